Context: an optimization exercise on an open-source flow, tuned for small area and a short achievable clock period. The choices shown serve that exercise and are no tape-out recipe.
Only simulation tests tie the RTL to the original design; equivalence was not proved.
Runs are listed by start time; runs that overlapped did not see each other's results, and the first one shown may already differ from the original design.
Not every run is shown, and edits may drop behaviour that the tests do not exercise.
Power is estimated from default activity; no workload was simulated.

**design/flow/design.v**
```verilog
`timescale 1ns / 1ps
module instruction_memory(
    input [31:0] pc,
    input clk,
    input [31:0] imem_rdata0,
    input [31:0] imem_rdata1,
    output reg [31:0] instr,
    output reg compressed_or_not,
    input reset
    );
    always @(*) begin
        if (reset == 1) begin
            instr = 0;
            compressed_or_not = 0;
        end
        else begin
            if (pc[1] == 0) begin
                if (imem_rdata0[1:0] == 3) begin  
                    instr = imem_rdata0;
                    compressed_or_not = 0;
                end
                else begin  
                    instr = {{16{1'b0}}, imem_rdata0[15:0]};
                    compressed_or_not = 1;
                end
            end
            else begin
                if (imem_rdata0[17:16] == 3) begin  
                    instr = {imem_rdata1[15:0], imem_rdata0[31:16]};
                    compressed_or_not = 0;
                end
                else begin  
                    instr = {{16{1'b0}}, imem_rdata0[31:16]};
                    compressed_or_not = 1;
                end
            end
        end
    end
endmodule
`timescale 1ns / 1ps
module instruction_decoder(
    input [31:0] instr,
    input compressed_or_not,
    output reg [31:0] instr_o
    );
    parameter reg00 = 5'b00000; parameter reg01 = 5'b00001; parameter reg02 = 5'b00010; parameter reg03 = 5'b00011;
    parameter reg04 = 5'b00100; parameter reg05 = 5'b00101; parameter reg06 = 5'b00110; parameter reg07 = 5'b00111;
    parameter reg08 = 5'b01000; parameter reg09 = 5'b01001; parameter reg10 = 5'b01010; parameter reg11 = 5'b01011;
    parameter reg12 = 5'b01100; parameter reg13 = 5'b01101; parameter reg14 = 5'b01110; parameter reg15 = 5'b01111;
    parameter reg16 = 5'b10000; parameter reg17 = 5'b10001; parameter reg18 = 5'b10010; parameter reg19 = 5'b10011;
    parameter reg20 = 5'b10100; parameter reg21 = 5'b10101; parameter reg22 = 5'b10110; parameter reg23 = 5'b10111;
    parameter reg24 = 5'b11000; parameter reg25 = 5'b11001; parameter reg26 = 5'b11010; parameter reg27 = 5'b11011;
    parameter reg28 = 5'b11100; parameter reg29 = 5'b11101; parameter reg30 = 5'b11110; parameter reg31 = 5'b11111;
    parameter opb = 7'b1100011;  
    parameter ops = 7'b0100011;  
    parameter opl = 7'b0000011;  
    parameter opz = 7'b0110011;  
    parameter opi = 7'b0010011;  
    parameter jlr = 7'b1100111;  
    parameter jal = 7'b1101111;  
    parameter lui = 7'b0110111;  
    parameter aui = 7'b0010111;  
    always@(*)begin
        if (compressed_or_not == 0) begin  
            instr_o = instr;
        end
        else begin  
            instr_o = 1;
            case(instr[1:0])
                2'b00:begin  
                    case(instr[15:13])
                        3'b000: begin  
                            instr_o = {{{2'b00},{instr[12:5]},{2'b00}},{reg02},{3'b000},{{2'b01},{instr[4:2]}},{opi}};
                        end
                        3'b001: begin  
                        end
                        3'b010: begin  
                            instr_o = {{{5'b00000},{instr[12:10],instr[6:5]},{2'b00}},{{2'b01},{instr[9:7]}},{3'b010},{{2'b01},{instr[4:2]}},{opl}};
                        end
                        3'b011: begin  
                        end
                        3'b101: begin  
                        end
                        3'b110: begin  
                            instr_o = {{{instr[12:10],instr[6:5]},{2'b00}},{{2'b01},{instr[4:2]}},{{2'b01},{instr[9:7]}},{3'b010},{5'b00000},{ops}};
                        end
                        3'b111: begin  
                        end
                    endcase
                end
                2'b01: begin  
                    case(instr[15:13])
                        3'b000:begin
                            case(instr[12:10])
                                3'b000: begin  
                                    instr_o = {{12'b000000000000},{reg00},{3'b000},{reg00},{7'b0000000}};
                                end
                                default: begin  
                                    instr_o = {{{6{instr[12]}},{instr[12]},{instr[6:2]}},{instr[11:7]},{3'b000},{instr[11:7]},{opi}};
                                end    
                            endcase 
                        end
                        3'b001:begin  
                            instr_o = {{{instr[12]},{instr[12:2]}},{8{instr[12]}},{reg01},{jal}};
                        end
                        3'b010:begin  
                            instr_o = {{{7{instr[12]}},{instr[6:2]}},{reg00},{3'b000},{instr[11:7]},{opi}};  
                        end
                        3'b011:begin  
                                    instr_o = {{{2'b00},{instr[12]},{instr[6:2]},{4'b0000}},{reg02},{3'b000},{reg02},{opi}};
                        end
                        3'b100:begin  
                            case(instr[11:10])
                                2'b00: begin  
                                    instr_o = {{6'b000000},{{instr[12]},{instr[6:2]}},{{2'b01},{instr[9:7]}},{3'b101},{{2'b01},{instr[9:7]}},{opi}};
                                end
                                2'b01: begin  
                                    instr_o = {{6'b010000},{{instr[12]},{instr[6:2]}},{{2'b01},{instr[9:7]}},{3'b101},{{2'b01},{instr[9:7]}},{opi}};
                                end
                                2'b01: begin  
                                    instr_o = {{6'b000000},{{instr[12]},{instr[6:2]}},{{2'b01},{instr[9:7]}},{3'b111},{{2'b01},{instr[9:7]}},{opi}};
                                end
                                2'b11: begin  
                                    case(instr[6:5])
                                        2'b00: begin  
                                            instr_o = {{7'b0100000},{{2'b01},{instr[4:2]}},{{2'b01},{instr[9:7]}},{3'b000},{{2'b01},{instr[9:7]}},{opz}};
                                        end                                         
                                        2'b01: begin  
                                            instr_o = {{7'b0000000},{{2'b01},{instr[4:2]}},{{2'b01},{instr[9:7]}},{3'b100},{{2'b01},{instr[9:7]}},{opz}};
                                        end                                         
                                        2'b10: begin  
                                            instr_o = {{7'b0000000},{{2'b01},{instr[4:2]}},{{2'b01},{instr[9:7]}},{3'b110},{{2'b01},{instr[9:7]}},{opz}};
                                        end                                         
                                        2'b11: begin  
                                            instr_o = {{7'b0000000},{{2'b01},{instr[4:2]}},{{2'b01},{instr[9:7]}},{3'b111},{{2'b01},{instr[9:7]}},{opz}}; 
                                        end
                                    endcase 
                                end
                           endcase
                        end
                        3'b101:begin  
                            instr_o = {{{instr[12]},{instr[12:2]}},{8{instr[12]}},{reg00},{jal}};
                        end
                        3'b110:begin  
                            instr_o = {{1'b0},{instr[6:2],{1'b0}},{{2'b01},{instr[9:7]}},{reg00},{3'b000},{{2'b01},{instr[12:10]}},{opb}};
                        end
                        3'b111:begin  
                            instr_o = {{1'b0},{instr[6:2],{1'b0}},{{2'b01},{instr[9:7]}},{reg00},{3'b001},{{2'b01},{instr[12:10]}},{opb}};
                        end
                    endcase
                end
                2'b10: begin
                    case(instr[15:13])
                        3'b000: begin  
                            instr_o = {{6'b000000},{{instr[12]},{instr[6:2]}},{instr[11:7]},{3'b001},{instr[11:7]},{opi}};
                        end
                        3'b001: begin  
                        end
                        3'b010: begin  
                            instr_o = {{4'b0000},{{instr[12]},{instr[6:2],{2'b00}}},{reg02},{3'b010},{instr[11:7]},{7'b0000011}};
                        end
                        3'b011: begin  
                        end
                        3'b100: begin  
                            case(instr[12])
                                0: begin
                                    if (instr[11:7] != 0 & instr[6:2] == 0) begin  
                                        instr_o = {{12'b000000000000},{instr[11:7]},{3'b000},{reg00},{jlr}};
                                    end
                                    else if(instr[11:7] != 0 & instr[6:2] != 0)begin  
                                        instr_o = {{7'b0000000},{instr[6:2]},{reg00},{3'b000},{{2'b01},{instr[9:7]}},{opz}};
                                    end
                                end
                                1: begin
                                    if (instr[11:7] == 0 & instr[6:2] == 0) begin  
                                    end
                                    else if(instr[11:7] != 0 & instr[6:2] == 0)begin  
                                        instr_o = {{12'b000000000000},{instr[11:7]},{3'b000},{reg01},{jlr}};
                                    end
                                    else if(instr[11:7] != 0 & instr[6:2] != 0)begin  
                                        instr_o = {{7'b0000000},{instr[6:2]},{instr[11:7]},{3'b000},{{instr[11:7]}},{opz}};
                                    end
                                end
                            endcase
                        end
                        3'b101: begin  
                        end
                        3'b110: begin  
                            instr_o = {{{4'b0000},{instr[12:7]},{2'b00}},{reg02},{3'b010},{instr[6:2]},{ops}};
                        end
                        3'b111: begin  
                        end
                    endcase
                end
            endcase
        end
    end
endmodule
`timescale 1ns / 1ps
module pc_adder(
    input [31:0] in_up,
    input [31:0] in_down,
    output reg [31:0] out,
    input reset,
    input compressed_or_not,
    input instruction_pointer
    );
    parameter [31:0] start_point = 32'h8000006c;
    always @ (*) begin  
        if (reset == 1) begin
            out = start_point;
        end
        else begin
            if (compressed_or_not == 0) begin
                out = in_up + in_down;
            end
            else begin
                out = in_up + 2;
            end
        end
    end
endmodule
`timescale 1ns / 1ps
module pc_adder_2(
    input [31:0] in_up,
    input [31:0] in_down,
    output reg [31:0] out,
    input reset
    );
    reg signed [31:0] srcA;
    reg signed [31:0] srcB;
    always @ (*) begin
        srcA = in_up;
        srcB = in_down;
        if (reset == 1) begin
            out = 0;
        end
        else begin
            out = srcA + srcB;
        end
    end
endmodule
`timescale 1ns / 1ps
module clk_pc_src_merge(
input clk,
input reset,
input [31:0] pc_1,
input [31:0] pc_2,
input [31:0] pc_3,
input [31:0] pc_4,
input [31:0] pc_5,
input StallF,
input jump,
input branch_o,branch_o_delay,
input zero,zero_delay,
input target_choose,
input branch_load_back,
output reg [31:0] pc_out
    );
    parameter [31:0] start_point = 32'h8000006c;
    always@(posedge clk) begin
        if (reset == 1) begin
            pc_out <= start_point;
        end
        else begin
            if (StallF == 1) begin
            end
            else begin
                if ((jump == 1 | (branch_o_delay == 1 & branch_load_back == 0)) & target_choose == 0)begin  
                    pc_out <= pc_2;  
                end
                else if (target_choose == 1 & jump ==1) begin
                    pc_out <= pc_2;
                end
                else if(target_choose == 1) begin
                    pc_out <= pc_3;
                end    
                else if(branch_load_back == 1 & zero == 0) begin
                    pc_out <= pc_4;
                end
                else if(branch_load_back == 1 & zero == 1) begin
                    pc_out <= pc_5;
                end
                else begin
                    pc_out <= pc_1;  
                end
            end
        end
    end
endmodule
`timescale 1ns / 1ps
module jump_branch(
    input zero,
    input branch,
    input jump,
    input branch_o_delayed,
    output pc_src,
    output pc_src_branch
    );
    assign pc_src = ((zero&branch_o_delayed)|jump);
    assign pc_src_branch = (branch | jump);
endmodule
`timescale 1ns / 1ps
module fetch_to_decode(
    input clk,
    input reset,
    input StallD,
    input FlushD,
    input [31:0] instr,
    input [31:0] pc_plus,
    input [31:0] pcf,
    output reg [31:0]instr_o,
    output reg [31:0]pc_plus_o,
    output reg [31:0]pcf_o
    );
    always@(posedge clk) begin
        if (reset == 1 | FlushD == 1) begin
            instr_o <= 0;
            pc_plus_o <= 0;
            pcf_o <= 0;
        end
        else begin
            if (StallD == 0) begin
                instr_o <= instr;
                pc_plus_o <= pc_plus;
                pcf_o <= pcf;
            end
            else begin
            end
        end
    end
endmodule
`timescale 1ns / 1ps
module register_file(
    input [4:0] a1,
    input [4:0] a2,
    input [4:0] a3,
    input [31:0] wd3,
    input reg_write,
    output reg [31:0] rd1,
    output reg [31:0] rd2,
    input reset,
    input clk
    );
    reg [31:0] mem [31:0];
    integer i;
    always @(*) begin
        if (reg_write == 1 && a3 != 0 && a3 == a1) rd1 = wd3;
        else rd1 = mem[a1];
        if (reg_write == 1 && a3 != 0 && a3 == a2) rd2 = wd3;
        else rd2 = mem[a2];
    end
    always @(posedge clk) begin
        if (reset == 1) begin
            for (i = 0; i < 32; i = i + 1) mem[i] <= 0;
        end
        else if (reg_write == 1 && a3 != 0) begin
            mem[a3] <= wd3;
        end
    end
endmodule
`timescale 1ns / 1ps
module extend(
    input [31:0] ex_in,
    input [2:0] imm_src,
    output reg [31:0] imm_ext
    );
    reg [31:0] holder0, holder1, holder2, holder3, holder4, holder5;
    always@(*) begin
        holder0 =  {{20{ex_in[31]}},ex_in[31:20]};
        holder1 =  {{18{ex_in[31]}},ex_in[31:25],ex_in[11:7],2'b00};
        holder2 =  {{20{ex_in[31]}},ex_in[7],ex_in[30:25],ex_in[11:8],1'b0}; 
        holder3 =  {{12{ex_in[31]}},ex_in[19:12],ex_in[20],ex_in[30:21],1'b0};; 
        holder4 =  {ex_in[31:12],{12{1'b0}}}; 
        holder5 =  {ex_in[20],ex_in[19:12],ex_in[11],ex_in[19:12],{11{1'b0}}}; 
        imm_ext = 0;
        case(imm_src)
            0: begin
                imm_ext = {{20{ex_in[31]}},ex_in[31:20]};  
            end
            1: begin
                imm_ext = {{18{ex_in[31]}},ex_in[31:25],ex_in[11:7],2'b00};
            end
            2: begin
                imm_ext = {{20{ex_in[31]}},ex_in[7],ex_in[30:25],ex_in[11:8],1'b0};  
            end
            3: begin
                imm_ext = {{12{ex_in[31]}},ex_in[19:12],ex_in[20],ex_in[30:21],1'b0};  
            end
            4: begin
                imm_ext = {ex_in[31:12],{12{1'b0}}};  
            end
            5: begin
                imm_ext = {ex_in[20],ex_in[19:12],ex_in[11],ex_in[19:12],{11{1'b0}}};  
            end
            6: begin
                imm_ext = {{12{ex_in[31]}},{ex_in[31:20]},{ex_in[11:7]},{ex_in[14:12]}};  
            end
        endcase
    end
endmodule
`timescale 1ns / 1ps
module control_unit(
    input [6:0] op,
    input [2:0] funct3,
    input funct7,
    input zero,
    output reg pc_src,  
    output reg [1:0] result_src,
    output reg [3:0] mem_write,
    output reg [6:0] alu_control,
    output reg alu_src,
    output reg [2:0] imm_src,
    output reg reg_write,
    output reg jump,
    output reg branch,
    output reg call_from_memory,
    input reset
    );
    always@(*)begin
        if (reset == 1) begin
            pc_src = 0;          
            result_src = 0; 
            mem_write = 0;  
            alu_control = 0;
            alu_src = 0;          
            imm_src = 0;    
            reg_write = 0;       
            jump = 0;             
            branch = 0;
            call_from_memory = 0;
        end
        else begin
        pc_src = 0;
        result_src = 0;
        mem_write = 0;
        alu_control = 0;
        alu_src = 0;
        imm_src = 0;
        reg_write = 0;
        jump = 0;
        branch = 0;
        call_from_memory = 0;
        case(op)
            7'b0000000: begin
                result_src = 0;
                alu_src = 0;
                alu_control = 0;
                reg_write = 0;
                imm_src = 0;
                pc_src = 0;
                mem_write = 0;
                jump = 0;
                branch = 0;
                call_from_memory = 0;
            end
            7'b0110111: begin  
                result_src = 0;
                alu_src = 1;
                alu_control = 16;
                reg_write = 1;
                imm_src = 4;
                pc_src = 0;
                mem_write = 0;
                jump = 0;
                branch = 0;
                call_from_memory = 0;
            end
            7'b0010111: begin  
                imm_src = 4;
                pc_src = 0;
                reg_write = 1;
                mem_write = 0;
                result_src = 3;
                alu_control = 0;  
                alu_src = 0;  
                jump = 0;
                branch = 0;
                call_from_memory = 0;
            end
            7'b1101111: begin  
                result_src = 2;
                imm_src = 3;
                pc_src = 1;  
                reg_write = 1;
                mem_write = 0;
                alu_control = 0;  
                alu_src = 0;  
                jump = 1;
                branch = 0;
                call_from_memory = 0;
            end
            7'b1100111: begin  
                case(funct3)
                    3'b000: begin
                        imm_src = 0; 
                        alu_src = 1;
                        alu_control = 0; 
                        result_src = 2;
                        pc_src = 1;
                        reg_write = 1;
                        jump = 1;
                        branch = 0;
                        call_from_memory = 0;
                    end
                endcase     
            end
            7'b1100011: begin  
                imm_src = 2;  
                reg_write = 1;
                alu_src = 0;
                mem_write = 0;
                result_src = 0;  
                jump = 0;
                branch = 1;
                call_from_memory = 0;
                case(funct3)
                    3'b000: begin  
                        alu_control = 10;
                    end
                    3'b001: begin  
                        alu_control = 11; 
                    end
                    3'b100: begin  
                        alu_control = 12;
                    end
                    3'b101: begin  
                        alu_control = 13; 
                    end
                    3'b110: begin  
                        alu_control = 14;
                    end
                    3'b111: begin  
                        alu_control = 15;
                    end
                endcase 
            end
            7'b0000011: begin  
                imm_src = 0;  
                reg_write = 1;
                alu_src = 1;
                result_src = 1;
                pc_src = 0;
                jump = 0;
                branch = 0;
                call_from_memory = 1;
                case(funct3)
                    3'b000: begin  
                        alu_control = 0;
                        mem_write = 6;
                    end
                    3'b001: begin  
                        alu_control = 0;
                        mem_write = 5;
                    end
                    3'b010: begin  
                        alu_control = 0;
                        mem_write = 4;
                    end
                    3'b100: begin  
                        alu_control = 0;
                        mem_write = 7;
                    end
                    3'b101: begin  
                        alu_control = 0;
                        mem_write = 8;
                    end
                endcase 
            end
            7'b0100011: begin  
                imm_src = 1;  
                reg_write = 0;
                alu_src = 1;
                result_src = 1;  
                pc_src = 0;
                alu_control = 0;
                jump = 0;
                branch = 0;
                call_from_memory = 0;
                case(funct3)
                    3'b000: begin  
                        mem_write = 3; 
                    end
                    3'b001: begin  
                        mem_write = 2;
                    end
                    3'b010: begin  
                        mem_write = 1;
                    end
                endcase 
            end
            7'b0010011: begin  
                reg_write = 1;
                imm_src = 0; 
                alu_src = 1;
                mem_write = 0;
                result_src = 0;
                pc_src = 0;
                jump = 0;
                branch = 0;
                call_from_memory = 0;
                case(funct3)
                    3'b000: begin  
                        alu_control = 0;
                    end
                    3'b010: begin  
                        alu_control = 5;
                    end
                    3'b011: begin  
                        alu_control = 7;
                    end
                    3'b100: begin  
                        alu_control = 4;
                    end
                    3'b110: begin  
                        alu_control = 3;
                    end
                    3'b111: begin  
                        alu_control = 2;
                    end
                    3'b001: begin  
                        alu_control = 6;
                    end
                    3'b101: begin  
                        case(funct7)
                        0: begin  
                            alu_control = 8;
                        end
                        1: begin  
                            alu_control = 9;
                        end
                        endcase
                    end
                endcase 
            end
            7'b0110011: begin   
                reg_write = 1;
                imm_src = 0;  
                alu_src = 0;
                mem_write = 0; 
                result_src = 0;
                pc_src = 0;
                jump = 0;
                branch = 0;
                call_from_memory = 0;
                case(funct3)
                    3'b000: begin  
                        case({op[5],funct7})
                            2'b00,2'b01,2'b10: begin  
                                alu_control = 0;
                            end
                            2'b11: begin  
                                alu_control = 1;
                            end
                        endcase
                    end
                    3'b001: begin  
                        alu_control = 6;
                    end
                    3'b010: begin  
                        alu_control = 5;
                    end
                    3'b011: begin  
                        alu_control = 7;
                    end
                    3'b100: begin  
                        alu_control = 4;
                    end
                    3'b101: begin  
                        case (funct7)
                        0: begin  
                            alu_control = 8;
                        end
                        1: begin  
                            alu_control = 9;    
                        end
                        endcase
                    end
                    3'b110: begin  
                        alu_control = 3;
                    end
                    3'b111: begin  
                        alu_control = 2;
                    end
                endcase 
            end
            7'b0000000: begin
                pc_src = 0;          
                result_src = 0; 
                mem_write = 0;  
                alu_control = 0;
                alu_src = 0;          
                imm_src = 0;    
                reg_write = 0;       
                jump = 0;             
                branch = 0;
                call_from_memory = 0;
            end
        endcase
    end  
    end
endmodule
`timescale 1ns / 1ps
module decode_to_execute(
    input clk,
    input reset,
    input FlushE,
    input reg_write,
    input [1:0] result_src,
    input [3:0] mem_write,
    input jump,
    input branch,
    input [6:0] alu_control,
    input alu_src,
    input [31:0] rd1,
    input [31:0] rd2,
    input [31:0] pc,
    input [4:0] rs1,
    input [4:0] rs2,
    input [4:0] rdD,
    input [31:0] imm_ext,
    input [31:0] pc_plus,
    input [31:0] pc_target_wire_pre,
    input target_choose,
    input call_from_memory,
    input StallE,
    output reg reg_write_o,
    output reg [1:0] result_src_o,
    output reg [3:0] mem_write_o,
    output reg jump_o,
    output reg branch_o,
    output reg [6:0] alu_control_o,
    output reg alu_src_o,
    output reg [31:0] rd1_o,
    output reg [31:0] rd2_o,
    output reg [31:0] pc_o,
    output reg [4:0] rs1_o,
    output reg [4:0] rs2_o,
    output reg [4:0] rdD_o,
    output reg [31:0] imm_ext_o,
    output reg [31:0] pc_plus_o,
    output reg [31:0] pc_target_wire,
    output reg target_choose_o,
    output reg call_from_memory_o
    );
    always@(posedge clk) begin
        if (reset == 1 | FlushE == 1) begin
            reg_write_o <= 0;
            result_src_o <= 0;
            mem_write_o <= 0;
            jump_o <= 0;
            branch_o <= 0;
            alu_control_o <= 0;
            alu_src_o <= 0;
            rd1_o <= 0;
            rd2_o <= 0;
            pc_o <= 0;
            rs1_o <= 0;
            rs2_o <= 0;
            rdD_o <= 0;
            imm_ext_o <= 0;
            pc_plus_o <= 0;
            pc_target_wire <= 0;
            target_choose_o <= 0;
            call_from_memory_o <= 0;
        end
        else begin
            if (StallE == 0) begin
                reg_write_o <= reg_write;
                result_src_o <= result_src;
                mem_write_o <= mem_write;
                jump_o <= jump;
                branch_o <= branch;
                alu_control_o <= alu_control;
                alu_src_o <= alu_src;
                rd1_o <= rd1;
                rd2_o <= rd2;
                pc_o <= pc;
                rs1_o <= rs1;
                rs2_o <= rs2;
                rdD_o <= rdD;
                imm_ext_o <= imm_ext;
                pc_plus_o <= pc_plus;
                pc_target_wire <= pc_target_wire_pre;
                target_choose_o <= target_choose;
                call_from_memory_o <= call_from_memory;
            end
        end
    end
endmodule
`timescale 1ns / 1ps
module two_bit_multiplexer(
    input [31:0]in_1,
    input [31:0]in_2,
    input [31:0]in_3,
    input [31:0]in_4,
    input [1:0] control,
    output reg [31:0]out,
    input reset
    );
    always@(*) begin
        if (reset == 1) begin
            out = 0;
        end
        else begin
            case(control)
                0: begin
                    out = in_1;
                end
                1: begin
                    out = in_2;
                end
                2: begin
                    out = in_3;
                end
                3: begin
                    out = in_4;
                end
            endcase
        end
    end
endmodule
`timescale 1ns / 1ps
module one_bit_multiplexer(
    input [31:0]in_up,
    input [31:0]in_down,
    input control,
    output reg [31:0]out
    );
    always@(*)begin
        case (control)
            0: begin
                out = in_up;
            end
            1: begin
                out = in_down;
            end
        endcase
    end
endmodule
`timescale 1ns / 1ps
module alu#(parameter N=32)(
    input [31:0] srcA_us,  
    input [31:0] srcB_us,  
    input [6:0] alu_control,
    input [6:0] alu_control_1,
    output reg [31:0] alu_result,
    output reg zero,
    input clk,
    input reset
    );
    wire [31:0] sum, sub;
    reg signed [31:0] srcA;
    reg signed [31:0] srcB;
    reg signed [31:0] takip;
    always@(*) begin
    srcA = srcA_us;
    srcB = srcB_us;
    zero = 0;
    alu_result = 0;
    if (reset == 1) begin
        zero = 0;
        alu_result = 0;
    end
    else begin
        srcA = srcA_us;
        srcB = srcB_us;
        case(alu_control)
            0:begin  
                alu_result = (srcA+srcB);
                zero = 0;
            end
            1:begin  
                    alu_result = (srcA-srcB);
                zero = 0;
            end
            2:begin  
                alu_result = srcA & srcB;
                zero = 0;
            end
            3:begin  
                alu_result = srcA | srcB;
                zero = 0;
            end
            4:begin  
                alu_result = srcA ^ srcB;
                zero = 0;
            end
            5:begin  
                zero = 0;
                if (srcA < srcB)begin
                    alu_result = 1;
                end
                else begin
                    alu_result = 0;
                end
            end
            6:begin  
                zero = 0;
                alu_result = srcA << srcB[4:0];
            end
            7:begin  
                zero = 0;
                if (srcA_us < srcB_us)begin
                    alu_result = 1;
                end
                else begin
                    alu_result = 0;
                end
            end
            8:begin  
                zero = 0;
                alu_result = srcA >> srcB[4:0];
            end
            9:begin  
                zero = 0;
                alu_result = srcA >>> srcB[4:0];
            end
            10:begin  
                if (srcA == srcB) begin
                    zero = 1;
                    alu_result = 1; 
                end
                else begin
                    zero = 0;
                    alu_result = 0;
                end
            end
            11:begin  
                if (srcA != srcB) begin
                    zero = 1;
                    alu_result = 1; 
                end
                else begin
                    zero = 0;
                    alu_result = 0;
                end
            end
            12:begin  
                if (srcA < srcB) begin
                    zero = 1; 
                    alu_result = 1;
                end
                else begin
                    zero = 0;
                    alu_result = 0;
                end
            end
            13:begin  
                if (srcA >= srcB) begin
                    zero = 1; 
                    alu_result = 1;
                end
                else begin
                    zero = 0;
                    alu_result = 0;
                end
            end
            14:begin  
                if (srcA_us < srcB_us) begin
                    zero = 1; 
                    alu_result = 1;
                end
                else begin
                    zero = 0;
                    alu_result = 0;
                end
            end
            15:begin  
                if (srcA_us >= srcB_us) begin
                    zero = 1; 
                    alu_result = 1;
                end
                else begin
                    zero = 0;
                    alu_result = 0;
                end
            end
            16:begin
                zero = 0;
                alu_result = srcB;
            end
            17:begin
            end
        endcase
    end  
    end
endmodule
`timescale 1ns / 1ps
module execute_to_memory(
    input clk,
    input reset,
    input reg_write,
    input [1:0] result_src,
    input [3:0] mem_write,
    input [31:0] alu_result,
    input [31:0] write_data,
    input [4:0] rdE,
    input [31:0] pc_plus,
    input [31:0] pc_target_wire,
    input target_choose,
    input StallM,
    input call_from_memory,
    output reg reg_write_o,
    output reg [1:0]  result_src_o,
    output reg [3:0]  mem_write_o,
    output reg [31:0] alu_result_o,
    output reg [31:0] write_data_o,
    output reg [4:0] rdE_o,
    output reg [31:0] pc_plus_o,
    output reg [31:0] pc_target_wire_o,
    output reg target_choose_o,
    output call_from_memory_o
    );
    always@(posedge clk) begin
        if (reset == 1) begin
            reg_write_o <= 0;
            result_src_o <= 0;
            mem_write_o <= 0;
            alu_result_o <= 0;
            write_data_o <= 0;
            rdE_o <= 0;
            pc_plus_o <= 0;
            pc_target_wire_o <= 0;
            target_choose_o <= 0;        
        end
        else begin
            if(StallM == 0)begin
                reg_write_o <= reg_write;
                result_src_o <= result_src;
                mem_write_o <= mem_write;
                alu_result_o <= alu_result;
                write_data_o <= write_data;
                rdE_o <= rdE;
                pc_plus_o <= pc_plus;
                pc_target_wire_o <= pc_target_wire;
                target_choose_o <= target_choose;
            end
        end
    end
endmodule
`timescale 1ns / 1ps
module load_unit(
    input [3:0] mem_write,
    input [31:0] addr,
    input [31:0] dmem_rdata,
    output reg [31:0] read_data
    );
    wire [15:0] half = addr[1] ? dmem_rdata[31:16] : dmem_rdata[15:0];
    reg [7:0] byte_sel;
    always @(*) begin
        case (addr[1:0])
            2'b00: byte_sel = dmem_rdata[7:0];
            2'b01: byte_sel = dmem_rdata[15:8];
            2'b10: byte_sel = dmem_rdata[23:16];
            default: byte_sel = dmem_rdata[31:24];
        endcase
        case (mem_write)
            4: read_data = dmem_rdata;
            5: read_data = {{16{half[15]}}, half};
            6: read_data = {{24{byte_sel[7]}}, byte_sel};
            7: read_data = {24'b0, byte_sel};
            8: read_data = {16'b0, half};
            default: read_data = addr;
        endcase
    end
endmodule
`timescale 1ns / 1ps
module memory_to_writeback(
    input clk,
    input reset,
    input reg_write,
    input [1:0] result_src,
    input [31:0] alu_result,
    input [31:0] read_data,
    input [4:0] rdM,
    input [31:0] pc_plus,
    input [31:0] pc_target_wire,
    output reg reg_write_o,
    output reg [1:0] result_src_o,
    output reg [31:0] alu_result_o,
    output reg [31:0] read_data_o,
    output reg [4:0] rdM_o,
    output reg [31:0] pc_plus_o,
    output reg [31:0] pc_target_wire_o
    );
    always@(posedge clk) begin
        if (reset == 1) begin
            reg_write_o <= 0;
            result_src_o <= 0;
            alu_result_o <= 0;
            read_data_o <= 0;
            rdM_o <= 0;
            pc_plus_o <= 0;
            pc_target_wire_o <= 0; 
        end
        else begin
            reg_write_o <= reg_write;
            result_src_o <= result_src;
            alu_result_o <= alu_result;
            read_data_o <= read_data;
            rdM_o <= rdM;
            pc_plus_o <=  pc_plus;
            pc_target_wire_o <= pc_target_wire;
        end
    end
endmodule
`timescale 1ns / 1ps
module hazard_unit(
    input clk,
    input reset,
    input [4:0] Rs1D,
    input [4:0] Rs2D,
    input [4:0] Rs2E,
    input [4:0] Rs1E,
    input PCSrcE,
    input [1:0] Result_SrcE,
    input [4:0] RdE,
    input [4:0] RdM,
    input [4:0] RdW,
    input RegWriteM,
    input RegWriteW,
    input [6:0] op,
    input branch_load_back,
    input branch_o,
    input miss,
    input call_from_memory,
    input call_from_memoryE,
    input call_from_memoryM,
    output reg [1:0] ForwardAE,
    output reg [1:0] ForwardBE,
    output reg StallF,
    output reg StallD,
    output reg StallE,
    output reg StallM,
    output reg FlushD,
    output reg FlushE
    );
    reg lwStall;
    reg [6:0] opD,opE,opM,opW;
    always@(posedge clk) begin
        opD <= op;
        opE <= op;
        opM <= opE;
        opW <= opM;
    end
    always@(*) begin
        if (reset == 1) begin
            ForwardAE   = 0;
            ForwardBE   = 0;
            lwStall     = 0;
            StallF      = 0;
            StallD      = 0;
            StallE      = 0;
            StallM      = 0;
            FlushD      = 0;
            FlushE      = 0;
        end
        else begin
            if (((Rs1E==RdM)&RegWriteM)&(Rs1E != 0)) begin
                ForwardAE = 2;
            end
            else if (((Rs1E==RdW)&RegWriteW)&(Rs1E != 0)) begin
                ForwardAE = 1;
            end
            else begin
                ForwardAE = 0;
            end
            if (((Rs2E==RdM)&RegWriteM)&(Rs2E != 0)) begin
                ForwardBE = 2;
            end
            else if (((Rs2E==RdW)&RegWriteW)&(Rs2E != 0)) begin
                ForwardBE = 1;
            end
            else begin
                ForwardBE <= 0;
            end
            lwStall = Result_SrcE&((Rs1D == RdE)|(Rs2D == RdE));
            StallF = lwStall | miss;
            StallD = lwStall | miss;
            StallE = miss ; 
            StallM = miss ; 
            FlushD = PCSrcE | branch_load_back ; 
            FlushE = lwStall | PCSrcE | branch_load_back;  
        end
    end
endmodule
`timescale 1ns / 1ps
module registerr(
    input reset,
    input clk,
    input in_1,
    input in_2,
    input in_3,
    input in_4,
    output reg out1,
    output reg out2,
    output reg out3,
    output reg out4
    );
    always @(posedge clk) begin
        if (reset == 1)begin
            out1 <= 0;
            out2 <= 0;
            out3 <= 0;
            out4 <= 0;
        end
        else begin
            out1 <= in_1;
            out2 <= in_2;
            out3 <= in_3;
            out4 <= in_4;
        end
    end
endmodule
`timescale 1ns / 1ps
module pc_register(
    input clk,
    input reset,
    input [31:0] PCPlus4,
    input [31:0] PCTarget,
    input branch_load_back,
    input compressed_or_not,
    output reg [31:0] PCE,
    output reg [31:0] PCTarE
    );
    reg [31:0] PCD,PCD1,PCD2,PCD3,PCTar,PCTar1,PCTar2,PCTar3;
    reg branch_holder;
    always @(posedge clk) begin
    if (reset) begin
        branch_holder <= 0;
        PCD <= 0;
        PCE <= 0;
        PCTar <= 0;
        PCTarE <= 0;
        end
    else begin
        branch_holder <= branch_load_back;
        if (branch_load_back == 0) begin
            if (branch_holder == 0) begin
               PCD <= PCPlus4;
               PCD1 <= PCD;
               PCD2 <= PCD1;
               PCD3 <= PCD2;
               PCE <= PCPlus4; 
               PCTar <= PCTarget;
               PCTar1 <= PCTar;
               PCTar2 <= PCTar1;
               PCTar3 <= PCTar2;
               PCTarE <= PCTarget;
            end
        end
    end
    end
endmodule
`timescale 1ns / 1ps
module branch_predictor_pc_based(
    input clk,
    input reset,
    input branch,
    input branch_delayed,
    input alu_branch,
    input [31:0] pc,
    input [31:0] pc_2,
    input branch_o_delayed,
    output reg branch_predict,
    output branch_load_back
    );
    parameter N = 256;
    reg [1:0] branch_mem [N:0];
    reg [1:0] branch_mem_2 [N:0];
    integer i;
    reg [7:0] global_history;
    reg [6:0]predict;
    reg bpredict;
    reg [6:0] any_holder;
    reg [6:0] any_holder2;
    reg [6:0] any_holder3;
    reg [6:0] any_holder4;
    reg predict_holder_gshare, predict_holder_bimodal;
    assign branch_load_back = (branch_o_delayed != alu_branch);
     always@(*) begin
        predict = 0;
        any_holder = pc[6:0];
        any_holder3 = pc[6:0] ^ global_history;
        if (reset == 1) begin
            branch_predict = 0;
            bpredict = 0;
        end
        else if (branch == 0)begin
            branch_predict = 0;
            bpredict = 0;
        end
        else begin
            predict = branch_mem_2[ pc[6:0] | global_history[6:0] ];
            any_holder = pc[6:0];
            any_holder3 = pc[6:0] ^ global_history;
            if (predict == 0 | predict == 1) begin
                bpredict = 0;
            end    
            else begin
                bpredict = 1;
            end
            if (branch_mem[pc[6:0]] == 0 | branch_mem[pc[6:0]] == 1) begin
                branch_predict = 0;
            end    
            else begin
                branch_predict = 1;
            end
        end
    end  
    reg [6:0] branch_holder;
    integer gshare=0,bimodal=0,m=0;
    always@(posedge clk) begin
        any_holder2 <= any_holder3;
        branch_holder <= pc[6:0];
        predict_holder_gshare <= bpredict;
        predict_holder_bimodal <= branch_predict;
        if (branch_delayed == 1)begin
            if (alu_branch == predict_holder_gshare)begin
                gshare = gshare +1;
            end
            if (alu_branch == predict_holder_bimodal) begin
                bimodal = bimodal + 1;
            end
            m = m + 1;
        end
        if (reset == 1) begin
            global_history <= 0;
            for (i=0;i<N+1;i=i+1) begin
                branch_mem[i] <= 1;
                branch_mem_2[i] <= 1;
            end
        end
        else begin
            if (branch_delayed == 1) begin
                global_history <= {global_history[6:0],predict_holder_gshare};
                if (alu_branch == 1) begin
                    case(branch_mem[branch_holder])
                        2'b00: begin
                             branch_mem[branch_holder] <= 2'b01;
                             end
                        2'b01: begin 
                             branch_mem[branch_holder] <= 2'b10;
                             end
                        2'b10: begin
                             branch_mem[branch_holder] <= 2'b11;
                             end
                        2'b11: begin
                             branch_mem[branch_holder] <= 2'b11;
                             end
                    endcase
                    case(branch_mem_2[any_holder2])
                        2'b00: begin
                             branch_mem_2[any_holder2] <= 2'b01;
                             end
                        2'b01: begin 
                             branch_mem_2[any_holder2] <= 2'b10;
                             end
                        2'b10: begin
                             branch_mem_2[any_holder2] <= 2'b11;
                             end
                        2'b11: begin
                             branch_mem_2[any_holder2] <= 2'b11;
                             end
                    endcase
                end
                else begin
                      case(branch_mem[branch_holder])
                        2'b00: begin 
                            branch_mem[branch_holder] <= 2'b00;
                            end
                        2'b01: begin 
                            branch_mem[branch_holder] <= 2'b00;
                            end
                        2'b10: begin 
                            branch_mem[branch_holder] <= 2'b01;
                            end
                        2'b11: begin 
                            branch_mem[branch_holder] <= 2'b10; 
                            end
                    endcase
                    case(branch_mem_2[any_holder2])
                        2'b00: begin 
                            branch_mem_2[any_holder2] <= 2'b00;
                            end
                        2'b01: begin 
                            branch_mem_2[any_holder2] <= 2'b00;
                            end
                        2'b10: begin 
                            branch_mem_2[any_holder2] <= 2'b01;
                            end
                        2'b11: begin 
                            branch_mem_2[any_holder2] <= 2'b10; 
                            end
                    endcase
                end  
            end
            else begin
            end
        end
    end
endmodule
`timescale 1ns / 1ps
module riscv_core(
    input clk,
    input reset,
    output [31:0] imem_addr,
    input [31:0] imem_rdata0,
    input [31:0] imem_rdata1,
    output [31:0] dmem_addr,
    output [31:0] dmem_wdata,
    output [3:0] dmem_op,
    input [31:0] dmem_rdata,
    output wb_en,
    output [4:0] wb_rd,
    output [31:0] wb_data
    );
    wire [31:0] SrcA,SrcB;
    wire [31:0] pc_wire;
    wire [31:0] pc_next_wire,pc_next_wire2;
    wire [31:0] instr_wire;
    wire [31:0] rd1_wire;
    wire [31:0] Alu_Carry;
    wire [31:0] srcb_wire;
    wire [31:0] rd2_wire;
    wire [31:0] imm_ext_wire;
    wire [31:0] alu_result_wire;
    wire [31:0] read_data_wire;
    wire [31:0] result_wire;
    wire [31:0] pc_plus_wire;
    wire [31:0] pc_target_wire, pc_target_wire_pre;
    wire zero;
    wire reg_write_wire;
    wire [2:0] imm_src_wire;
    wire alu_src_wire;
    wire [6:0] alu_control_wire;
    wire [3:0] mem_write_wire;
    wire [1:0] result_src_wire;
    wire  pc_src_wire;
    wire [31:0] pc_plus_adder = 4;
    wire [31:0] PCF, PCD, PCE;
    wire [31:0] InstrF;  
    wire [4:0] Rs1E,Rs2E;  
    wire [4:0] RdE,RdM,RdW;  
    wire [31:0] ImmExtE;  
    wire [31:0] PcPlus4F, PcPlus4D, PcPlusE, PcPlusM, PcPlusW;  
    wire [31:0] RD1E,RD2E;  
    wire [31:0] WriteDataE,WriteDataM;
    wire [31:0] AluResultM, AluResultW;  
    wire [31:0] ReadDataW;  
    wire RegWriteE, RegWriteM, RegWriteW;  
    wire JumpD, JumpE, BranchD, BranchE;
    wire [3:0] MemWriteE, MemWriteM;  
    wire [1:0] Result_SrcE, Result_SrcM, Result_SrcW;  
    wire Alu_SrcE;
    wire [31:0] pc_targetM, pc_targetW;
    wire [1:0] ForwardBE, ForwardAE;
    wire StallF,StallD,StallE,StallM,FlushD,FlushE;
    wire target_choose,target_chooseE,target_chooseM;
    wire branch_o;
    wire [31:0] pc_wire_pre;
    wire branch_o_delay, branch_delayed;
    wire branch_load_back, branch_load_back_delayed;
    wire [31:0] pc_holder_for_branch_load_back, PCTar_reg_delay, PCPlus_reg_delay;
    wire pc_src_branch, zero_delay;
    wire compressed_or_not;
    wire [31:0] instruction_carry,instruction_carry_2;
    wire call_from_memory_wire, call_from_memory_wireE, call_from_memory_wireM;
    wire miss_wire;
    wire [31:0] cache_data_wire;
    wire [31:0] mainmem_result_wire;
    wire save_to_cache_wire;
    jump_branch jbra (.jump(JumpE),.branch(branch_o),.zero(zero),.pc_src(pc_src_wire),.branch_o_delayed(branch_o_delay),.pc_src_branch(pc_src_branch));
    clk_pc_src_merge pc_src_all (.reset(reset),.clk(clk),.StallF(StallF),.pc_1(PcPlus4F),.pc_2(pc_target_wire),.pc_3(alu_result_wire),.pc_4(PCPlus_reg_delay),
                                 .pc_5(PCTar_reg_delay),.jump(JumpE),.branch_o(branch_o),.branch_o_delay(branch_o_delay),.target_choose(target_chooseE),.zero(zero),
                                 .zero_delay(zero_delay),.branch_load_back(branch_load_back),.pc_out(pc_wire));
    instruction_memory in_mem (.clk(clk),.reset(reset),.pc(pc_wire),.imem_rdata0(imem_rdata0),.imem_rdata1(imem_rdata1),.instr(instruction_carry),.compressed_or_not(compressed_or_not));
    instruction_decoder in_dec (.instr(instruction_carry),.compressed_or_not(compressed_or_not),.instr_o(InstrF));
    pc_adder pc_add_1 (.reset(reset),.in_up(pc_wire),.in_down(pc_plus_adder),.out(PcPlus4F),.compressed_or_not(compressed_or_not));
    fetch_to_decode f2d (.StallD(StallD),.FlushD(FlushD),.clk(clk),.reset(reset),.instr(InstrF),.instr_o(instr_wire),
                         .pc_plus(PcPlus4F),.pc_plus_o(PcPlus4D),.pcf(pc_wire),.pcf_o(PCD));
    register_file reg_file (.clk(clk),.reset(reset),.a1(instr_wire[19:15]),.a2(instr_wire[24:20]),.a3(RdW),
                            .wd3(result_wire),.reg_write(RegWriteW),.rd1(rd1_wire),.rd2(rd2_wire));
    extend ext (.ex_in(instr_wire),.imm_src(imm_src_wire),.imm_ext(imm_ext_wire));
    control_unit c_unit (.reset(reset),.jump(JumpD),.branch(BranchD),.op(instr_wire[6:0]),.funct3(instr_wire[14:12]),.funct7(instr_wire[30]),
                        .zero(zero),.pc_src(target_choose),.result_src(result_src_wire),
                        .mem_write(mem_write_wire),.alu_control(alu_control_wire),.alu_src(alu_src_wire),
                        .imm_src(imm_src_wire),.reg_write(reg_write_wire),.call_from_memory(call_from_memory_wire));
    pc_adder_2 pc_add_2 (.reset(reset),.in_up(PCD),.in_down(imm_ext_wire),.out(pc_target_wire_pre));
    decode_to_execute d2e (.StallE(StallE),.FlushE(FlushE),.clk(clk),.reset(reset),.reg_write(reg_write_wire),.result_src(result_src_wire),.mem_write(mem_write_wire),.jump(JumpD),.branch(BranchD),
                            .alu_control(alu_control_wire),.alu_src(alu_src_wire),.rd1(rd1_wire),.rd2(rd2_wire),.pc(PCD),.rs1(instr_wire[19:15]),
                            .rs2(instr_wire[24:20]),.rdD(instr_wire[11:7]),.imm_ext(imm_ext_wire),.pc_plus(PcPlus4D),.pc_target_wire_pre(pc_target_wire_pre),.target_choose(target_choose),
                            .call_from_memory(call_from_memory_wire),
                            .reg_write_o(RegWriteE),.result_src_o(Result_SrcE),.mem_write_o(MemWriteE),.jump_o(JumpE),.branch_o(BranchE),
                            .alu_control_o(Alu_Carry[6:0]),.alu_src_o(Alu_SrcE),.rd1_o(RD1E),.rd2_o(RD2E),.pc_o(PCE),.rs1_o(Rs1E),
                            .rs2_o(Rs2E),.rdD_o(RdE),.imm_ext_o(ImmExtE),.pc_plus_o(PcPlusE),.pc_target_wire(pc_target_wire),.target_choose_o(target_chooseE),
                            .call_from_memory_o(call_from_memory_wireE));
    two_bit_multiplexer srca (.reset(reset),.in_1(RD1E),.in_2(result_wire),.in_3(AluResultM),.in_4(32'd0),.control(ForwardAE),.out(SrcA));
    two_bit_multiplexer w_data_e (.reset(reset),.in_1(RD2E),.in_2(result_wire),.in_3(AluResultM),.in_4(32'd0),.control(ForwardBE),.out(WriteDataE));
    one_bit_multiplexer alu_src_mult (.in_up(WriteDataE),.in_down(ImmExtE),.control(Alu_SrcE),.out(srcb_wire));
    alu alu1 (.reset(reset),.clk(clk),.srcA_us(SrcA),.srcB_us(srcb_wire),.alu_control(Alu_Carry[6:0]),
              .alu_control_1(alu_control_wire),.zero(zero),.alu_result(alu_result_wire));
    execute_to_memory e2m (.StallM(StallM),.clk(clk),.reset(reset),.reg_write(RegWriteE),.result_src(Result_SrcE),.mem_write(MemWriteE),.call_from_memory(call_from_memory_wireE),
                            .alu_result(alu_result_wire),.write_data(WriteDataE),.rdE(RdE),.pc_plus(PcPlusE),.pc_target_wire(pc_target_wire),.target_choose(target_chooseE),
                            .reg_write_o(RegWriteM),.result_src_o(Result_SrcM),.mem_write_o(MemWriteM),.call_from_memory_o(call_from_memory_wireM),
                            .alu_result_o(AluResultM),.write_data_o(WriteDataM),.rdE_o(RdM),.pc_plus_o(PcPlusM),.pc_target_wire_o(pc_targetM),.target_choose_o(target_chooseM));
    assign miss_wire = 1'b0;
    load_unit ld_unit (.mem_write(MemWriteM),.addr(AluResultM),.dmem_rdata(dmem_rdata),.read_data(read_data_wire));
    memory_to_writeback m2w (.clk(clk),.reset(reset),.reg_write(RegWriteM),.result_src(Result_SrcM),.alu_result(AluResultM),
                             .read_data(read_data_wire),.rdM(RdM),.pc_plus(PcPlusM),.pc_target_wire(pc_targetM),
                             .reg_write_o(RegWriteW),.result_src_o(Result_SrcW),.alu_result_o(AluResultW),
                             .read_data_o(ReadDataW),.rdM_o(RdW),.pc_plus_o(PcPlusW),.pc_target_wire_o(pc_targetW));
    two_bit_multiplexer result_src_mult (.reset(reset),.in_1(AluResultW),.in_2(ReadDataW),.in_3(PcPlusW),.in_4(pc_targetW),.control(Result_SrcW),.out(result_wire));
    hazard_unit hunit (.clk(clk),.reset(reset),.op(instr_wire[6:0]),.branch_load_back(branch_load_back),.miss(miss_wire),
                       .StallF(StallF),.StallD(StallD),.StallE(StallE),.StallM(StallM),.FlushD(FlushD),.Rs1D(instr_wire[19:15]),.Rs2D(instr_wire[24:20]),.FlushE(FlushE),.RdE(RdE),.Rs2E(Rs2E),
                       .Rs1E(Rs1E),.PCSrcE(pc_src_wire),.ForwardAE(ForwardAE),.ForwardBE(ForwardBE),.call_from_memory(call_from_memory_wire),.call_from_memoryE(call_from_memory_wireE),.call_from_memoryM(call_from_memory_wireM),
                       .Result_SrcE(Result_SrcE),.RdM(RdM),.RegWriteM(RegWriteM),.RdW(RdW),.RegWriteW(RegWriteW),.branch_o(branch_o));
    registerr regreg (.reset(reset),.clk(clk),.in_1(branch_o),.in_2(BranchD),.in_3(branch_load_back),.in_4(zero),.out1(branch_o_delay),.out2(branch_delayed),.out3(branch_load_back_delayed),.out4(zero_delay));
    pc_register pc_reg (.clk(clk),.reset(reset),.PCPlus4(PcPlus4D),.PCTarget(pc_target_wire_pre),.PCE(PCPlus_reg_delay),.PCTarE(PCTar_reg_delay),.branch_load_back(branch_load_back),.compressed_or_not(compressed_or_not));
    branch_predictor_pc_based bra_pre_pc_base (.clk(clk),.reset(reset),.branch(BranchD),.alu_branch(zero),.pc(PCD),.pc_2(pc_wire)
                                              ,.branch_delayed(branch_delayed),.branch_o_delayed(branch_o_delay),.branch_load_back(branch_load_back),.branch_predict(branch_o));
    assign imem_addr = pc_wire;
    assign dmem_addr = AluResultM;
    assign dmem_wdata = WriteDataM;
    assign dmem_op = MemWriteM;
    assign wb_en = RegWriteW;
    assign wb_rd = RdW;
    assign wb_data = result_wire;
endmodule
```
**design/flow/run.sh**
```bash
#!/bin/bash
# synth_recipe.tcl (not shown) runs the flow's synth.tcl, then flattens the netlist and writes it again
# the make line also repeats each setting of config.mk as NAME=value (left out here)
make -C /OpenROAD-flow-scripts/flow DESIGN_CONFIG=/design/flow/config.mk WORK_HOME=/design/flow/orfs CLKGATE_MAP_FILE= SYNTH_SCRIPT=/design/flow/synth_recipe.tcl finish
```
**design/flow/config.mk**
```make
export PLATFORM = sky130hd
export DESIGN_NAME = riscv_core
export DESIGN_NICKNAME = riscv_core
export VERILOG_FILES = /design/flow/design.v
export SDC_FILE = /design/flow/constraint.sdc
export NUM_CORES = 4
export LEC_CHECK = 0
export CAP_MARGIN = 20
export CORE_MARGIN = 2
export CORE_UTILIZATION = 40
export PLACE_DENSITY = 0.6
export SLEW_MARGIN = 20
```
**design/flow/constraint.sdc**
```tcl
create_clock -name core_clock -period 15.0 [get_ports {clk}]
set_input_delay 3.0000 -clock core_clock [delete_from_list [all_inputs] [get_ports {clk}]]
set_output_delay 3.0000 -clock core_clock [all_outputs]
set_load 0.01 [all_outputs]
```
==> impl_metrics.csv, run 1 <==
group,metric,value,unit
flow_run,drv_cap,0,
critical_path,critPathKind,"in2reg",
critical_path,cp-start-kind,"input pin",
pwr,finalPower,12970,uW
global_routing,grt_pass1_wl,575.4,mm
cells_and_area,nets,9183,
sta,fin_crit_sh,71.56,%
clock_tree,post_cts_buffers,0,
detailed_routing,via_count,79876,
sta,slew_headroom,18.88,%
detailed_routing,drt_first_iter_violations,10992,
cells_and_area,final_area,115600,sq um
placed_design,place_congestion,0.9963,
synth,ys_warn_count,20,
floorplanning,coreArea,256700,sq um
pwr,p_comb_share,13.9,%
global_routing,gr-total-overflow,0,
synth,netlist_top_cells_area,"edfxtp_1, mux4_2, dfxtp_1",
floorplanning,initial_core_util,40.22,%
floorplanning,die_h,512.0,um
detailed_routing,drc,0,
synth,synth_edf_count,1280,
cells_and_area,drive_gt1_share,17.67,%
min_path,min_path_type,"reg2reg",
clock_tree,numCtsBuffers,206,
pwr,ir_worst_vdd,128.3,uV
synth,syn-cell-area,103200,sq um
sta,tns,0,ps
synth,ys_types,100,
pwr,p_switching,3543,uW
clock_tree,cts_tree,"yes",
global_routing,grt_max_degree,160,
pwr,p_sw_share,27.32,%
clock_tree,cts.hold.buffers_added,0,
synth,post-synth-top-count-cell,"nor2_1",
sta,post-route-min-period,10730,ps
detailed_routing,drtAntennaViolNets,0,
pwr,p_per_area,112.1,nW/um^2
clock_tree,htreeDepth,4,
placed_design,io_buffers,219,
synth,yosysSeqAreaShare,50.30,%
floorplanning,die_w,512.0,um
outcome,status,"complete, no violations",
sta,worstMarginPinSlew,1217,ps
floorplanning,num_rows,186,
sta,final-hold-violation-count,0,
floorplanning,io-pin-count,236,
critical_path,end_kind,"flip-flop",
clock_tree,clk_path_buf_depth,3,
synth,synth.avg_cell_area,11.40,sq um
pwr,internal-power,9424,uW
sta,slew_viol_final,0,
sta,whs,431.5,ps
pwr,p_leak,0.03831,uW
clock_tree,clock-root-buffer,"clkbuf_16",
clock_tree,cts.repair.resized,0,
clock_tree,clk_latency,890,ps
sta,grt_setup_unrepaired,"no",
floorplanning,dieArea,262200,sq um
synth,yosys.area.top_type,"edfxtp_1",
cells_and_area,multi_input_area,47760,sq um
pwr,p_clk_share,39.1,%
synth,synth-async-reset-ratio,0,%
clock_tree,clock_sinks,1954,
cells_and_area,fin_util,45.05,%
critical_path,crit_required,15790,ps
detailed_routing,wl,408.8,mm
cells_and_area,seq_area,51980,sq um
placed_design,dpl_cell_area,109000,sq um
sta,timing.fmax,0.09316,GHz
synth,ys_ff_latch,1954,
global_routing,grt_pass1_vias,77721,
cells_and_area,syn2layout_area_growth,12.01,%
synth,synthTopCellsByCount,"nor2_1, edfxtp_1, nand2_1",
global_routing,grt_usage,30.45,%
detailed_routing,post_drt_wl_per_cell,32.68,um
synth,syn_inst,9057,
cells_and_area,fillCellCount,23366,
synth,synthFlopType,"edfxtp_1",
detailed_routing,viasPerCell,6.386,
global_routing,antenna_found_initial,17,
detailed_routing,drt-pass1-iter-count,6,
placed_design,dp_hpwl,269.5,mm
synth,synth_top_area_share,37.23,%
pwr,p_seq_share,47.0,%
critical_path,cp_max_fo,40,
critical_path,worstPathArrival,11520,ps
clock_tree,clk_pin_slew_worst_paths,70,ps
sta,skew,57.51,ps
sta,setup_viol,0,
## worst max-delay path, cell delays in order
cell and delay (ps):
buf_8 390, nor2b_1 90, buf_4 210, o211a_1 250
nand2_2 290, buf_4 420, nor2_1 90, a21oi_1 240
a211oi_1 140, mux2i_1 560, inv_1 100, ha_1 470
or2_2 370, or4_1 610, nor3_1 400, nand2_1 110
nor4_1 840, o41ai_1 250, a211oi_2 270, buf_4 280
nand2_1 120, ha_2 460, nor2b_4 660, buf_4 450
nor2_1 70, a211oi_1 250
## power groups by stage
stage,sequential [uW],combinational [uW],clock (uW)
detailed placement,6200,1750,0
finish,6090,1800,5080
global placement,6190,1750,0
CTS,6090,1750,5110
floorplan,6090,1100,0
global route,6100,1880,5320
## layout by cell type (no fill, tap or decap), types with 209 or more instances in the layout
master | Yosys | layout
a211oi_1 | 211 | 209
a21oi_1 | 405 | 403
buf_4 | 15 | 274
clkbuf_16 | 0 | 209
clkdlybuf4s50_1 | 0 | 218
dfxtp_1 | 674 | 659
edfxtp_1 | 1280 | 1280
mux4_2 | 810 | 810
nand2_1 | 861 | 792
nor2_1 | 1609 | 1603
nor2b_1 | 279 | 278
o21ai_0 | 314 | 312
## sequential cells by signal, indices dropped and copies added (netlist names), 7 cells and up, named ones only
signal,cells
m2w.pc_target_wire_o,32
pc_reg.PCTarE,32
e2m.pc_target_wire_o,32
f2d.pc_plus_o,32
f2d.pcf_o,32
pc_reg.PCE,32
m2w.pc_plus_o,32
e2m.write_data_o,32
d2e.pc_plus_o,32
bra_pre_pc_base.branch_holder,7
pc_src_all.pc_out,32
m2w.read_data_o,32
d2e.imm_ext_o,32
bra_pre_pc_base.branch_mem,256
e2m.pc_plus_o,32
d2e.rd2_o,32
m2w.alu_result_o,32
d2e.pc_target_wire,32
d2e.rd1_o,32
f2d.instr_o,32
e2m.alu_result_o,32
reg_file.mem,1024
## stage by stage
step | setup WS (ps) | std cells
2_1_floorplan | 6087 | 9088
6_report | 4265 | 12508
3_5_place_dp | 3295 | 12121
4_1_cts | 4220 | 12499
3_3_place_gp | 3355 | 12120
5_1_grt | 4063 | 12500
## cells by family (layout without fill, tap and decap cells)
group,Yosys count,after routing,synth area share [%]
simple gates,3317,3317,13.94
flops,1954,1954,50.30
compound gates,1538,1538,9.873
buf+inv,1024,1051,3.962
mux,963,963,19.18
fa+ha+maj,142,142,1.743
xor+xnor,118,118,1.001
other cells,1,41,0.003632
## cell type report
cell class | count | share of cell area, %
Antenna cell | 9 | 0.01948
Clock buffer | 283 | 4.901
Clock inverter | 95 | 0.8212
Inverter | 174 | 0.5724
Multi-Input combinational cell | 6110 | 41.31
Sequential cell | 1954 | 44.95
Tap cell | 3384 | 3.661
Timing Repair Buffer | 499 | 3.770
## final timing paths
check | to | depth (start not counted) | slack (ps) | start
max | pc_reg.PCTarE[2]$_SDFFE_PP0P_ | 26 | 4270 | reset
max reg2reg | pc_reg.PCTarE[2]$_SDFFE_PP0P_ | 23 | 5870 | m2w.result_src_o[0]$_SDFF_PP0_
min | m2w.pc_target_wire_o[23]$_SDFF_PP0_ | 1 | 430 | e2m.pc_target_wire_o[23]$_SDFF_PP0_
min reg2reg | m2w.pc_target_wire_o[23]$_SDFF_PP0_ | 1 | 430 | e2m.pc_target_wire_o[23]$_SDFF_PP0_
## per-layer routing
layer	global-route usage (%)	vias up	share of wire (%)
li1	-	33322	-
met4	14.94	10	5.6
met2	48.52	5214	46
met5	0	-	0.018
met3	7.085	1011	11
met1	39.01	40319	37
==> run 2, diff against run 1 <==
==> design/flow/design.v (replaced) <==
`timescale 1ns / 1ps
module rvc_expand(
    input  [15:0] h,
    output reg [31:0] o
    );
    localparam [6:0] opb = 7'b1100011, ops = 7'b0100011, opl = 7'b0000011,
                     opz = 7'b0110011, opi = 7'b0010011, jlr = 7'b1100111,
                     jal = 7'b1101111;
    always @(*) begin
        o = 32'd1;
        case (h[1:0])
            2'b00: case (h[15:13])
                3'b000: o = {2'b00, h[12:5], 2'b00, 5'd2, 3'b000, 2'b01, h[4:2], opi};
                3'b010: o = {5'b00000, h[12:10], h[6:5], 2'b00, 2'b01, h[9:7], 3'b010, 2'b01, h[4:2], opl};
                3'b110: o = {h[12:10], h[6:5], 2'b00, 2'b01, h[4:2], 2'b01, h[9:7], 3'b010, 5'b00000, ops};
                default: ;
            endcase
            2'b01: case (h[15:13])
                3'b000: if (h[12:10] == 3'b000) o = 32'd0;
                        else o = {{7{h[12]}}, h[6:2], h[11:7], 3'b000, h[11:7], opi};
                3'b001: o = {h[12], h[12:2], {8{h[12]}}, 5'd1, jal};
                3'b010: o = {{7{h[12]}}, h[6:2], 5'd0, 3'b000, h[11:7], opi};
                3'b011: o = {2'b00, h[12], h[6:2], 4'b0000, 5'd2, 3'b000, 5'd2, opi};
                3'b100: case (h[11:10])
                    2'b00: o = {6'b000000, h[12], h[6:2], 2'b01, h[9:7], 3'b101, 2'b01, h[9:7], opi};
                    2'b01: o = {6'b010000, h[12], h[6:2], 2'b01, h[9:7], 3'b101, 2'b01, h[9:7], opi};
                    2'b11: case (h[6:5])
                        2'b00: o = {7'b0100000, 2'b01, h[4:2], 2'b01, h[9:7], 3'b000, 2'b01, h[9:7], opz};
                        2'b01: o = {7'b0000000, 2'b01, h[4:2], 2'b01, h[9:7], 3'b100, 2'b01, h[9:7], opz};
                        2'b10: o = {7'b0000000, 2'b01, h[4:2], 2'b01, h[9:7], 3'b110, 2'b01, h[9:7], opz};
                        default: o = {7'b0000000, 2'b01, h[4:2], 2'b01, h[9:7], 3'b111, 2'b01, h[9:7], opz};
                    endcase
                    default: ;
                endcase
                3'b101: o = {h[12], h[12:2], {8{h[12]}}, 5'd0, jal};
                3'b110: o = {1'b0, h[6:2], 1'b0, 2'b01, h[9:7], 5'd0, 3'b000, 2'b01, h[12:10], opb};
                default: o = {1'b0, h[6:2], 1'b0, 2'b01, h[9:7], 5'd0, 3'b001, 2'b01, h[12:10], opb};
            endcase
            2'b10: case (h[15:13])
                3'b000: o = {6'b000000, h[12], h[6:2], h[11:7], 3'b001, h[11:7], opi};
                3'b010: o = {4'b0000, h[12], h[6:2], 2'b00, 5'd2, 3'b010, h[11:7], opl};
                3'b100: begin
                    if (h[11:7] != 5'd0) begin
                        if (h[6:2] == 5'd0) o = {12'd0, h[11:7], 3'b000, 4'd0, h[12], jlr};
                        else if (h[12]) o = {7'b0000000, h[6:2], h[11:7], 3'b000, h[11:7], opz};
                        else o = {7'b0000000, h[6:2], 5'd0, 3'b000, 2'b01, h[9:7], opz};
                    end
                end
                3'b110: o = {4'b0000, h[12:7], 2'b00, 5'd2, 3'b010, h[6:2], ops};
                default: ;
            endcase
            default: ;
        endcase
    end
endmodule
`timescale 1ns / 1ps
module riscv_core(
    input clk,
    input reset,
    output [31:0] imem_addr,
    input [31:0] imem_rdata0,
    input [31:0] imem_rdata1,
    output [31:0] dmem_addr,
    output [31:0] dmem_wdata,
    output [3:0] dmem_op,
    input [31:0] dmem_rdata,
    output wb_en,
    output [4:0] wb_rd,
    output [31:0] wb_data
    );
    localparam [31:0] START = 32'h8000006c;
    reg  [31:0] pc;
    reg  [31:0] rawD;
    reg  [31:0] pcD;
    reg  [1:0]  incD;           
    reg         regwE, jumpE, brE, ldsE;
    reg  [1:0]  rsrcE;
    reg  [3:0]  memopE;
    reg  [2:0]  f3E;
    reg         altE, passbE, alusrcE;
    reg  [4:0]  rs1E, rs2E, rdE;
    reg  [31:0] rd1E, rd2E, immE;
    reg         holdR;
    reg  [31:0] pcPlusR, pcTarR;
    reg         regwM;
    reg  [1:0]  rsrcM;
    reg  [3:0]  memopM;
    reg  [4:0]  rdM;
    reg  [31:0] aluM, dataM;
    reg         regwW;
    reg  [4:0]  rdW;
    reg  [31:0] resW;
    reg         bod, bdel;
    reg  [6:0]  bpIdx;
    reg  [1:0]  bpVal;
    reg  [1:0]  bpt [0:127];
    wire [15:0] lo16 = pc[1] ? imem_rdata0[31:16] : imem_rdata0[15:0];
    wire [15:0] hi16 = pc[1] ? imem_rdata1[15:0]  : imem_rdata0[31:16];
    wire        cF   = (lo16[1:0] != 2'b11);
    wire [31:0] pcPlus2F = pc + 32'd2;
    wire [31:0] pcPlus4F = pc + 32'd4;
    wire [31:0] pcPlusF  = cF ? pcPlus2F : pcPlus4F;
    wire        cD = incD[0];
    wire [31:0] expD;
    rvc_expand u_exp (.h(rawD[15:0]), .o(expD));
    wire [31:0] iD = cD ? expD : rawD;
    wire [6:0]  op  = iD[6:0];
    wire [2:0]  f3  = iD[14:12];
    wire        f7  = iD[30];
    wire [4:0]  rs1D = iD[19:15];
    wire [4:0]  rs2D = iD[24:20];
    wire [4:0]  rdD  = iD[11:7];
    wire isLUI  = (op == 7'b0110111);
    wire isAUI  = (op == 7'b0010111);
    wire isJAL  = (op == 7'b1101111);
    wire isJALR = (op == 7'b1100111) && (f3 == 3'b000);
    wire isBR   = (op == 7'b1100011);
    wire isLD   = (op == 7'b0000011);
    wire isST   = (op == 7'b0100011);
    wire isOPI  = (op == 7'b0010011);
    wire isOP   = (op == 7'b0110011);
    wire brValid = isBR && (f3[2] || !f3[1]);
    wire regwD  = isLUI | isAUI | isJAL | isJALR | isBR | isLD | isOPI | isOP;
    wire jumpD  = isJAL | isJALR;
    wire [1:0] rsrcD = isAUI ? 2'd3 : jumpD ? 2'd2 : (isLD | isST) ? 2'd1 : 2'd0;
    reg  [3:0] memopD;
    always @(*) begin
        memopD = 4'd0;
        if (isLD) case (f3)
            3'b000: memopD = 4'd6;
            3'b001: memopD = 4'd5;
            3'b010: memopD = 4'd4;
            3'b100: memopD = 4'd7;
            3'b101: memopD = 4'd8;
            default: ;
        endcase
        if (isST) case (f3)
            3'b000: memopD = 4'd3;
            3'b001: memopD = 4'd2;
            3'b010: memopD = 4'd1;
            default: ;
        endcase
    end
    wire alusrcD = isLUI | isJALR | isLD | isST | isOPI;
    wire [2:0] f3aD  = (isOP | isOPI | brValid) ? f3 : 3'b000;
    wire       altD  = (isOP & f7 & (f3 == 3'b000)) | ((isOP | isOPI) & f7 & (f3 == 3'b101));
    wire       passbD = isLUI;
    reg [31:0] immD;
    always @(*) begin
        if (isLUI | isAUI)      immD = {iD[31:12], 12'd0};
        else if (isJAL)         immD = {{12{iD[31]}}, iD[19:12], iD[20], iD[30:21], 1'b0};
        else if (isBR)          immD = {{20{iD[31]}}, iD[7], iD[30:25], iD[11:8], 1'b0};
        else if (isST)          immD = {{18{iD[31]}}, iD[31:25], iD[11:7], 2'b00};
        else                    immD = {{20{iD[31]}}, iD[31:20]};
    end
    wire [31:0] pcTarD  = pcD + immD;
    wire [31:0] pcPlusD = pcD + {29'd0, incD, 1'b0};
    reg  [31:0] rf [1:31];
    wire        wrW = regwW && (rdW != 5'd0);
    reg  [31:0] rf1, rf2;
    integer k;
    always @(*) begin
        rf1 = 32'd0;
        rf2 = 32'd0;
        for (k = 1; k < 32; k = k + 1) begin
            if (rs1D == k) rf1 = rf1 | rf[k];
            if (rs2D == k) rf2 = rf2 | rf[k];
        end
    end
    wire [31:0] rd1D = (wrW && rdW == rs1D) ? resW : rf1;
    wire [31:0] rd2D = (wrW && rdW == rs2D) ? resW : rf2;
    wire [31:0] rfWd = reset ? 32'd0 : resW;
    genvar g;
    generate
        for (g = 1; g < 32; g = g + 1) begin : g_rf
            always @(posedge clk)
                if (reset || (wrW && rdW == g)) rf[g] <= rfWd;
        end
    endgenerate
    wire fa2 = regwM && (rdM == rs1E) && (rs1E != 5'd0);
    wire fa1 = regwW && (rdW == rs1E) && (rs1E != 5'd0);
    wire fb2 = regwM && (rdM == rs2E) && (rs2E != 5'd0);
    wire fb1 = regwW && (rdW == rs2E) && (rs2E != 5'd0);
    wire [31:0] srcA = fa2 ? aluM : fa1 ? resW : rd1E;
    wire [31:0] wdE  = fb2 ? aluM : fb1 ? resW : rd2E;
    wire [31:0] srcB = alusrcE ? immE : wdE;
    wire eqAB  = (srcA == wdE);
    wire ltAB  = ({~srcA[31], srcA[30:0]} < {~wdE[31], wdE[30:0]});
    wire ltuAB = (srcA < wdE);
    wire brCond = f3E[2] ? ((f3E[1] ? ltuAB : ltAB) ^ f3E[0]) : (eqAB ^ f3E[0]);
    wire zero = brE & brCond;
    wire [31:0] sum = altE ? (srcA - srcB) : (srcA + srcB);
    wire sltr  = ({~srcA[31], srcA[30:0]} < {~srcB[31], srcB[30:0]});
    wire sltur = (srcA < srcB);
    wire signed [31:0] srcAs = srcA;
    wire [31:0] sraR = srcAs >>> srcB[4:0];
    wire [31:0] srlR = srcA >> srcB[4:0];
    wire [31:0] shr = altE ? sraR : srlR;
    reg  [31:0] aluE;
    always @(*) begin
        if (passbE)   aluE = srcB;
        else if (brE) aluE = {31'd0, brCond};
        else case (f3E)
            3'b000: aluE = sum;
            3'b001: aluE = srcA << srcB[4:0];
            3'b010: aluE = {31'd0, sltr};
            3'b011: aluE = {31'd0, sltur};
            3'b100: aluE = srcA ^ srcB;
            3'b101: aluE = shr;
            3'b110: aluE = srcA | srcB;
            default: aluE = srcA & srcB;
        endcase
    end
    wire lwStall = ldsE && ((rs1D == rdE) || (rs2D == rdE));
    wire blb     = bod ^ zero;
    wire flushD  = jumpE | bod | zero;
    wire flushE  = lwStall | flushD;
    always @(posedge clk) begin
        if (reset)
            pc <= START;
        else if (!lwStall)
            pc <= (jumpE | zero) ? pcTarR : bod ? pcPlusR : pcPlusF;
    end
    always @(posedge clk) begin
        if (reset || flushD) begin
            rawD <= 32'd0;
            pcD  <= 32'd0;
            incD <= 2'b00;
        end else if (!lwStall) begin
            rawD <= {hi16, lo16};
            pcD  <= pc;
            incD <= cF ? 2'b01 : 2'b10;
        end
    end
    always @(posedge clk) begin
        if (reset || flushE) begin
            regwE  <= 1'b0;
            jumpE  <= 1'b0;
            brE    <= 1'b0;
            ldsE   <= 1'b0;
            memopE <= 4'd0;
        end else begin
            regwE  <= regwD;
            jumpE  <= jumpD;
            brE    <= brValid;
            ldsE   <= rsrcD[0];
            memopE <= memopD;
        end
        rsrcE   <= rsrcD;
        f3E     <= f3aD;
        altE    <= altD;
        passbE  <= passbD;
        alusrcE <= alusrcD;
        rs1E    <= rs1D;
        rs2E    <= rs2D;
        rdE     <= rdD;
        rd1E    <= rd1D;
        rd2E    <= rd2D;
        immE    <= immD;
    end
    always @(posedge clk) begin
        holdR <= !reset && blb;
        if (!blb && !holdR) begin
            pcPlusR <= pcPlusD;
            pcTarR  <= pcTarD;
        end
    end
    always @(posedge clk) begin
        if (reset) begin
            regwM  <= 1'b0;
            memopM <= 4'd0;
        end else begin
            regwM  <= regwE;
            memopM <= memopE;
        end
        rsrcM <= rsrcE;
        rdM   <= rdE;
        aluM  <= aluE;
        dataM <= rsrcE[1] ? (rsrcE[0] ? pcTarR : pcPlusR) : wdE;
    end
    wire [15:0] half = aluM[1] ? dmem_rdata[31:16] : dmem_rdata[15:0];
    wire [7:0]  byt  = aluM[0] ? half[15:8] : half[7:0];
    reg  [31:0] ldM;
    always @(*) begin
        case (memopM)
            4'd4: ldM = dmem_rdata;
            4'd5: ldM = {{16{half[15]}}, half};
            4'd6: ldM = {{24{byt[7]}}, byt};
            4'd7: ldM = {24'd0, byt};
            4'd8: ldM = {16'd0, half};
            default: ldM = aluM;
        endcase
    end
    wire [31:0] resM = rsrcM[1] ? dataM : rsrcM[0] ? ldM : aluM;
    always @(posedge clk) begin
        regwW <= !reset && regwM;
        rdW   <= rdM;
        resW  <= resM;
    end
    wire [1:0] bpRd = bpt[pcD[6:0]];
    wire [1:0] bpNew = zero ? ((bpVal == 2'b11) ? 2'b11 : bpVal + 2'd1)
                            : ((bpVal == 2'b00) ? 2'b00 : bpVal - 2'd1);
    wire bpUpd = bdel;
    always @(posedge clk) begin
        bod   <= !reset && isBR && bpRd[1];
        bdel  <= !reset && isBR;
        bpIdx <= pcD[6:0];
        bpVal <= (bpUpd && bpIdx == pcD[6:0]) ? bpNew : bpRd;
    end
    wire [1:0] bpWd = reset ? 2'b01 : bpNew;
    generate
        for (g = 0; g < 128; g = g + 1) begin : g_bp
            always @(posedge clk)
                if (reset || (bpUpd && bpIdx == g)) bpt[g] <= bpWd;
        end
    endgenerate
    assign imem_addr  = pc;
    assign dmem_addr  = aluM;
    assign dmem_wdata = dataM;
    assign dmem_op    = memopM;
    assign wb_en      = regwW;
    assign wb_rd      = rdW;
    assign wb_data    = resW;
endmodule
==> impl_metrics.csv, run 2 <==
group,metric,value,unit
critical_path,crit_path_max_incr_delay,920,ps
sta,setup_viol,0,
cells_and_area,top_regs,"rf x992, bpt x256",
sta,skew,98.02,ps
placed_design,place_inst,10499,
critical_path,crit_chain,"nand2_1, a21o_1, a21oi_1, o32ai_1, a22oi_1, nand3_1, nand2_1, o21ai_0, a211oi_1, ha_1, o21ai_0, a2111o_1, a21oi_1, o21ai_0, a21boi_0, o311ai_0, o211ai_1, nand4_1, a311oi_1, nor4_1, a311o_1",
pwr,p_leak,0.03481,uW
synth,post-synth-top-count-cell,"edfxtp_1",
cells_and_area,largest_register,"rf",
cells_and_area,largest_register_ff_count,992,
floorplanning,io-pin-count,236,
critical_path,end_kind,"flip-flop",
floorplanning,num_rows,169,
critical_path,cp-start-kind,"flip-flop",
detailed_routing,viasPerCell,7.352,
clock_tree,cts_tree,"yes",
critical_path,crit_required,15600,ps
global_routing,gr-total-overflow,0,
synth,ys_types,110,
placed_design,dp_hpwl,281.3,mm
outcome,status,"complete, no violations",
detailed_routing,drt-pass1-iter-count,12,
synth,syn_inst,7706,
floorplanning,die_h,464.4,um
min_path,min_path_type,"reg2reg",
synth,netlist_top_cells_area,"edfxtp_1, dfxtp_1, a22oi_1",
synth,ys_ff_latch,1663,
cells_and_area,multi_input_area,36160,sq um
clock_tree,clock-root-buffer,"clkbuf_16",
floorplanning,coreArea,211500,sq um
critical_path,startpoint,"rawD[11]$_SDFFE_PP0N_",
clock_tree,clk_latency,900,ps
global_routing,grt_usage,39.92,%
global_routing,grt_pass1_vias,73379,
detailed_routing,drt_first_iter_violations,17275,
pwr,p_per_area,184.1,nW/um^2
placed_design,io_buffers,219,
cells_and_area,drive_gt1_share,11.22,%
critical_path,worstPathArrival,8660,ps
clock_tree,numCtsBuffers,177,
synth,synth_top_area_share,46.46,%
synth,ys_warn_count,4,
min_path,min_from,"rdE[3]$_DFF_P_",
synth,synth.avg_cell_area,11.00,sq um
critical_path,cp_max_fo,23,
sta,post-route-min-period,8066,ps
sta,tns,0,ps
clock_tree,clk_path_buf_depth,3,
floorplanning,initial_core_util,40.10,%
synth,yosys.area.top_type,"edfxtp_1",
detailed_routing,drc,0,
pwr,ir_worst_vdd,141.5,uV
sta,slew_viol_final,0,
synth,yosysSeqAreaShare,54.75,%
synth,syn-cell-area,84800,sq um
sta,fin_crit_sh,53.77,%
clock_tree,htreeDepth,4,
critical_path,slowest_stage,"dfxtp_1",
clock_tree,cts.hold.buffers_added,0,
cells_and_area,fillCellCount,19339,
flow_run,drv_cap,0,
detailed_routing,post_drt_wl_per_cell,41.30,um
cells_and_area,final_common_cell,"edfxtp_1",
placed_design,place_congestion,1.056,
critical_path,timing.rr.start,"rawD[11]$_SDFFE_PP0N_",
critical_path,critPathKind,"reg2reg",
synth,synthTopCellsByCount,"edfxtp_1, a22oi_1, nand2_1",
cells_and_area,seq_area,46430,sq um
sta,final-hold-violation-count,0,
cells_and_area,fin_cells,10856,
critical_path,critPathBufInv,0,
critical_path,crit_family,"compound AO/OA/AOI/OAI gates",
detailed_routing,wl,448.3,mm
floorplanning,dieArea,215700,sq um
synth,synthFlopType,"edfxtp_1",
clock_tree,clock_sinks,1663,
sta,worstMarginPinSlew,1258,ps
synth,synth-async-reset-ratio,0,%
cells_and_area,layout_common_cells,"edfxtp_1, a22oi_1, nand2_1",
global_routing,grt_max_degree,162,
synth,synth_edf_count,1312,
global_routing,antenna_found_initial,43,
sta,timing.fmax,0.1240,GHz
detailed_routing,drtAntennaViolNets,0,
sta,grt_setup_unrepaired,"no",
cells_and_area,nets,8140,
clock_tree,post_cts_buffers,0,
critical_path,cp_common_cell,"o21ai_0",
cells_and_area,syn2layout_area_growth,15.25,%
detailed_routing,via_count,79812,
floorplanning,die_w,464.4,um
global_routing,grt_pass1_wl,603.7,mm
clock_tree,clk_pin_slew_worst_paths,60,ps
clock_tree,cts.repair.resized,0,
sta,slew_headroom,15.42,%
-- run 2: cell types whose count changed after synthesis, sizes merged, moves of 99 or more --
cell / delta
a22o: +206
nand4: +138
nor2b: -197
nand3: +108
clkbuf: -283
a211oi: -99
nor2: -1108
a221oi: +187
dfxtp: -323
a22oi: +507
nand2: -334
mux4: -808
a21o: +128
-- run 2: cells by family (layout without fill, tap and decap cells) --
logic type / Yosys count / count (layout) / synth area share [%]
AOI/OAI and AO/OA: 2741 / 2741 / 23.27
xor gates and xnor gates: 145 / 145 / 1.498
adders and majority gates: 183 / 183 / 2.736
buffers and inverters: 746 / 1051 / 3.619
DFF: 1663 / 1663 / 54.75
muxes: 214 / 214 / 2.637
other: 0 / 24 / 0
and+or+nand+nor: 2014 / 2014 / 11.49
-- run 2: report_power, final --
group          leakage (uW)  internal [uW]  total (uW)  switching [uW]
Clock               0.00299           2660        4690            2030
Combinational        0.0155           1890        6160            4280
Sequential           0.0163           6130        7140            1010
Total                0.0348          10700       18000            7310
-- run 2: final cells by class --
cell class	count	area share (%)
Antenna cell	24	0.06145
Clock buffer	231	5.071
Clock inverter	100	1.269
Inverter	165	0.6337
Multi-Input combinational cell	5297	37.00
Sequential cell	1663	47.51
Tap cell	2821	3.612
Timing Repair Buffer	555	4.848
-- run 2: per-stage QoR --
| stage | hold WS [ps] | total power [uW] | util (%) | setup slack (ps) | instance area, sq um |
|---|---|---|---|---|---|
| 3_3_place_gp | 385.9 | 12890 | 43.23 | 7312 | 91410 |
| 4_1_cts | 397.0 | 17520 | 46.16 | 7167 | 97610 |
| 2_1_floorplan | 329.0 | 9797 | - | 6745 | 84800 |
| 5_1_grt | 405.0 | 18280 | 46.19 | 6409 | 97680 |
| 3_5_place_dp | 388.6 | 12900 | 43.23 | 7177 | 91420 |
| 6_report | 398.9 | 17990 | 46.22 | 6934 | 97730 |
-- run 2: routing by layer --
metal | GRT usage, % | share of wire [%] | vias up | wire length (um)
li1 | - | - | 30810 | -
met1 | 49.72 | 35 | 38599 | 155500
met2 | 55.29 | 40 | 8172 | 178600
met3 | 16.43 | 16 | 2201 | 71340
met4 | 28.95 | 9.5 | 30 | 42440
met5 | 0.8244 | 0.11 | - | 485
-- run 2: path summary, 6_finish.rpt --
path                     endpoint  cells past startpoint  slack [ps]
max reg2reg  pcTarR[29]$_DFFE_PP_                     21        6930
max          pcTarR[29]$_DFFE_PP_                     21        6930
min reg2reg        rdM[3]$_DFF_P_                      0         400
min                rdM[3]$_DFF_P_                      0         400
==> run 3, diff against run 2 <==
--- a/design/flow/design.v
+++ b/design/flow/design.v
@@ -71,4 +71,6 @@
     localparam [31:0] START = 32'h8000006c;
     reg  [31:0] pc;
+    reg         resetR;         
+    always @(posedge clk) resetR <= reset;
     reg  [31:0] rawD;
     reg  [31:0] pcD;
@@ -79,4 +81,6 @@
     reg  [2:0]  f3E;
     reg         altE, passbE, alusrcE;
+    reg         fa2E, fa1E, fb2E, fb1E;
+    reg  [5:0]  brSelE;
     reg  [4:0]  rs1E, rs2E, rdE;
     reg  [31:0] rd1E, rd2E, immE;
@@ -98,11 +102,14 @@
     wire [15:0] hi16 = pc[1] ? imem_rdata1[15:0]  : imem_rdata0[31:16];
     wire        cF   = (lo16[1:0] != 2'b11);
-    wire [31:0] pcPlus2F = pc + 32'd2;
-    wire [31:0] pcPlus4F = pc + 32'd4;
-    wire [31:0] pcPlusF  = cF ? pcPlus2F : pcPlus4F;
-    wire        cD = incD[0];
-    wire [31:0] expD;
-    rvc_expand u_exp (.h(rawD[15:0]), .o(expD));
-    wire [31:0] iD = cD ? expD : rawD;
+    wire [29:0] pcIncF   = pc[31:2] + 30'd1;
+    wire [31:0] pcPlusF  = {(cF & ~pc[1]) ? pc[31:2] : pcIncF, cF ^ pc[1], pc[0]};
+    wire [31:0] expLo, expHi;
+    rvc_expand u_expLo (.h(imem_rdata0[15:0]),  .o(expLo));
+    rvc_expand u_expHi (.h(imem_rdata0[31:16]), .o(expHi));
+    wire        cLo = (imem_rdata0[1:0] != 2'b11);
+    wire        cHi = (imem_rdata0[17:16] != 2'b11);
+    wire [31:0] instF = pc[1] ? (cHi ? expHi : {imem_rdata1[15:0], imem_rdata0[31:16]})
+                              : (cLo ? expLo : imem_rdata0);
+    wire [31:0] iD = rawD;
     wire [6:0]  op  = iD[6:0];
     wire [2:0]  f3  = iD[14:12];
@@ -121,4 +128,6 @@
     wire isOP   = (op == 7'b0110011);
     wire brValid = isBR && (f3[2] || !f3[1]);
+    wire [5:0] brSelD = {6{isBR}} & {f3 == 3'b111, f3 == 3'b110, f3 == 3'b101,
+                                     f3 == 3'b100, f3 == 3'b001, f3 == 3'b000};
     wire regwD  = isLUI | isAUI | isJAL | isJALR | isBR | isLD | isOPI | isOP;
     wire jumpD  = isJAL | isJALR;
@@ -144,5 +153,6 @@
     wire alusrcD = isLUI | isJALR | isLD | isST | isOPI;
     wire [2:0] f3aD  = (isOP | isOPI | brValid) ? f3 : 3'b000;
-    wire       altD  = (isOP & f7 & (f3 == 3'b000)) | ((isOP | isOPI) & f7 & (f3 == 3'b101));
+    wire       altD  = (isOP & f7 & (f3 == 3'b000)) | ((isOP | isOPI) & f7 & (f3 == 3'b101))
+                     | ((isOP | isOPI) & (f3 == 3'b010 || f3 == 3'b011));
     wire       passbD = isLUI;
     reg [31:0] immD;
@@ -155,5 +165,7 @@
     end
     wire [31:0] pcTarD  = pcD + immD;
-    wire [31:0] pcPlusD = pcD + {29'd0, incD, 1'b0};
+    wire [29:0] pcIncD  = pcD[31:2] + 30'd1;
+    wire [31:0] pcPlusD = {(incD[1] | (incD[0] & pcD[1])) ? pcIncD : pcD[31:2],
+                           incD[0] ^ pcD[1], pcD[0]};
     reg  [31:0] rf [1:31];
     wire        wrW = regwW && (rdW != 5'd0);
@@ -170,38 +182,80 @@
     wire [31:0] rd1D = (wrW && rdW == rs1D) ? resW : rf1;
     wire [31:0] rd2D = (wrW && rdW == rs2D) ? resW : rf2;
-    wire [31:0] rfWd = reset ? 32'd0 : resW;
+    wire [31:0] rfWd = resetR ? 32'd0 : resW;
     genvar g;
     generate
         for (g = 1; g < 32; g = g + 1) begin : g_rf
             always @(posedge clk)
-                if (reset || (wrW && rdW == g)) rf[g] <= rfWd;
+                if (resetR || (wrW && rdW == g)) rf[g] <= rfWd;
         end
     endgenerate
-    wire fa2 = regwM && (rdM == rs1E) && (rs1E != 5'd0);
-    wire fa1 = regwW && (rdW == rs1E) && (rs1E != 5'd0);
-    wire fb2 = regwM && (rdM == rs2E) && (rs2E != 5'd0);
-    wire fb1 = regwW && (rdW == rs2E) && (rs2E != 5'd0);
-    wire [31:0] srcA = fa2 ? aluM : fa1 ? resW : rd1E;
-    wire [31:0] wdE  = fb2 ? aluM : fb1 ? resW : rd2E;
+    wire [31:0] srcA = fa2E ? aluM : fa1E ? resW : rd1E;
+    wire [31:0] wdE  = fb2E ? aluM : fb1E ? resW : rd2E;
     wire [31:0] srcB = alusrcE ? immE : wdE;
-    wire eqAB  = (srcA == wdE);
-    wire ltAB  = ({~srcA[31], srcA[30:0]} < {~wdE[31], wdE[30:0]});
-    wire ltuAB = (srcA < wdE);
-    wire brCond = f3E[2] ? ((f3E[1] ? ltuAB : ltAB) ^ f3E[0]) : (eqAB ^ f3E[0]);
-    wire zero = brE & brCond;
-    wire [31:0] sum = altE ? (srcA - srcB) : (srcA + srcB);
-    wire sltr  = ({~srcA[31], srcA[30:0]} < {~srcB[31], srcB[30:0]});
-    wire sltur = (srcA < srcB);
-    wire signed [31:0] srcAs = srcA;
-    wire [31:0] sraR = srcAs >>> srcB[4:0];
-    wire [31:0] srlR = srcA >> srcB[4:0];
-    wire [31:0] shr = altE ? sraR : srlR;
+    wire [31:0] cLt0 = {1'b0, ~srcA[30:0] & wdE[30:0]};
+    wire [31:0] cEq0 = {1'b1, ~(srcA[30:0] ^ wdE[30:0])};
+    wire [15:0] cLt1, cEq1;
+    wire [7:0]  cLt2, cEq2;
+    wire [3:0]  cLt3, cEq3;
+    wire [1:0]  cLt4, cEq4;
+    genvar c;
+    generate
+        for (c = 0; c < 16; c = c + 1) begin : g_c1
+            assign cLt1[c] = cLt0[2*c+1] | (cEq0[2*c+1] & cLt0[2*c]);
+            assign cEq1[c] = cEq0[2*c+1] & cEq0[2*c];
+        end
+        for (c = 0; c < 8; c = c + 1) begin : g_c2
+            assign cLt2[c] = cLt1[2*c+1] | (cEq1[2*c+1] & cLt1[2*c]);
+            assign cEq2[c] = cEq1[2*c+1] & cEq1[2*c];
+        end
+        for (c = 0; c < 4; c = c + 1) begin : g_c3
+            assign cLt3[c] = cLt2[2*c+1] | (cEq2[2*c+1] & cLt2[2*c]);
+            assign cEq3[c] = cEq2[2*c+1] & cEq2[2*c];
+        end
+        for (c = 0; c < 2; c = c + 1) begin : g_c4
+            assign cLt4[c] = cLt3[2*c+1] | (cEq3[2*c+1] & cLt3[2*c]);
+            assign cEq4[c] = cEq3[2*c+1] & cEq3[2*c];
+        end
+    endgenerate
+    wire lowLt = cLt4[1] | (cEq4[1] & cLt4[0]);
+    wire lowEq = cEq4[1] & cEq4[0];
+    wire msbEq = ~(srcA[31] ^ wdE[31]);
+    wire eqAB  = msbEq & lowEq;
+    wire ltAB  = (srcA[31] & ~wdE[31]) | (msbEq & lowLt);
+    wire ltuAB = (~srcA[31] & wdE[31]) | (msbEq & lowLt);
+    wire zero = (brSelE[0] & eqAB) | (brSelE[1] & ~eqAB) | (brSelE[2] & ltAB)
+              | (brSelE[3] & ~ltAB) | (brSelE[4] & ltuAB) | (brSelE[5] & ~ltuAB);
+    wire [32:0] sum33 = {1'b0, srcA} + {1'b0, srcB ^ {32{altE}}} + {32'd0, altE};
+    wire [31:0] sum   = sum33[31:0];
+    wire sltur = ~sum33[32];
+    wire sltr  = (srcA[31] ^ srcB[31]) ? srcA[31] : sum33[31];
+    wire        isSll = (f3E == 3'b001);
+    wire [31:0] srcArev;
+    genvar r;
+    generate
+        for (r = 0; r < 32; r = r + 1) begin : g_rev
+            assign srcArev[r] = srcA[31-r];
+        end
+    endgenerate
+    wire [31:0] shX  = isSll ? srcArev : srcA;
+    wire        fill = altE & srcA[31];
+    wire [31:0] sh0  = srcB[0] ? {fill, shX[31:1]} : shX;
+    wire [31:0] sh1  = srcB[1] ? {{2{fill}}, sh0[31:2]} : sh0;
+    wire [31:0] sh2  = srcB[2] ? {{4{fill}}, sh1[31:4]} : sh1;
+    wire [31:0] sh3  = srcB[3] ? {{8{fill}}, sh2[31:8]} : sh2;
+    wire [31:0] shr  = srcB[4] ? {{16{fill}}, sh3[31:16]} : sh3;
+    wire [31:0] shl;
+    generate
+        for (r = 0; r < 32; r = r + 1) begin : g_rev2
+            assign shl[r] = shr[31-r];
+        end
+    endgenerate
     reg  [31:0] aluE;
     always @(*) begin
         if (passbE)   aluE = srcB;
-        else if (brE) aluE = {31'd0, brCond};
+        else if (brE) aluE = {31'd0, zero};
         else case (f3E)
             3'b000: aluE = sum;
-            3'b001: aluE = srcA << srcB[4:0];
+            3'b001: aluE = shl;
             3'b010: aluE = {31'd0, sltr};
             3'b011: aluE = {31'd0, sltur};
@@ -220,5 +274,5 @@
             pc <= START;
         else if (!lwStall)
-            pc <= (jumpE | zero) ? pcTarR : bod ? pcPlusR : pcPlusF;
+            pc <= flushD ? ((jumpE | zero) ? pcTarR : pcPlusR) : pcPlusF;
     end
     always @(posedge clk) begin
@@ -228,5 +282,5 @@
             incD <= 2'b00;
         end else if (!lwStall) begin
-            rawD <= {hi16, lo16};
+            rawD <= instF;
             pcD  <= pc;
             incD <= cF ? 2'b01 : 2'b10;
@@ -237,5 +291,5 @@
             regwE  <= 1'b0;
             jumpE  <= 1'b0;
-            brE    <= 1'b0;
+            brSelE <= 6'd0;
             ldsE   <= 1'b0;
             memopE <= 4'd0;
@@ -243,9 +297,14 @@
             regwE  <= regwD;
             jumpE  <= jumpD;
-            brE    <= brValid;
+            brSelE <= brSelD;
             ldsE   <= rsrcD[0];
             memopE <= memopD;
         end
         rsrcE   <= rsrcD;
+        brE     <= brValid;
+        fa2E    <= regwE && (rdE == rs1D) && (rs1D != 5'd0);
+        fa1E    <= regwM && (rdM == rs1D) && (rs1D != 5'd0);
+        fb2E    <= regwE && (rdE == rs2D) && (rs2D != 5'd0);
+        fb1E    <= regwM && (rdM == rs2D) && (rs2D != 5'd0);
         f3E     <= f3aD;
         altE    <= altD;
@@ -279,18 +338,31 @@
         dataM <= rsrcE[1] ? (rsrcE[0] ? pcTarR : pcPlusR) : wdE;
     end
+    wire        ldSel = (rsrcM == 2'b01);
+    wire        selWd = ldSel & (memopM == 4'd4);
+    wire        selHf = ldSel & (memopM == 4'd5 || memopM == 4'd8);
+    wire        selBy = ldSel & (memopM == 4'd6 || memopM == 4'd7);
+    wire        sxHf  = ldSel & (memopM == 4'd5);
+    wire        sxBy  = ldSel & (memopM == 4'd6);
+    wire        selAl = (rsrcM == 2'b00) | (ldSel & ~(memopM == 4'd4 || memopM == 4'd5 ||
+                        memopM == 4'd6 || memopM == 4'd7 || memopM == 4'd8));
+    wire        selDt = rsrcM[1];
     wire [15:0] half = aluM[1] ? dmem_rdata[31:16] : dmem_rdata[15:0];
-    wire [7:0]  byt  = aluM[0] ? half[15:8] : half[7:0];
-    reg  [31:0] ldM;
+    reg  [7:0]  byt;
     always @(*) begin
-        case (memopM)
-            4'd4: ldM = dmem_rdata;
-            4'd5: ldM = {{16{half[15]}}, half};
-            4'd6: ldM = {{24{byt[7]}}, byt};
-            4'd7: ldM = {24'd0, byt};
-            4'd8: ldM = {16'd0, half};
-            default: ldM = aluM;
+        case (aluM[1:0])
+            2'd0: byt = dmem_rdata[7:0];
+            2'd1: byt = dmem_rdata[15:8];
+            2'd2: byt = dmem_rdata[23:16];
+            default: byt = dmem_rdata[31:24];
         endcase
     end
-    wire [31:0] resM = rsrcM[1] ? dataM : rsrcM[0] ? ldM : aluM;
+    wire        sgn  = (sxHf & half[15]) | (sxBy & byt[7]);
+    wire [31:0] early = ({32{selAl}} & aluM) | ({32{selDt}} & dataM);
+    wire [31:0] resM;
+    assign resM[7:0]   = early[7:0] | ({8{selWd}} & dmem_rdata[7:0]) | ({8{selHf}} & half[7:0])
+                       | ({8{selBy}} & byt);
+    assign resM[15:8]  = early[15:8] | ({8{selWd}} & dmem_rdata[15:8]) | ({8{selHf}} & half[15:8])
+                       | {8{sxBy & byt[7]}};
+    assign resM[31:16] = early[31:16] | ({16{selWd}} & dmem_rdata[31:16]) | {16{sgn}};
     always @(posedge clk) begin
         regwW <= !reset && regwM;
@@ -298,19 +370,29 @@
         resW  <= resM;
     end
-    wire [1:0] bpRd = bpt[pcD[6:0]];
-    wire [1:0] bpNew = zero ? ((bpVal == 2'b11) ? 2'b11 : bpVal + 2'd1)
-                            : ((bpVal == 2'b00) ? 2'b00 : bpVal - 2'd1);
-    wire bpUpd = bdel;
+    reg        pend, pZ;
+    reg  [6:0] pIdx;
+    reg  [1:0] pVal;
+    wire [1:0] pNew = pZ ? ((pVal == 2'b11) ? 2'b11 : pVal + 2'd1)
+                         : ((pVal == 2'b00) ? 2'b00 : pVal - 2'd1);
+    wire [1:0] bpRdT = bpt[pcD[6:0]];
+    wire [1:0] bpRd  = (pend && pIdx == pcD[6:0]) ? pNew : bpRdT;
+    wire [1:0] bpInc = (bpVal == 2'b11) ? 2'b11 : bpVal + 2'd1;
+    wire [1:0] bpDec = (bpVal == 2'b00) ? 2'b00 : bpVal - 2'd1;
+    wire [1:0] bpNew = zero ? bpInc : bpDec;
     always @(posedge clk) begin
         bod   <= !reset && isBR && bpRd[1];
         bdel  <= !reset && isBR;
         bpIdx <= pcD[6:0];
-        bpVal <= (bpUpd && bpIdx == pcD[6:0]) ? bpNew : bpRd;
+        bpVal <= (bdel && bpIdx == pcD[6:0]) ? bpNew : bpRd;
+        pend  <= !reset && bdel;
+        pIdx  <= bpIdx;
+        pVal  <= bpVal;
+        pZ    <= zero;
     end
-    wire [1:0] bpWd = reset ? 2'b01 : bpNew;
+    wire [1:0] bpWd = resetR ? 2'b01 : pNew;
     generate
         for (g = 0; g < 128; g = g + 1) begin : g_bp
             always @(posedge clk)
-                if (reset || (bpUpd && bpIdx == g)) bpt[g] <= bpWd;
+                if (resetR || (pend && pIdx == g)) bpt[g] <= bpWd;
         end
     endgenerate
==> design/flow/flow/run.sh (new file) <==
#!/bin/bash
set -uo pipefail
bash standard.sh SETUP_SLACK_MARGIN=10.4 "BUFFER_PORTS_ARGS=-buffer_cell sky130_fd_sc_hd__buf_2" finish > standard_flow.log 2>&1
==> design/flow/standard.sh (new file) <==
#!/bin/bash
# synth_recipe.tcl (not shown) runs the flow's synth.tcl, then flattens the netlist and writes it again
# the make line also repeats each setting of config.mk as NAME=value (left out here)
make -C /OpenROAD-flow-scripts/flow DESIGN_CONFIG=/design/flow/config.mk WORK_HOME=/design/flow/orfs CLKGATE_MAP_FILE= SYNTH_SCRIPT=/design/flow/synth_recipe.tcl "${@:-finish}"
--- a/design/flow/config.mk
+++ b/design/flow/config.mk
@@ -9,4 +9,7 @@
 export CORE_MARGIN = 2
 export CORE_UTILIZATION = 40
+export CTS_BUF_LIST = sky130_fd_sc_hd__clkbuf_4 sky130_fd_sc_hd__clkbuf_8
+export CTS_CLUSTER_DIAMETER = 80
+export CTS_CLUSTER_SIZE = 16
 export PLACE_DENSITY = 0.6
 export SLEW_MARGIN = 20
removed: design/flow/run.sh
==> impl_metrics.csv, run 3 <==
group,metric,value,unit
detailed_routing,drc,0,
cells_and_area,largest_register,"rf",
critical_path,cp_max_fo,2,
sta,slew_headroom,8.540,%
detailed_routing,drt_first_iter_violations,13664,
clock_tree,clk_pin_slew_worst_paths,100,ps
detailed_routing,post_drt_wl_per_cell,39.45,um
sta,post-route-min-period,4656,ps
synth,post-synth-top-count-cell,"edfxtp_1",
floorplanning,io-pin-count,236,
pwr,ir_worst_vdd,157.7,uV
pwr,finalPower,16980,uW
synth,synth_top_area_share,47.76,%
sta,slew_viol_final,0,
flow_run,drv_cap,0,
critical_path,worstPathArrival,1660,ps
synth,syn-cell-area,82490,sq um
synth,yosys.area.top_type,"edfxtp_1",
placed_design,dp_hpwl,240.2,mm
floorplanning,dieArea,209900,sq um
synth,netlist_top_cells_area,"edfxtp_1, dfxtp_1, a22oi_1",
synth,yosysSeqAreaShare,56.57,%
pwr,internal-power,9655,uW
clock_tree,numCtsBuffers,131,
cells_and_area,drive_gt1_share,17.60,%
detailed_routing,wl,402.0,mm
detailed_routing,via_count,72529,
synth,ys_warn_count,4,
clock_tree,clk_path_buf_depth,3,
detailed_routing,drt-pass1-iter-count,11,
global_routing,grt_max_degree,167,
global_routing,grt_pass1_vias,68277,
pwr,p_leak,0.03405,uW
synth,ys_ff_latch,1675,
pwr,p_comb_share,41.5,%
synth,synth-async-reset-ratio,0,%
critical_path,crit_family,"flip-flops",
critical_path,critPathBufInv,1,
floorplanning,initial_core_util,40.28,%
critical_path,slowest_stage,"dfxtp_4",
critical_path,startpoint,"resW[19]$_DFF_P_",
cells_and_area,largest_register_ff_count,992,
global_routing,antenna_found_initial,28,
cells_and_area,fillCellCount,18879,
global_routing,grt_usage,36.89,%
sta,skew,99.78,ps
synth,synth_edf_count,1312,
pwr,p_per_area,182.7,nW/um^2
min_path,min_from,"bpIdx[4]$_DFF_P_",
floorplanning,coreArea,204800,sq um
cells_and_area,nets,7660,
sta,fin_crit_sh,31.04,%
sta,grt_setup_unrepaired,"yes",
synth,synth.avg_cell_area,11.43,sq um
synth,synthFlopType,"edfxtp_1",
cells_and_area,syn2layout_area_growth,12.68,%
cells_and_area,top_regs,"rf x992, bpt x256",
critical_path,crit_chain,"buf_6",
floorplanning,num_rows,166,
sta,setup_viol,0,
synth,syn_inst,7220,
critical_path,cp-start-kind,"flip-flop",
critical_path,timing.rr.start,"rawD[20]$_SDFFE_PP0N_",
critical_path,critPathKind,"reg2out",
clock_tree,cts_tree,"yes",
sta,final-hold-violation-count,0,
pwr,p_clk_share,15.3,%
critical_path,crit_required,12000,ps
cells_and_area,layout_common_cells,"edfxtp_1, nand2_1, a22oi_1",
critical_path,ff2ff_path_depth,8,
synth,ys_types,90,
global_routing,gr-total-overflow,0,
detailed_routing,drtAntennaViolNets,0,
clock_tree,cts.hold.buffers_added,0,
sta,timing.fmax,0.2148,GHz
outcome,status,"complete, no violations",
clock_tree,htreeDepth,4,
clock_tree,clk_latency,1010,ps
critical_path,crit_cells,1,
min_path,min_path_type,"reg2reg",
pwr,p_sw_share,43.14,%
pwr,p_switching,7325,uW
clock_tree,clock-root-buffer,"clkbuf_8",
sta,worstMarginPinSlew,1361,ps
critical_path,end_kind,"primary output",
critical_path,crit_path_max_incr_delay,540,ps
detailed_routing,viasPerCell,7.118,
cells_and_area,final_common_cell,"edfxtp_1",
sta,tns,0,ps
floorplanning,die_w,458.1,um
synth,synthTopCellsByCount,"edfxtp_1, nand2_1, clkbuf_1, nor2_1, a22oi_1",
floorplanning,die_h,458.1,um
placed_design,place_congestion,1.026,
clock_tree,clock_sinks,1675,
min_path,hold_path_depth,0,
global_routing,grt_pass1_wl,543.4,mm
placed_design,io_buffers,219,
pwr,p_seq_share,43.2,%
[run 3: cell count changes after synthesis, moves of 66 or more]
cell,delta
a22o_1,+66
clkbuf_1,+133
nand3_1,-88
o21ai_0,-66
buf_2,-129
a221oi_1,+77
a22oi_1,-83
[run 3: routing by layer]
metal	track usage (%)	share of wire, %	vias to the layer above
met5	0.04592	0.023	-
met4	29.35	10	14
met2	53.23	41	6555
met3	12.26	14	1760
met1	45.09	35	35296
li1	-	-	28904
[run 3: path summary, 6_finish.rpt]
check	endpoint	slack (ps)
max	wb_data[19]	10340
min	pIdx[4]$_DFF_P_	370
max reg2reg	rd2E[1]$_DFF_P_	10420
min reg2reg	pIdx[4]$_DFF_P_	370
[run 3: cells by family (layout without fill, tap and decap cells)]
kind of cell,Yosys count,in the layout,synth area share [%]
fa+ha+maj,172,172,2.615
buf+inv,702,933,3.311
flops,1675,1675,56.57
other cells,0,48,0
xor+xnor,178,178,1.899
simple gates,1734,1735,9.915
mux,294,294,3.800
compound gates,2465,2466,21.89
[run 3: timing repair]
action,in CTS,in global routing
endpoints found under the setup margin,329,194
gates resized for setup,375,124
pin swaps,13,16
gates cloned,7,2
setup buffers,99,18
[run 3: final cells by class]
cell class / count / area, sq um / share of cell area (%)
multi-input combinational: 4845 / 34850 / 37.49
clock inverter: 26 / 311.5 / 0.3352
antenna: 48 / 120.1 / 0.1292
clock buffer: 166 / 2085 / 2.243
inverter: 129 / 499.2 / 0.5371
tap: 2688 / 3363 / 3.618
timing repair buffer: 612 / 4646 / 4.998
sequential: 1675 / 47080 / 50.65
[run 3: power by group through the flow]
stage / Clock (uW) / Combinational [uW] / Sequential, uW
4_1_cts: 2590 / 6540 / 7280
5_1_grt: 2750 / 7240 / 7390
6_report: 2600 / 7040 / 7340
3_5_place_dp: 0 / 5910 / 7410
2_1_floorplan: 0 / 3440 / 6920
3_3_place_gp: 0 / 5880 / 7390
[run 3: through the flow]
step / hold slack, ps / worst slack [ps] / utilization [%] / cells / instance area [sq um]
5_1_grt: 376.7 / 10270 / 45.36 / 10168 / 92900
3_5_place_dp: 353.0 / 8869 / 42.82 / 9820 / 87690
3_3_place_gp: 352.9 / 8872 / 42.81 / 9819 / 87670
2_1_floorplan: 329.0 / 10110 / - / 7220 / 82760
6_report: 368.4 / 10340 / 45.39 / 10189 / 92950
4_1_cts: 365.0 / 10300 / 44.94 / 10118 / 92040
==> run 4, diff against run 3 <==
--- a/design/flow/design.v
+++ b/design/flow/design.v
@@ -104,11 +104,7 @@
     wire [29:0] pcIncF   = pc[31:2] + 30'd1;
     wire [31:0] pcPlusF  = {(cF & ~pc[1]) ? pc[31:2] : pcIncF, cF ^ pc[1], pc[0]};
-    wire [31:0] expLo, expHi;
-    rvc_expand u_expLo (.h(imem_rdata0[15:0]),  .o(expLo));
-    rvc_expand u_expHi (.h(imem_rdata0[31:16]), .o(expHi));
-    wire        cLo = (imem_rdata0[1:0] != 2'b11);
-    wire        cHi = (imem_rdata0[17:16] != 2'b11);
-    wire [31:0] instF = pc[1] ? (cHi ? expHi : {imem_rdata1[15:0], imem_rdata0[31:16]})
-                              : (cLo ? expLo : imem_rdata0);
+    wire [31:0] expF;
+    rvc_expand u_exp (.h(lo16), .o(expF));
+    wire [31:0] instF = cF ? expF : {hi16, lo16};
     wire [31:0] iD = rawD;
     wire [6:0]  op  = iD[6:0];
--- a/design/flow/config.mk
+++ b/design/flow/config.mk
@@ -6,10 +6,10 @@
 export NUM_CORES = 4
 export LEC_CHECK = 0
-export CAP_MARGIN = 20
+export CAP_MARGIN = 30
 export CORE_MARGIN = 2
 export CORE_UTILIZATION = 40
 export CTS_BUF_LIST = sky130_fd_sc_hd__clkbuf_4 sky130_fd_sc_hd__clkbuf_8
-export CTS_CLUSTER_DIAMETER = 80
-export CTS_CLUSTER_SIZE = 16
+export CTS_CLUSTER_DIAMETER = 70
+export CTS_CLUSTER_SIZE = 14
 export PLACE_DENSITY = 0.6
 export SLEW_MARGIN = 20
==> impl_metrics.csv, run 4 <==
group,metric,value,unit
pwr,p_per_area,184.9,nW/um^2
synth,synth-compound-area-share,19.88,%
critical_path,timing.rr.start,"fa1E$_DFF_P_",
sta,tns,0,ps
synth,ys_ff_latch,1675,
cells_and_area,syn2layout_area_growth,13.98,%
sta,whs,358.7,ps
cells_and_area,multi_input_area,33280,sq um
pwr,p_comb_share,42.2,%
cells_and_area,largest_register_ff_count,992,
detailed_routing,via_count,71690,
global_routing,antenna_found_initial,29,
sta,setup_viol,0,
clock_tree,clock_sinks,1675,
synth,synth-xor-area-share,1.905,%
clock_tree,clock-root-buffer,"clkbuf_8",
global_routing,grt_pass1_vias,66865,
min_path,whs_endpoint,"pIdx[2]$_DFF_P_",
sta,slew_viol_final,0,
synth,ys_warn_count,4,
pwr,internal-power,9731,uW
synth,yosysSeqAreaShare,57.71,%
global_routing,grt_max_degree,82,
clock_tree,cts_tree,"yes",
pwr,p_sw_share,42.88,%
clock_tree,clk_pin_slew_worst_paths,90,ps
min_path,min_from,"bpIdx[2]$_DFF_P_",
pwr,p_leak,0.03364,uW
synth,yosys.area.top_type,"edfxtp_1",
cells_and_area,nets,7609,
floorplanning,initial_core_util,40.13,%
cells_and_area,fillCellCount,18540,
cells_and_area,top_regs,"rf x992, bpt x256",
detailed_routing,wl,395.8,mm
synth,synth.avg_cell_area,11.51,sq um
cells_and_area,final_common_cell,"edfxtp_1",
floorplanning,die_w,453.6,um
critical_path,critPathKind,"reg2reg",
clock_tree,numCtsBuffers,146,
sta,fin_crit_sh,30.96,%
synth,synthAdderAreaFrac,2.668,%
detailed_routing,drtAntennaViolNets,0,
global_routing,gr-total-overflow,0,
detailed_routing,drt_first_iter_violations,14583,
floorplanning,die_h,453.6,um
synth,synthTopCellsByCount,"edfxtp_1, nand2_1, a22oi_1",
sta,post-route-min-period,4644,ps
detailed_routing,drt-pass1-iter-count,15,
pwr,p_clk_share,16.0,%
synth,synth_mux_area_share,4.504,%
clock_tree,clk_latency,1000,ps
critical_path,worstPathArrival,5520,ps
global_routing,grt_usage,36.99,%
outcome,status,"complete, no violations",
placed_design,dpl_cell_area,86560,sq um
pwr,p_switching,7305,uW
synth,yosys.area_share.simple,10.25,%
pwr,ir_worst_vdd,126.1,uV
synth,synth_top_area_share,48.72,%
critical_path,ff2ff_path_depth,16,
synth,ys_types,89,
floorplanning,num_rows,165,
clock_tree,htreeDepth,4,
cells_and_area,largest_register,"rf",
sta,worstMarginPinSlew,1128,ps
critical_path,end_kind,"flip-flop",
sta,final-hold-violation-count,0,
min_path,hold_path_depth,0,
placed_design,io_buffers,219,
sta,skew,55.11,ps
floorplanning,dieArea,205800,sq um
sta,timing.fmax,0.2153,GHz
cells_and_area,final_area,92160,sq um
detailed_routing,drc,0,
synth,syn_inst,7025,
synth,synthFlopType,"edfxtp_1",
cells_and_area,seq_area,46990,sq um
sta,grt_setup_unrepaired,"yes",
critical_path,rrSetupSlack,10360,ps
floorplanning,coreArea,201500,sq um
clock_tree,cts.hold.buffers_added,0,
synth,post-synth-top-count-cell,"edfxtp_1",
sta,slew_headroom,24.77,%
floorplanning,io-pin-count,236,
synth,synth_edf_count,1312,
cells_and_area,drive_gt1_share,18.29,%
critical_path,worstReg2RegEnd,"brSelE[4]$_SDFF_PP0_",
critical_path,cp-start-kind,"flip-flop",
detailed_routing,post_drt_wl_per_cell,39.18,um
detailed_routing,viasPerCell,7.095,
placed_design,place_congestion,1.016,
global_routing,grt_pass1_wl,532.7,mm
cells_and_area,layout_common_cells,"edfxtp_1, nand2_1, a22oi_1",
critical_path,cp_max_fo,26,
clock_tree,clk_path_buf_depth,3,
synth,netlist_top_cells_area,"edfxtp_1, dfxtp_1, a22oi_1",
synth,syn-cell-area,80860,sq um
critical_path,crit_required,15880,ps
cells_and_area,fin_util,45.74,%
min_path,min_path_type,"reg2reg",
pwr,p_seq_share,41.8,%
synth,synth-async-reset-ratio,0,%
synth,synth_top_family_by_area,"compound AO/OA/AOI/OAI gates",
placed_design,dp_hpwl,235.3,mm
flow_run,drv_cap,0,
==> run 4: cell count changes after synthesis, moves of 27 or more <==
| cell | previous run | this run |
|---|---|---|
| mux2i_1 | 205 | 233 |
| nand2_1 | 487 | 623 |
| nor2_1 | 484 | 457 |
| a21o_1 | 171 | 52 |
| clkbuf_1 | 484 | 426 |
| o21a_1 | 27 | 56 |
==> run 4: power groups by stage <==
stage / Sequential, uW / Combinational (uW) / Clock (uW)
final: 7120 / 7190 / 2730
after global routing: 7170 / 7360 / 2880
after CTS: 7070 / 6510 / 2720
after detailed placement: 7240 / 5890 / 0
after global placement: 7220 / 5850 / 0
after floorplan: 6830 / 3370 / 0
==> run 4: stage by stage <==
step	setup WS, ps	instances	total power (uW)
2_1_floorplan	10390	7025	10200
3_3_place_gp	8569	9702	13070
3_5_place_dp	8577	9715	13120
4_1_cts	10290	10027	16290
5_1_grt	10300	10090	17410
6_report	10360	10104	17040
==> run 4: critical path, cell delays in order, from the launching register on <==
cell	delay, ps
dfxtp_4	400
buf_12	160
buf_4	130
mux2i_1	120
o21a_1	480
ha_1	360
a21oi_1	240
o221ai_1	200
a221oi_2	380
o22ai_2	200
a221oi_4	390
o2111ai_4	190
buf_12	190
or3_4	380
buf_8	190
or3_1	390
nor3_2	130
==> run 4: timing repair <==
action,4_1_cts,5_1_grt
setup endpoints to repair,322,184
pin swaps,14,18
buffers inserted,86,43
gates cloned,6,8
resized for setup,334,101
==> run 4: final cells by class <==
| type | instances | area share (%) |
|---|---|---|
| well taps | 2672 | 3.628 |
| repair buffers | 667 | 5.713 |
| clock inverters | 28 | 0.3027 |
| inverters | 143 | 0.6014 |
| clock buffers | 192 | 2.609 |
| flip-flops and latches | 1675 | 50.99 |
| diodes | 17 | 0.04616 |
| multi-input cells | 4710 | 36.11 |
==> run 4: how the worst max path moves through the flow <==
stage	slack [ps]	endpoint	startpoint
finish	10360	brSelE[4]$_SDFF_PP0_	fa1E$_DFF_P_
global route	10300	brSelE[4]$_SDFF_PP0_	fa1E$_DFF_P_
CTS	10290	brSelE[4]$_SDFF_PP0_	fa2E$_DFF_P_
detailed placement	8580	brSelE[0]$_SDFF_PP0_	fb1E$_DFF_P_
global placement	8570	brSelE[0]$_SDFF_PP0_	fb1E$_DFF_P_
floorplan	10390	pc[21]$_SDFFE_PP0P_	imem_rdata0[0]
==> run 4: per-layer routing <==
layer,up-vias,share of wire [%],global-route usage (%),wire [um]
met5,-,0.052,0,205
met2,6918,41,52.44,162400
li1,28189,-,-,-
met4,16,9.1,27.08,36110
met1,34817,35,46.35,137600
met3,1750,15,13.25,59580
==> run 4: logic make-up after synthesis <==
family	after synthesis
muxes	338
xor gates and xnor gates	175
AOI/OAI and AO/OA	2216
adders and majority gates	172
and+or+nand+nor	1807
DFF	1675
buffers and inverters	642
==> run 5, diff against run 4 <==
--- a/design/flow/config.mk
+++ b/design/flow/config.mk
@@ -6,10 +6,10 @@
 export NUM_CORES = 4
 export LEC_CHECK = 0
-export CAP_MARGIN = 30
+export CAP_MARGIN = 20
 export CORE_MARGIN = 2
 export CORE_UTILIZATION = 40
 export CTS_BUF_LIST = sky130_fd_sc_hd__clkbuf_4 sky130_fd_sc_hd__clkbuf_8
-export CTS_CLUSTER_DIAMETER = 70
-export CTS_CLUSTER_SIZE = 14
+export CTS_CLUSTER_DIAMETER = 80
+export CTS_CLUSTER_SIZE = 16
 export PLACE_DENSITY = 0.6
 export SLEW_MARGIN = 20
==> impl_metrics.csv, run 5 <==
group,metric,value,unit
detailed_routing,via_count,71330,
global_routing,grt_max_degree,82,
clock_tree,clk_latency,1020,ps
cells_and_area,syn2layout_area_growth,13.20,%
clock_tree,numCtsBuffers,120,
critical_path,cp-start-kind,"flip-flop",
outcome,status,"complete, no violations",
global_routing,grt_pass1_vias,66569,
floorplanning,die_h,453.6,um
placed_design,io_buffers,219,
pwr,ir_worst_vdd,198.2,uV
sta,worstMarginPinSlew,1242,ps
cells_and_area,final_area,91530,sq um
synth,netlist_top_cells_area,"edfxtp_1, dfxtp_1, a22oi_1",
min_path,min_path_type,"reg2reg",
sta,timing.fmax,0.2161,GHz
synth,ys_types,89,
global_routing,gr-total-overflow,0,
synth,synthTopCellsByCount,"edfxtp_1, nand2_1, a22oi_1",
placed_design,dp_slack,8565,ps
critical_path,startpoint,"resW[18]$_DFF_P_",
synth,post-synth-top-count-cell,"edfxtp_1",
clock_tree,clock_sinks,1675,
detailed_routing,drtAntennaViolNets,0,
placed_design,dp_hpwl,234.6,mm
synth,ys_ff_latch,1675,
detailed_routing,post_drt_wl_per_cell,39.27,um
flow_run,drv_cap,0,
floorplanning,dieArea,205800,sq um
global_routing,grt_usage,36.87,%
min_path,min_from,"bpIdx[0]$_DFF_P_",
floorplanning,num_rows,165,
sta,final-hold-violation-count,0,
pwr,p_leak,0.03331,uW
floorplanning,coreArea,201500,sq um
critical_path,cp_max_fo,2,
synth,synth-async-reset-ratio,0,%
clock_tree,clock-root-buffer,"clkbuf_8",
synth,yosys.area.top_type,"edfxtp_1",
cells_and_area,largest_register,"rf",
detailed_routing,drt_first_iter_violations,15750,
clock_tree,clk_pin_slew_worst_paths,100,ps
synth,synth_edf_count,1312,
sta,setup_viol,0,
clock_tree,clk_path_buf_depth,3,
detailed_routing,wl,394.8,mm
global_routing,grt_pass1_wl,531.3,mm
cells_and_area,layout_common_cells,"edfxtp_1, nand2_1, a22oi_1",
clock_tree,cts_tree,"yes",
critical_path,end_kind,"primary output",
critical_path,critPathKind,"reg2out",
floorplanning,die_w,453.6,um
cells_and_area,drive_gt1_share,17.68,%
global_routing,antenna_found_initial,28,
floorplanning,initial_core_util,40.13,%
sta,fin_crit_sh,30.85,%
detailed_routing,drc,0,
cells_and_area,top_regs,"rf x992, bpt x256",
synth,synth.avg_cell_area,11.51,sq um
sta,slew_viol_final,0,
detailed_routing,viasPerCell,7.095,
clock_tree,htreeDepth,3,
sta,grt_setup_unrepaired,"yes",
cells_and_area,nets,7551,
cells_and_area,final_common_cell,"edfxtp_1",
synth,synthFlopType,"edfxtp_1",
critical_path,worstPathArrival,1630,ps
detailed_routing,drt-pass1-iter-count,10,
synth,ys_warn_count,4,
critical_path,crit_required,12000,ps
critical_path,timing.rr.start,"fa1E$_DFF_P_",
pwr,p_per_area,182.3,nW/um^2
synth,syn_inst,7025,
synth,yosysSeqAreaShare,57.71,%
synth,synth_top_area_share,48.72,%
synth,syn-cell-area,80860,sq um
sta,skew,85.61,ps
cells_and_area,largest_register_ff_count,992,
placed_design,place_congestion,1.016,
sta,tns,0,ps
sta,post-route-min-period,4628,ps
sta,layout_setup_ws,10370,ps
placed_design,dpl_cell_area,86450,sq um
floorplanning,io-pin-count,236,
sta,slew_headroom,16.59,%
==> run 5: final timing paths <==
path	end	slack, ps	depth (start not counted)
max	wb_data[18]	10370	2
min	pIdx[0]$_DFF_P_	370	0
max reg2reg	brSelE[4]$_SDFF_PP0_	10430	17
min reg2reg	pIdx[0]$_DFF_P_	370	0
==> run 5: report_power, final <==
group / switching [uW] / leakage, uW / internal [uW]
combinational: 4770 / 0.0156 / 2220
clock: 1600 / 0.00125 / 965
sequential: 808 / 0.0164 / 6320
==> run 5: timing repair <==
item | 4_1_cts | 5_1_grt
gates resized for setup | 334 | 90
setup endpoints to repair | 321 | 183
hold endpoints to repair | 0 | 0
hold buffers | 0 | 0
buffers inserted | 88 | 29
cloned | 7 | 6
pin swaps | 13 | 14
==> run 5: cell families (layout without fill, tap and decap cells) <==
family / count (synthesis) / count (layout) / share of synthesized area [%]
compound gates: 2216 / 2216 / 19.88
simple gates: 1807 / 1809 / 10.25
flops: 1675 / 1675 / 57.71
buf+inv: 642 / 974 / 3.081
mux: 338 / 338 / 4.504
xor+xnor: 175 / 175 / 1.905
fa+ha+maj: 172 / 172 / 2.668
other cells: 0 / 23 / 0
==> run 5: area by class of cell <==
cell class / count / area (sq um)
Multi-Input combinational cell: 4710 / 33280
Clock buffer: 179 / 2120
Fill cell: 18586 / 110000
Antenna cell: 23 / 57.56
Timing Repair Buffer: 635 / 4930
Tap cell: 2672 / 3343
Inverter: 143 / 556.8
Sequential cell: 1675 / 47010
Clock inverter: 17 / 240.2
==> run 5: critical path, stage by stage, from the launching register on <==
cell and delay, ps:
dfxtp_2 350, buf_12 160, buf_6 110
==> run 5: per-layer routing <==
| metal | part of all wire (%) | up-vias | track usage (%) |
|---|---|---|---|
| li1 | - | 28122 | - |
| met1 | 35 | 34474 | 46.50 |
| met2 | 41 | 6923 | 52.42 |
| met3 | 15 | 1795 | 12.64 |
| met4 | 9.3 | 16 | 26.75 |
| met5 | 0.024 | - | 0.2799 |
==> run 5: metrics by stage <==
| step | hold slack, ps | utilization, % | power [uW] | instances |
|---|---|---|---|---|
| 4_1_cts | 368.7 | 45.00 | 16110 | 9993 |
| 3_5_place_dp | 354.8 | 42.91 | 13100 | 9702 |
| 5_1_grt | 373.2 | 45.40 | 17080 | 10034 |
| 6_report | 367.6 | 45.43 | 16690 | 10054 |
| 2_1_floorplan | 329.0 | - | 10200 | 7025 |
| 3_3_place_gp | 352.3 | 42.90 | 13070 | 9702 |
==> run 6, diff against run 5 <==
==> design/flow/flow/run.sh (replaced) <==
#!/bin/bash
set -uo pipefail
bash standard.sh SETUP_SLACK_MARGIN=10.3 "BUFFER_PORTS_ARGS=-buffer_cell sky130_fd_sc_hd__buf_2" finish > standard_flow.log 2>&1
--- a/design/flow/config.mk
+++ b/design/flow/config.mk
@@ -6,10 +6,10 @@
 export NUM_CORES = 4
 export LEC_CHECK = 0
-export CAP_MARGIN = 20
+export CAP_MARGIN = 30
 export CORE_MARGIN = 2
 export CORE_UTILIZATION = 40
 export CTS_BUF_LIST = sky130_fd_sc_hd__clkbuf_4 sky130_fd_sc_hd__clkbuf_8
-export CTS_CLUSTER_DIAMETER = 80
-export CTS_CLUSTER_SIZE = 16
+export CTS_CLUSTER_DIAMETER = 70
+export CTS_CLUSTER_SIZE = 14
 export PLACE_DENSITY = 0.6
 export SLEW_MARGIN = 20
==> impl_metrics.csv, run 6 <==
group,metric,value,unit
clock_tree,clk_pin_slew_worst_paths,100,ps
detailed_routing,post_drt_wl_per_cell,39.09,um
synth,synth-async-reset-ratio,0,%
sta,grt_setup_unrepaired,"yes",
clock_tree,cts.hold.buffers_added,0,
synth,yosys.area.top_type,"edfxtp_1",
detailed_routing,drc,0,
sta,whs,364.0,ps
floorplanning,die_w,453.6,um
critical_path,critPathKind,"reg2reg",
outcome,status,"complete, no violations",
detailed_routing,drt_first_iter_violations,15376,
synth,synth_top_area_share,48.72,%
global_routing,grt_usage,36.65,%
critical_path,crit_family,"compound AO/OA/AOI/OAI gates",
synth,syn-cell-area,80860,sq um
cells_and_area,largest_register_ff_count,992,
floorplanning,coreArea,201500,sq um
critical_path,crit_chain,"bufbuf_16, mux2_2, mux2i_1, inv_1, ha_1, a21oi_1, nor4b_1, a211oi_2, buf_4, a21oi_4, o31a_1, a21oi_1, a2111oi_2, buf_4, a2bb2oi_2",
cells_and_area,fillCellCount,18712,
critical_path,cp-start-kind,"flip-flop",
floorplanning,io-pin-count,236,
clock_tree,numCtsBuffers,147,
sta,final-hold-violation-count,0,
placed_design,io_buffers,219,
sta,skew,89.24,ps
sta,timing.fmax,0.2090,GHz
detailed_routing,viasPerCell,7.078,
synth,synthTopCellsByCount,"edfxtp_1, nand2_1, a22oi_1",
floorplanning,die_h,453.6,um
global_routing,grt_max_degree,96,
cells_and_area,syn2layout_area_growth,12.80,%
cells_and_area,drive_gt1_share,16.78,%
global_routing,grt_pass1_vias,65514,
global_routing,grt_pass1_wl,527.3,mm
sta,post-route-min-period,4785,ps
critical_path,crit_cells,15,
cells_and_area,top_regs,"rf x992, bpt x256",
clock_tree,cts_tree,"yes",
sta,fin_crit_sh,31.90,%
critical_path,end_kind,"flip-flop",
clock_tree,clk_path_buf_depth,3,
detailed_routing,via_count,71031,
placed_design,place_congestion,1.011,
floorplanning,num_rows,165,
synth,post-synth-top-count-cell,"edfxtp_1",
critical_path,cp_max_fo,16,
pwr,p_per_area,185.3,nW/um^2
min_path,min_path_type,"reg2reg",
placed_design,dp_hpwl,235.7,mm
cells_and_area,largest_register,"rf",
clock_tree,clock-root-buffer,"clkbuf_8",
sta,slew_headroom,21.66,%
global_routing,antenna_found_initial,27,
clock_tree,clock_sinks,1675,
synth,netlist_top_cells_area,"edfxtp_1, dfxtp_1, a22oi_1",
critical_path,worstPathArrival,5610,ps
synth,ys_ff_latch,1675,
synth,syn_inst,7025,
pwr,p_leak,0.03318,uW
detailed_routing,drtAntennaViolNets,0,
cells_and_area,final_common_cell,"edfxtp_1",
floorplanning,initial_core_util,40.13,%
sta,tns,0,ps
critical_path,crit_path_max_incr_delay,570,ps
critical_path,slowest_stage,"mux2i_1",
sta,setup_viol,0,
detailed_routing,wl,392.3,mm
flow_run,drv_cap,0,
floorplanning,dieArea,205800,sq um
min_path,hold_path_depth,0,
critical_path,critPathBufInv,4,
detailed_routing,drt-pass1-iter-count,22,
sta,slew_viol_final,0,
synth,ys_types,89,
synth,synth.avg_cell_area,11.51,sq um
synth,synth_edf_count,1312,
critical_path,crit_required,15820,ps
critical_path,ff2ff_path_depth,15,
global_routing,gr-total-overflow,0,
critical_path,rrSetupSlack,10220,ps
cells_and_area,layout_common_cells,"edfxtp_1, nand2_1, a22oi_1",
synth,yosysSeqAreaShare,57.71,%
clock_tree,clk_latency,1000,ps
pwr,ir_worst_vdd,115.9,uV
sta,worstMarginPinSlew,1175,ps
synth,ys_warn_count,4,
clock_tree,htreeDepth,4,
synth,synthFlopType,"edfxtp_1",
cells_and_area,nets,7531,
-- run 6: power breakdown --
part / internal [uW] / leakage, uW / switching (uW) / total [uW]
logic: 2210 / 0.0153 / 4650 / 6870
clock network: 1130 / 0.00147 / 1680 / 2820
registers: 6300 / 0.0164 / 911 / 7210
-- run 6: area by class of cell --
type | count | area (sq um) | area share [%]
flip-flops and latches | 1675 | 46860 | 51.38
clock inverters | 32 | 401.6 | 0.4404
diodes | 22 | 55.05 | 0.06036
multi-input cells | 4710 | 33110 | 36.30
inverters | 143 | 555.5 | 0.6091
well taps | 2672 | 3343 | 3.666
repair buffers | 588 | 4474 | 4.906
clock buffers | 193 | 2406 | 2.638
-- run 6: per-stage QoR --
stage	cell area, sq um	instances	worst slack (ps)	total power, uW	utilization, %
after floorplan	80950	7025	10300	10180	-
after global placement	86300	9690	8555	13100	42.83
after detailed placement	86480	9709	8534	13150	42.92
after CTS	90440	9966	10250	16270	44.88
after global routing	91160	10018	10160	17290	45.24
final	91210	10035	10220	16900	45.27
-- run 6: cells by family (layout without fill, tap and decap cells) --
kind of cell,count (synthesis),count (layout),synth area share (%)
DFF,1675,1675,57.71
adders and majority gates,172,172,2.668
buffers and inverters,642,956,3.081
xor gates and xnor gates,175,175,1.905
AOI/OAI and AO/OA,2216,2216,19.88
other,0,22,0
muxes,338,339,4.504
and+or+nand+nor,1807,1808,10.25
-- run 6: routing by layer --
metal / global-route usage, % / up-vias / routed length [um]
li1: - / 28079 / -
met1: 47.19 / 34548 / 141100
met2: 51.51 / 6782 / 159100
met3: 13.47 / 1604 / 59480
met4: 23.90 / 18 / 32370
met5: 0.4897 / - / 256
-- run 6: path summary, 6_finish.rpt --
kind / to / start
worst max-delay path: aluM[0]$_DFF_P_ / fa1E$_DFF_P_
worst min-delay path: pIdx[6]$_DFF_P_ / bpIdx[6]$_DFF_P_
worst max register to register: aluM[0]$_DFF_P_ / fa1E$_DFF_P_
worst min register to register: pIdx[6]$_DFF_P_ / bpIdx[6]$_DFF_P_
-- run 6: timing repair --
| action | 4_1_cts | 5_1_grt |
|---|---|---|
| buffers inserted | 24 | 34 |
| setup endpoints to repair | 294 | 131 |
| pin swaps | 13 | 16 |
| cloned | 8 | 6 |
| resized for setup | 237 | 45 |

==> port drivers added, routing unchanged <==
How much do the figures lean on ideal ports? The routed layouts below were timed once more, with nothing changed but the port constraints. Step 1: set_driving_cell puts a clkbuf_16 on clk and a buf_2 on each other input, an assumption about the parent block. Step 2 adds t to the input delays and takes it off the output delays; t is the mean of the earliest and latest rising clock arrival at the registers after step 1. Input paths then give back, and output paths get back, about the clock's delay inside the block. a / b / c = ideal ports / drivers / drivers and shift; a / b = the first two.
run | t, ns | setup WS [ns] | worst register clock-pin slew, ns
run 1 | 0.950 | 4.265 / 4.300 / 3.351 | 0.08 / 0.08
run 2 | 0.942 | 6.934 / 6.934 / 6.934 | 0.07 / 0.07
run 3 | 1.028 | 10.344 / 10.251 / 9.437 | 0.12 / 0.12
run 4 | 1.060 | 10.356 / 10.273 / 9.407 | 0.11 / 0.11
run 5 | 1.065 | 10.372 / 10.284 / 9.381 | 0.12 / 0.12
run 6 | 1.042 | 10.215 / 10.215 / 9.303 | 0.11 / 0.11
After both steps setup and hold are still met in every run listed. For run 5, which loses most, drivers alone change the setup slack by -0.088 ns; drivers and shift together by -0.991 ns.
